What follows belongs to an exercise in optimizing a design on an open flow for small area; a production flow would make more cautious choices.
Where RTL was checked, it was by simulation tests only, not by an equivalence proof against the original.
Order is by start time. A run may have started before the one above it ended, and the first run may already hold edits.
Not every run is shown, and edits may drop behaviour that the tests do not exercise.
No functional check of the RTL was part of runs 2 and 3.

<file path="design/flow/design.v">
module pe (input clk, trigger, rst,
       input 		       rsel_i, csel_i,  
       input               vga_rsel, vga_csel,  
       input [3-1:0]    cmd,
       output [1-1:0] status_out,  
       input [1-1:0]  state_in,
       output reg [1-1:0] state_out,  
       output reg [1-1:0] vga_out,
       output 		       active,  
       input [1-1:0]  w_i, e_i, n_i, s_i,  
       input [1-1:0]  nw_i, ne_i, sw_i, se_i,     
       output reg written  
       );
   logic sel_i, vga_sel, nwritten;
   assign sel_i = rsel_i & csel_i;
   assign vga_sel = vga_rsel & vga_csel;
   logic [1-1:0] 	      state, nstate, nstate_out, nvga_out;
    function [1-1:0] status_from_state;
        input [1-1:0] state;
        status_from_state = state;   
    endfunction  
    assign              status_out = status_from_state(state);
   logic [3*1:0] 			 neighbor_count;
   assign neighbor_count = w_i + n_i + e_i + s_i
      + nw_i + ne_i + sw_i + se_i;
    always_ff @(posedge clk)
        if (rst) begin 
            state <= 1'b0;
            state_out <= 1'b0;
            vga_out <= 1'b0;
            written <= 0;
        end
        else begin 
            state <= nstate;
            state_out <= nstate_out;
            vga_out <= nvga_out;
            written <= nwritten;
        end
    always_comb begin
        if(vga_sel)
            nvga_out = state;
        else
            nvga_out = 0;
       nstate_out = 0;
       nstate = state;
       nwritten = 0;
       case (cmd)
            3'd0: begin
                    nstate = state;   
                end
            3'd1: begin
                    if (!trigger) nstate = state;  
                    else if (neighbor_count < 2) nstate = 1'b0;
                    else if (neighbor_count == 2) nstate = state;
                    else if (neighbor_count == 3) nstate = 1'b1;
                    else nstate = 1'b0;
                end
            3'd3:
                if (sel_i) begin
                    nstate = state_in;
                    nwritten = 1;
                end
                else begin
                    nstate = state;
                    nwritten = 0;
                end
            3'd2:
                if(sel_i) begin
                    nstate_out = state;
                end
            default: begin
                nstate = state;
                nstate_out = 0;
            end
        endcase  
   end  
   assign active = nstate != state;
endmodule  
module pe_array ( input                       clk,
          input trigger,
 		  input [3-1:0]    cmd,
		  input [1-1:0]  state_in,
		  output logic [1-1:0] state_out,
		  output logic [1-1:0] vga_out,
		  output logic		      active,
		  output logic            written,
		  input [5-1:0]      adr_x_i,
		  input [5-1:0]      adr_y_i,
          input [5-1:0]      adr_x_vga,
          input [5-1:0]      adr_y_vga
		  );
   assign reset = (cmd == 3'd4);
   genvar i, j;
   logic [32+2-1:0][32+2-1:0][1-1:0] status_a;   
   logic [32-1:0][32-1:0] active_a;
   logic [32-1:0][32-1:0][1-1:0] state_out_a; 
   logic [32-1:0][32-1:0][1-1:0] vga_out_a; 
   logic [32-1:0][32-1:0] written_a; 
    logic [32-1:0] 		csel_i;
    logic [32-1:0] 		rsel_i;
    logic [32-1:0] 		csel_vga;
    logic [32-1:0] 		rsel_vga;
    generate
        for (i=0; i<32; i=i+1) begin
            assign csel_i[i] = (adr_x_i == i);
            assign csel_vga[i] = (adr_x_vga == i);
        end
    endgenerate
    generate
        for (i=0; i<32; i=i+1) begin
            assign rsel_i[i] = (adr_y_i == i);
            assign rsel_vga[i] = (adr_y_vga == i);
        end
    endgenerate
    generate
        for (i=1; i<32+1; i=i+1)  
	    begin: col
	        for (j=1; j<32+1; j=j+1)  
	        begin : row
		    pe PE_INST (
		                .clk(clk),
		                .trigger(trigger),
		                .rst(reset),
		                .rsel_i(rsel_i[(j-1)]),
		                .csel_i(csel_i[(i-1)]),
                        .vga_rsel(rsel_vga[(j-1)]),
                        .vga_csel(csel_vga[(i-1)]),
                        .cmd(cmd),
		      	        .status_out(status_a[(i)][(j)]),
		      	        .state_in(state_in),
		                .state_out(state_out_a[(i-1)][(j-1)]),
		      	        .active(active_a[(i-1)][(j-1)]),
		      	        .vga_out(vga_out_a[(i-1)][(j-1)]),
		      	        .w_i(status_a[i-1][j]),
		      	        .n_i(status_a[i][j-1]),
		      	        .e_i(status_a[i+1][j]),
		      	        .s_i(status_a[i][j+1]),
		      	        .nw_i(status_a[i-1][j-1]),
		      	        .ne_i(status_a[i+1][j-1]),
		      	        .se_i(status_a[i+1][j+1]),
		      	        .sw_i(status_a[i-1][j+1]),
		      	        .written(written_a[i-1][j-1])
	                    );
		  end
	    end
    endgenerate
    generate
        for (i=0; i<32+2; i=i+1) begin
            assign status_a[i][0] = 1'b0;    
	        assign status_a[i][32+1] = 1'b0;   
        end
    endgenerate
    generate
        for (j=1; j<32+2; j=j+1) begin
	       assign status_a[0][j] = 1'b0;    
	       assign status_a[32+1][j] = 1'b0;   
        end
    endgenerate
    always_comb
        begin
	       integer i, j;
	       active = 0;
	       state_out = 0;
	       written = 0;
	       for (i=0; i<32; i=i+1) begin
	           for (j=0; j<32; j=j+1) begin
	               active = active | active_a[i][j];
	               state_out = state_out | state_out_a[i][j];
	               written = written | written_a[i][j];
	           end
	       end
        end
     always_comb
         begin
            integer i, j;
            vga_out = 0;
            for (i=0; i<32; i=i+1) begin
                for (j=0; j<32; j=j+1) begin
                    vga_out = vga_out | vga_out_a[i][j];
                end
            end
         end
endmodule  
`timescale 1ns / 1ps
module Timer(
    input clk,
    input rst,
    output reg trigger
    );
    parameter COUNT_MAX = 1000;
    reg [31:0] count;
    always @(posedge clk) begin
      if (rst) begin
        count <= 0;
        trigger <= 0;
      end
      else begin
        count <= count + 1;
        if (count == COUNT_MAX) begin
            trigger <= 1;
            count <= 0;
        end
        else trigger <= 0;
      end
   end
endmodule
`timescale 1ns / 1ps
module VESADriver(
		  input clk,
		  input rst,
		  output reg Hsyncb,
		  output reg Vsyncb,
		  output [10:0] x,
		  output reg [10:0] y
		  );
   parameter 		 HLEN             = 11'd1280;
   parameter 		 HFRONT_PORCH_LEN = 11'd48;
   parameter 		 HSYNC_WIDTH      = 11'd112;
   parameter 		 HBACK_PORCH_LEN  = 11'd248;
   parameter 		 HTOTAL           = 11'd1688;
   parameter 		 VHEIGHT          = 11'd1024;
   parameter  		 VFRONT_PORCH_LEN = 11'd1;
   parameter 		 VSYNC_LEN        = 11'd3; 
   parameter 		 VBACK_PORCH_LEN  = 11'd38;
   parameter 		 VTOTAL           = 11'd1066;
   reg [10:0] 		 xinternal;
   assign 		 x = xinternal;
   assign 		 Hsync = ~((xinternal > HLEN + HFRONT_PORCH_LEN)
				   && (xinternal < HLEN + HFRONT_PORCH_LEN + HSYNC_WIDTH));
   assign 		 Vsync = ~((y > VHEIGHT + VFRONT_PORCH_LEN)
				   && (y < VHEIGHT + VFRONT_PORCH_LEN + VSYNC_LEN));
   assign 		 frame = (xinternal == HTOTAL-1 && y == VTOTAL-1);
   always @(posedge clk) begin
    if (rst) begin
      Hsyncb <= 1'b1;
      Vsyncb <= 1'b1;
      xinternal <= 0;
      y <= 0;
    end
    else begin
      Hsyncb <= Hsync;
      Vsyncb <= Vsync;
      if (xinternal == HTOTAL-1 && y != VTOTAL-1) begin
			 xinternal <= 0;
			 y <= y+1;
      end
      else xinternal<= xinternal+1;
      if (xinternal == HTOTAL-1 &&y == VTOTAL-1) begin
			 y <= 0;
			 xinternal <= 0;
      end
    end
   end
endmodule
`timescale 1ns / 1ps
module Display(
    input [10:0] x,
    input [10:0] y,
    input [1-1:0] state,
    output [11:0] rgb,
    output [5-1:0] x_array,
    output [5-1:0] y_array
    );
    logic [11:0] color;
    assign out_of_range = x[10] == 1'b1 || y[10] == 1'b1;
    assign rgb = ~out_of_range ? color : 0;
    assign x_array = x[9:9-5+1];
    assign y_array = y[9:9-5+1];
    always_comb begin
        case(state)
        1'b1:
            color = 12'hFFF;
        1'b0:
            color = 12'h000;
        default:
            color = 12'h000;
        endcase
    end
endmodule
`timescale 1ns / 1ps
module Top(
    input clk,
    input rst,
    input [5-1:0] adr_x,
    input [5-1:0] adr_y,
    input [3-1:0] opcode,
    input [1-1:0] vali,
    output [1-1:0] valo,
    output [3:0] red,
    output [3:0] green,
    output [3:0] blue,
    output Hsync, Vsync, written
    );
    logic [1:0] cmd;
    wire [10:0] x,y;
    wire [5-1:0] vga_x;
    wire [5-1:0] vga_y;
    wire [1-1:0] vga_out;
    Timer #(.COUNT_MAX(7)) timer (.clk(clk),.rst(rst),.trigger(trigger));
    pe_array ARRAY (.clk(clk),
                    .trigger(trigger),
                    .cmd(opcode),
                    .adr_x_i(adr_x),
                    .adr_y_i(adr_y),
                    .adr_x_vga(vga_x),
                    .adr_y_vga(vga_y),
                    .state_in(vali),
                    .active(active),
                    .state_out(valo),
                    .vga_out(vga_out),
                    .written(written)
                    );
    VESADriver vga_driver (.clk(clk),
                           .rst(rst),
                           .Hsyncb(Hsync),
                           .Vsyncb(Vsync),
                           .x(x),
                           .y(y)
                           );
    Display display (.x(x),
                     .y(y),
                     .state(vga_out),
                     .rgb({red,green,blue}),
                     .x_array(vga_x),
                     .y_array(vga_y)
                     );
endmodule
</file>
<file path="design/flow/run.sh">
#!/bin/bash
# synth_recipe.tcl (not shown) runs the flow's synth.tcl, then flattens the netlist and writes it again
# the make line also repeats each setting of config.mk as NAME=value (left out here)
make -C /OpenROAD-flow-scripts/flow DESIGN_CONFIG=/design/flow/config.mk WORK_HOME=/design/flow/orfs CLKGATE_MAP_FILE= SYNTH_SCRIPT=/design/flow/synth_recipe.tcl finish
</file>
<file path="design/flow/config.mk">
export PLATFORM = sky130hd
export DESIGN_NAME = Top
export DESIGN_NICKNAME = Top
export VERILOG_FILES = /design/flow/design.v
export SDC_FILE = /design/flow/constraint.sdc
export NUM_CORES = 8
export LEC_CHECK = 0
export CAP_MARGIN = 20
export CORE_MARGIN = 2
export CORE_UTILIZATION = 35
export PLACE_DENSITY_LB_ADDON = 0.2
export SLEW_MARGIN = 20
</file>
<file path="design/flow/constraint.sdc">
create_clock -name core_clock -period 10.0 [get_ports {clk}]
set_input_delay 2.0000 -clock core_clock [delete_from_list [all_inputs] [get_ports {clk}]]
set_output_delay 2.0000 -clock core_clock [all_outputs]
set_load 0.01 [all_outputs]
</file>
==> reports/results.tsv, run 1 <==
stage	metric	value	unit
status	status	timing/DRC/antenna clean	
cells_and_area	final_common_cell	inv_1	
synthesis	ys.flop_type	dfxtp_1	
clock_network	post_cts_buffers	0	
clock_network	cts_tree	yes	
global_routing	grt_start_max_net_pins	147	
routing	routedWlPerCell	25.7	um
routing	vias	246000	
synthesis	yosys_register_bits	4153	
setup_path	cp.required	8.00	ns
timing	skew	0.0805	ns
clock_network	cts_max_level	5	
setup_path	reg2reg_to	ARRAY.col[30].row[13].PE_INST.state	
setup_path	cp_max_fo	8	
setup_path	worstSetupEndpointType	primary output	
setup_path	max_stage_delay	1.18	ns
clock_network	ctsHoldBuffers	0	
synthesis	async_flop_share	0	%
setup_path	arrival	6.04	ns
clock_network	clkSinkCount	4153	
synthesis	synth_edf_count	0	
setup_path	crit_family	simple AND/OR/NAND/NOR gates	
routing	drc_errors	0	
timing	grt_setup_unrepaired	false	
floorplan	die_w	945	um
cells_and_area	area_delta_synth_final	10.3	%
routing	vias_per_cell	5.45	
place	gp_congestion	0.864	
cells_and_area	layoutNonFillerInstCount	45100	
timing	setup_violations	0	
floorplan	num_rows	345	
clock_network	cts_inserted_buffers	477	
routing	drt_iter0_markers	20300	
routing	routed_wl	1160000	um
cells_and_area	fin_util	38.7	%
setup_path	worst_path_most_repeated_cell	nand4_1	
timing	worstMarginPinSlew	1.29	ns
floorplan	start_util	35.1	%
timing	drv_slew	0	
timing	tns	0	ns
timing	finalCriticalPeriod	8.04	ns
timing	hold_viol_final	0	
setup_path	worstPathCellList	nor4_1 -> nand4_1 -> nor4_2 -> nand4_1 -> or4_1 -> clkdlybuf4s50_1	
routing	first_pass_iters	6	
global_routing	antenna_found_initial	139	
synthesis	avgSynthCellArea	9.34	um2
setup_path	crit_end	written	
floorplan	die_area	894000	um2
clock_network	clk_latency	1.16	ns
global_routing	grt-ovfl-total	0	
clock_network	cts_max_path_buffers	4	
synthesis	ys_seq_area_share	26.8	%
setup_path	cp-startpoint	ARRAY.col[2].row[2].PE_INST.written	
synthesis	yosys_warnings	12	
setup_path	worstReg2RegStart	ARRAY.col[31].row[14].PE_INST.state	
flow_run	drv_cap	0	
setup_path	critPathLaunchType	flop	
cells_and_area	final_nets	39500	
setup_path	path_buf_inv	1	
timing	slew_headroom	13.8	%
floorplan	coreArea	883000	um2
synthesis	netlist_instances	33200	
synthesis	synth_cell_types	54	
floorplan	chipHeight	945	um
setup_path	crit_type	flop to primary output	
cells_and_area	drive_above_1_share	4.25	%
setup_path	reg2reg_depth	14	
global_routing	grt_pass1_wl	1710000	um
global_routing	grt_pass1_vias	249000	
synthesis	synth_area	310000	um2
floorplan	boundaryPins	32	
clock_network	root_buffer	clkbuf_16	
hold_path	hold_path.class	flop to flop	
place	dpl.hpwl	836000	um
global_routing	grt.total_usage	25.6	%
routing	ant_nets	0	
timing	min_period_over_period	80.4	%
place	dpl.cell_count	44000	
clock_network	path_clk_slew	0.06	ns
clock_network	cts_resized	0	
place	numPortBuffers	31	
setup_path	ff2ff_setup_slack	5.74	ns
cells_and_area	final_cell_mix	inv_1, dfxtp_1, nor2_1	
setup_path	worstSetupPathDepth	6	
timing	timing.fmax	124	MHz
cells_and_area	fill_cells	87500	
setup_path	cpMaxStageDelayCell	or4_1	
-- final cells by class --
class / count / area [um2] / share of cell area, %
Sequential cell: 4153 / 83100 / 24.3
Clock inverter: 292 / 4050 / 1.18
Clock buffer: 609 / 13200 / 3.86
Antenna cell: 217 / 543 / 0.159
Inverter: 6684 / 25100 / 7.34
Timing Repair Buffer: 396 / 3750 / 1.10
Multi-Input combinational cell: 21000 / 197000 / 57.7
Tap cell: 11800 / 14800 / 4.32
-- tightest hold or removal path: stages, from the launching register on --
cell,delay (ns)
dfxtp_1,0.32
nand2_1,0.06
nor3_1,0.03
-- through the flow --
stage / hold slack [ns] / worst slack, ns / area, um2
after floorplan: 0.418 / 6.28 / 310000
after global placement: 0.429 / 1.06 / 324000
after detailed placement: 0.444 / 3.06 / 324000
after CTS: 0.455 / 1.87 / 341000
after global routing: 0.481 / 2.01 / 342000
final: 0.452 / 1.96 / 342000
-- registers in the layout (all words and copies together), names as in the netlist --
name,cells
timer.count,32
vga_driver.xinternal,11
ARRAY.col.row.PE_INST.vga_out,1024
ARRAY.col.row.PE_INST.state_out,1024
ARRAY.col.row.PE_INST.state,1024
timer.trigger,1
vga_driver.Hsyncb,1
ARRAY.col.row.PE_INST.written,1024
vga_driver.y,11
vga_driver.Vsyncb,1
-- kinds of logic (layout without fill, tap and decap cells) --
kind of cell | Yosys count | count (layout) | synth area share (%)
simple gates | 9345 | 9345 | 13.8
buf+inv | 8051 | 7981 | 9.87
fa+ha+maj | 6789 | 6789 | 36.7
compound gates | 4231 | 4231 | 10.8
flops | 4153 | 4153 | 26.8
mux | 579 | 579 | 1.87
xor+xnor | 41 | 41 | 0.116
other cells | 0 | 217 | 0
-- metal layers --
| layer | track usage [%] | routed length, um |
|---|---|---|
| met4 | 10.2 | 49500 |
| met1 | 34.0 | 486000 |
| met2 | 41.9 | 539000 |
| met3 | 3.96 | 87700 |
| met5 | 0 | 165 |
-- worst min path at each step --
stage                                             start  depth (start not counted)  slack [ns]                                 endpoint
floorplan                                timer.count[0]                          1        0.42                           timer.count[0]
global placement                         timer.count[0]                          1        0.43                           timer.count[0]
detailed placement                       timer.count[0]                          1        0.44                           timer.count[0]
CTS                                      timer.count[0]                          1        0.45                           timer.count[0]
global route        ARRAY.col[32].row[32].PE_INST.state                          2        0.48  ARRAY.col[32].row[32].PE_INST.state_out
finish              ARRAY.col[32].row[32].PE_INST.state                          2        0.45  ARRAY.col[32].row[32].PE_INST.state_out
-- cells in the mapped netlist, drive strengths merged (15+ instances only) --
library cell,instances,share of area (%)
a211oi,1597,3.9
clkbuf,1041,1.3
nand3,338,0.55
nor2,3970,4.8
nand3b,125,0.30
buf,326,0.51
fa,3844,25
a221o,892,2.9
a21oi,453,0.73
xnor2,15,0.042
nor3b,25,0.061
inv,6684,8.1
nand4,216,0.44
xor2,26,0.073
a311oi,915,2.6
mux2i,576,1.9
nand2b,341,0.69
o21ai,239,0.39
ha,2945,12
a31oi,17,0.034
a41oi,106,0.30
nor4,836,1.7
dfxtp,4153,27
nor3,189,0.31
nand2,2097,2.5
and3,1144,2.3
Power of run 1 is not shown: the default activity estimate is doubtful for this run.
==> run 2, diff against run 1 <==
==> design/flow/design.v (replaced) <==
module Top(
    input clk,
    input rst,
    input [4:0] adr_x,
    input [4:0] adr_y,
    input [2:0] opcode,
    input [0:0] vali,
    output reg [0:0] valo,
    output [3:0] red,
    output [3:0] green,
    output [3:0] blue,
    output reg Hsync,
    output reg Vsync,
    output reg written
    );
    wire op_proc  = (opcode == 3'd1);
    wire op_read  = (opcode == 3'd2);
    wire op_write = (opcode == 3'd3);
    wire op_reset = (opcode == 3'd4);
    reg [2:0] cnt;
    reg trig;
    always @(posedge clk)
        if (rst) begin
            cnt <= 3'd0;
            trig <= 1'b0;
        end else begin
            cnt <= cnt + 3'd1;
            trig <= (cnt == 3'd7);
        end
    reg [10:0] x, y;
    always @(posedge clk)
        if (rst) begin
            x <= 11'd0;
            y <= 11'd0;
            Hsync <= 1'b1;
            Vsync <= 1'b1;
        end else begin
            Hsync <= ~((x > 11'd1328) && (x < 11'd1440));
            Vsync <= ~((y > 11'd1025) && (y < 11'd1028));
            if (x == 11'd1687) begin
                x <= 11'd0;
                y <= (y == 11'd1065) ? 11'd0 : y + 11'd1;
            end else
                x <= x + 11'd1;
        end
    wire gen = op_proc & trig;
    wire keep_all = ~gen & ~op_reset;
    wire [31:0] wset_c, keep_c, keep_r, row_r;
    genvar i, j;
    generate
        for (i = 0; i < 32; i = i + 1) begin : dec
            wire colh = op_write & (adr_x == i);
            assign wset_c[i] = colh & vali;
            assign keep_c[i] = keep_all & ~(colh & ~vali);
            assign row_r[i]  = (adr_y == i);
            assign keep_r[i] = keep_all & ~row_r[i];
        end
    endgenerate
    reg  [31:0] s [0:31];
    reg  [31:0] nxt [0:15];
    wire [31:0] life [0:15];         
    wire [31:0] d [0:31];
    wire [31:0] halo;                
    generate
        for (i = 0; i < 32; i = i + 1) begin : col
            for (j = 0; j < 32; j = j + 1) begin : row
                if (i < 16)
                    upd_a ua (.g(gen), .t(nxt[i][j]), .wc(wset_c[i]), .row(row_r[j]),
                              .kc(keep_c[i]), .kr(keep_r[j]), .s(s[i][j]), .d(d[i][j]));
                else
                    upd_a ub (.g(gen), .t(life[31-i][j]), .wc(wset_c[i]), .row(row_r[j]),
                              .kc(keep_c[i]), .kr(keep_r[j]), .s(s[i][j]), .d(d[i][j]));
            end
            always @(posedge clk)
                s[i] <= d[i];
        end
        for (j = 0; j < 32; j = j + 1) begin : hl
            upd_b uh (.gl(1'b0), .wc(wset_c[16]), .row(row_r[j]),
                      .kc(keep_c[16]), .kr(keep_r[j]), .s(s[16][j]), .d(halo[j]));
        end
    endgenerate
    wire [31:0] u [0:16];
    generate
        for (i = 0; i < 17; i = i + 1) begin : um
            for (j = 0; j < 32; j = j + 1) begin : r
                if (i < 16)
                    mux2 m (.s(trig), .a(d[i][j]), .b(s[31-i][j]), .y(u[i][j]));
                else
                    mux2 m (.s(trig), .a(halo[j]), .b(s[15][j]), .y(u[i][j]));
            end
        end
    endgenerate
    wire [31:0] v0 [0:17];
    wire [31:0] v1 [0:17];
    assign v0[0] = 32'd0;
    assign v1[0] = 32'd0;
    generate
        for (i = 0; i < 17; i = i + 1) begin : vs
            ha2 vt (.a(u[i][0]), .b(u[i][1]), .s(v0[i+1][0]), .co(v1[i+1][0]));
            for (j = 1; j < 31; j = j + 1) begin : r
                fa3 vf (.a(u[i][j-1]), .b(u[i][j]), .c(u[i][j+1]), .s(v0[i+1][j]), .co(v1[i+1][j]));
            end
            ha2 vb (.a(u[i][30]), .b(u[i][31]), .s(v0[i+1][31]), .co(v1[i+1][31]));
        end
    endgenerate
    generate
        for (i = 0; i < 16; i = i + 1) begin : lc
            for (j = 0; j < 32; j = j + 1) begin : lr
                wire up = (j > 0) ? u[i][j-1] : 1'b0;
                wire dn = (j < 31) ? u[i][j+1] : 1'b0;
                wire p0, p1, n0, q, d0, d1;
                if (i == 0) begin : e
                    ha2 f1 (.a(v0[i+2][j]), .b(up), .s(p0), .co(p1));
                    ha2 f2 (.a(p0), .b(dn), .s(n0), .co(q));
                    ha2 f3 (.a(v1[i+2][j]), .b(p1), .s(d0), .co(d1));
                end else begin : m
                    fa3 f1 (.a(v0[i][j]), .b(v0[i+2][j]), .c(up), .s(p0), .co(p1));
                    ha2 f2 (.a(p0), .b(dn), .s(n0), .co(q));
                    fa3 f3 (.a(v1[i][j]), .b(v1[i+2][j]), .c(p1), .s(d0), .co(d1));
                end
                lfin lf (.d0(d0), .d1(d1), .q(q), .n0(n0), .me(u[i][j]), .life(life[i][j]));
                always @(posedge clk)
                    nxt[i][j] <= life[i][j];
            end
        end
    endgenerate
    wire [1023:0] sflat;
    generate
        for (i = 0; i < 32; i = i + 1) begin : fl
            assign sflat[32*i+31:32*i] = s[i];
        end
    endgenerate
    wire rd;
    mux1k rmux (.c(sflat), .x(adr_x), .y(adr_y), .q(rd));
    always @(posedge clk) begin
        valo <= op_read & rd;
        written <= op_write;
    end
    wire pv;
    reg p;
    mux1k vmux (.c(sflat), .x(x[9:5]), .y(y[9:5]), .q(pv));
    always @(posedge clk)
        p <= ~op_reset & pv;
    wire vis = p & ~x[10] & ~y[10];
    assign red = {4{vis}};
    assign green = {4{vis}};
    assign blue = {4{vis}};
endmodule
module fa3(input a, b, c, output s, co);
    assign s = a ^ b ^ c;
    assign co = (a & b) | (a & c) | (b & c);
endmodule
module ha2(input a, b, output s, co);
    assign s = a ^ b;
    assign co = a & b;
endmodule
module mux2(input s, a, b, output y);
    assign y = s ? b : a;
endmodule
module mux4(input [1:0] s, input [3:0] a, output y);
    assign y = a[s];
endmodule
module lfin(input d0, d1, q, n0, me, output life);
    assign life = ~d1 & (d0 ^ q) & (n0 | me);
endmodule
module upd_a(input g, t, wc, row, kc, kr, s, output d);
    assign d = (g & t) | (wc & row) | (s & (kc | kr));
endmodule
module upd_b(input gl, wc, row, kc, kr, s, output d);
    assign d = gl | (wc & row) | (s & (kc | kr));
endmodule
module mux1k(input [1023:0] c, input [4:0] x, input [4:0] y, output q);
    wire [255:0] l1;
    wire [63:0] l2;
    wire [15:0] l3;
    wire [3:0] l4;
    genvar i, k;
    generate
        for (i = 0; i < 32; i = i + 1) begin : cl
            for (k = 0; k < 8; k = k + 1) begin : a
                mux4 m (.s(y[1:0]), .a(c[32*i+4*k+3:32*i+4*k]), .y(l1[8*i+k]));
            end
            for (k = 0; k < 2; k = k + 1) begin : b
                mux4 m (.s(y[3:2]), .a(l1[8*i+4*k+3:8*i+4*k]), .y(l2[2*i+k]));
            end
        end
        for (i = 0; i < 16; i = i + 1) begin : c3
            mux4 m (.s({x[0], y[4]}), .a(l2[4*i+3:4*i]), .y(l3[i]));
        end
        for (i = 0; i < 4; i = i + 1) begin : c4
            mux4 m (.s(x[2:1]), .a(l3[4*i+3:4*i]), .y(l4[i]));
        end
    endgenerate
    mux4 m5 (.s(x[4:3]), .a(l4), .y(q));
endmodule
--- a/design/flow/config.mk
+++ b/design/flow/config.mk
@@ -11,2 +11,4 @@
 export PLACE_DENSITY_LB_ADDON = 0.2
 export SLEW_MARGIN = 20
+export SYNTH_HIERARCHICAL = 1
+export SYNTH_MINIMUM_KEEP_SIZE = 0
==> run 2 against run 1 <==
Net effect:
- die area down 62%
- count of clock-buffer cells in the layout down 329
- critical path depth up 9
- highest routed layer unchanged
- fmax up 17%
- still clean
==> reports/results.tsv, run 2 <==
stage	metric	value	unit
status	status	timing/DRC/antenna clean	
setup_path	arrival	7.71	ns
routing	drt_iter0_markers	8129	
floorplan	start_util	35.1	%
setup_path	cp.required	10.82	ns
place	gp_congestion	0.930	
setup_path	critPathLaunchType	input port	
global_routing	antenna_found_initial	40	
routing	ant_nets	0	
synthesis	yosys.area.top_type	dfxtp_1	
clock_network	clkSinkCount	1567	
cells_and_area	drive_above_1_share	18.9	%
synthesis	ys.flop_type	dfxtp_1	
floorplan	num_rows	213	
cells_and_area	area_delta_synth_final	13.0	%
timing	tns	0	ns
cells_and_area	largest_register	s	
clock_network	cts_inserted_buffers	197	
routing	routed_wl	412000	um
synthesis	avgSynthCellArea	12.5	um2
cells_and_area	final_cell_mix	dfxtp_1, fa_1, nand2_1	
clock_network	post_cts_buffers	0	
setup_path	worstPathCellList	clkdlybuf4s50_1 -> nor2_1 -> nand2_1 -> nor2_4 -> buf_4 -> a21oi_1 -> nand2_1 -> mux2_4 -> fa_1 -> fa_1 -> fa_1 -> o22ai_1 -> a211oi_1 -> a22oi_1 -> nand2_1	
synthesis	yosys_warnings	11	
timing	worstMarginPinSlew	1.20	ns
timing	slew_headroom	20.1	%
synthesis	synth_edf_count	0	
clock_network	path_clk_slew	0.06	ns
floorplan	die_area	342000	um2
cells_and_area	final_common_cell	dfxtp_1	
timing	finalCriticalPeriod	6.89	ns
timing	grt_setup_unrepaired	false	
floorplan	chipHeight	584	um
floorplan	boundaryPins	32	
timing	timing.fmax	145	MHz
global_routing	grt-ovfl-total	0	
synthesis	yosysMostFrequentCell	dfxtp_1	
clock_network	cts_max_path_buffers	4	
routing	drc_errors	0	
routing	vias	88900	
routing	first_pass_iters	6	
synthesis	async_flop_share	0	%
synthesis	yosys_register_bits	1567	
cells_and_area	largest_reg_flops	1024	
place	numPortBuffers	31	
timing	min_period_over_period	68.9	%
floorplan	coreArea	336000	um2
setup_path	max_stage_delay	0.95	ns
timing	hold_viol_final	0	
hold_path	hold_path.class	flop to flop	
setup_path	cpMaxStageDelayCell	clkdlybuf4s50_1	
synthesis	netlist.area_leader.share	26.6	%
synthesis	ys_seq_area_share	26.6	%
synthesis	synth_area	118000	um2
flow_run	drv_cap	0	
setup_path	cp_max_fo	33	
global_routing	grt_start_max_net_pins	137	
synthesis	netlist_instances	9405	
clock_network	cts_max_level	4	
place	dpl.hpwl	318000	um
synthesis	synthTopCellsByCount	dfxtp_1, fa_1, nand2_1	
global_routing	grt.total_usage	24.1	%
routing	vias_per_cell	6.12	
setup_path	worstSetupEndpointType	flop	
global_routing	grt_pass1_wl	619000	um
cells_and_area	final_nets	12000	
clock_network	clk_latency	0.88	ns
timing	drv_slew	0	
clock_network	ctsHoldBuffers	0	
timing	setup_violations	0	
clock_network	cts_resized	0	
clock_network	cts_tree	yes	
clock_network	root_buffer	clkbuf_16	
floorplan	die_w	584	um
routing	routedWlPerCell	28.4	um
synthesis	synth_area_leaders	dfxtp_1, fa_1, mux4_2	
setup_path	crit_type	input port to flop	
timing	skew	0.0365	ns
synthesis	synth_cell_types	48	
cells_and_area	reg.largest.list	s x1024, nxt x512	
global_routing	grt_pass1_vias	93800	
run 2: cell types whose count changed in the layout (fill, tap and decap cells not counted), moves of 789 or more:
cell      delta
a211oi_1  -1085
a22oi_1   +1024
ha_1      -2329
nor4_1     -800
o21ai_0    +789
a221o_1    -892
nor2_1    -3837
inv_1     -6678
dfxtp_1   -2591
and3_1    -1139
nand2_1   -1013
fa_1      -2375
a311oi_1   -915
run 2: final cells by class:
type                    instances  area, um2
multi-input cells            7862      87200
repair buffers                237       2180
diodes                          4       10.0
clock buffers                 280       5780
clock inverters                61        955
well taps                    4515       5650
fillers                     31600     203000
flip-flops and latches       1567      31400
inverters                       6       22.5
run 2: worst paths after layout:
path | start | to | cells after the start | slack [ns]
max | adr_x[2] | s[16][26] | 15 | 3.11
min | cnt[0] | cnt[0] | 1 | 0.42
max reg2reg | trig | s[29][4] | 16 | 3.63
min reg2reg | cnt[0] | cnt[0] | 1 | 0.42
run 2: metal layers:
layer / GRT usage [%] / vias to the layer above / part of all wire, % / wire [um]
li1: - / 38200 / - / -
met1: 32.2 / 46600 / 41 / 169000
met2: 40.0 / 3410 / 48 / 199000
met3: 3.47 / 691 / 7.3 / 30000
met4: 8.03 / 4 / 3.6 / 14700
met5: 0 / - / 0.0065 / 27
run 2: per-module statistics from Yosys, one instance, submodules excluded, a selection:
| module | flip-flops and latches | cells |
|---|---|---|
| Top | 1567 | 1907 |
| mux4 | 0 | 1 |
| fa3 | 0 | 1 |
| upd_a | 0 | 3 |
| mux2 | 0 | 1 |
| lfin | 0 | 2 |
| upd_b | 0 | 3 |
run 2: worst max-delay path, delay by kind of cell:
kind | cells | cell delay, ns
fa+ha+maj | 3 | 1.37
compound gates | 4 | 0.66
simple gates | 5 | 1.93
buf+inv | 2 | 1.46
mux | 1 | 0.19
run 2: through the flow:
stage               setup slack, ns  utilization, %  hold slack [ns]  cells  instance area (um2)
floorplan                    -42.92               -            0.397   9468               118000
global placement               2.43            37.6            0.407  14200               126000
detailed placement             2.38            37.6            0.413  14200               126000
CTS                            3.30            39.6            0.422  14500               133000
global route                   2.93            39.6            0.437  14500               133000
finish                         3.11            39.6            0.417  14500               133000
run 2: kinds of logic (layout without fill, tap and decap cells):
logic type,count (synthesis),count (layout),share of synthesized area (%)
compound gates,3188,3188,17.4
fa+ha+maj,2086,2086,31.5
flops,1567,1567,26.6
simple gates,1286,1286,4.33
mux,1226,1226,20.0
buf+inv,39,584,0.180
xor+xnor,12,12,0.0891
other cells,1,68,0.00318
Power of run 2 is not shown: the default activity estimate is doubtful for this run.
==> run 3, diff against run 2 <==
--- a/design/flow/design.v
+++ b/design/flow/design.v
@@ -76,5 +76,5 @@
         end
         for (j = 0; j < 32; j = j + 1) begin : hl
-            upd_b uh (.gl(1'b0), .wc(wset_c[16]), .row(row_r[j]),
+            upd_h uh (.wc(wset_c[16]), .row(row_r[j]),
                       .kc(keep_c[16]), .kr(keep_r[j]), .s(s[16][j]), .d(halo[j]));
         end
@@ -93,6 +93,4 @@
     wire [31:0] v0 [0:17];
     wire [31:0] v1 [0:17];
-    assign v0[0] = 32'd0;
-    assign v1[0] = 32'd0;
     generate
         for (i = 0; i < 17; i = i + 1) begin : vs
@@ -107,17 +105,33 @@
         for (i = 0; i < 16; i = i + 1) begin : lc
             for (j = 0; j < 32; j = j + 1) begin : lr
-                wire up = (j > 0) ? u[i][j-1] : 1'b0;
-                wire dn = (j < 31) ? u[i][j+1] : 1'b0;
                 wire p0, p1, n0, q, d0, d1;
-                if (i == 0) begin : e
-                    ha2 f1 (.a(v0[i+2][j]), .b(up), .s(p0), .co(p1));
-                    ha2 f2 (.a(p0), .b(dn), .s(n0), .co(q));
+                if (i == 0 && j == 0) begin : p_a
+                    assign p0 = v0[i+2][j];
+                end else if (i == 0) begin : p_b
+                    ha2 f1 (.a(v0[i+2][j]), .b(u[i][j-1]), .s(p0), .co(p1));
+                end else if (j == 0) begin : p_c
+                    ha2 f1 (.a(v0[i][j]), .b(v0[i+2][j]), .s(p0), .co(p1));
+                end else begin : p_d
+                    fa3 f1 (.a(v0[i][j]), .b(v0[i+2][j]), .c(u[i][j-1]), .s(p0), .co(p1));
+                end
+                if (j < 31) begin : n_a
+                    ha2 f2 (.a(p0), .b(u[i][j+1]), .s(n0), .co(q));
+                end else begin : n_b
+                    assign n0 = p0;
+                end
+                if (i == 0 && j == 0) begin : d_a
+                    assign d0 = v1[i+2][j];
+                end else if (i == 0) begin : d_b
                     ha2 f3 (.a(v1[i+2][j]), .b(p1), .s(d0), .co(d1));
-                end else begin : m
-                    fa3 f1 (.a(v0[i][j]), .b(v0[i+2][j]), .c(up), .s(p0), .co(p1));
-                    ha2 f2 (.a(p0), .b(dn), .s(n0), .co(q));
+                end else begin : d_c
                     fa3 f3 (.a(v1[i][j]), .b(v1[i+2][j]), .c(p1), .s(d0), .co(d1));
                 end
-                lfin lf (.d0(d0), .d1(d1), .q(q), .n0(n0), .me(u[i][j]), .life(life[i][j]));
+                if (i == 0 && j == 0) begin : f_a
+                    lfin_d q0 (.d0(d0), .q(q), .n0(n0), .me(u[i][j]), .life(life[i][j]));
+                end else if (j == 31) begin : f_b
+                    lfin_q lf (.d0(d0), .d1(d1), .n0(n0), .me(u[i][j]), .life(life[i][j]));
+                end else begin : f_c
+                    lfin lf (.d0(d0), .d1(d1), .q(q), .n0(n0), .me(u[i][j]), .life(life[i][j]));
+                end
                 always @(posedge clk)
                     nxt[i][j] <= life[i][j];
@@ -167,6 +181,12 @@
     assign d = (g & t) | (wc & row) | (s & (kc | kr));
 endmodule
-module upd_b(input gl, wc, row, kc, kr, s, output d);
-    assign d = gl | (wc & row) | (s & (kc | kr));
+module upd_h(input wc, row, kc, kr, s, output d);
+    assign d = (wc & row) | (s & (kc | kr));
+endmodule
+module lfin_d(input d0, q, n0, me, output life);
+    assign life = (d0 ^ q) & (n0 | me);
+endmodule
+module lfin_q(input d0, d1, n0, me, output life);
+    assign life = ~d1 & d0 & (n0 | me);
 endmodule
 module mux1k(input [1023:0] c, input [4:0] x, input [4:0] y, output q);
--- a/design/flow/config.mk
+++ b/design/flow/config.mk
@@ -8,5 +8,6 @@
 export CAP_MARGIN = 20
 export CORE_MARGIN = 2
-export CORE_UTILIZATION = 35
+export CORE_UTILIZATION = 50
+export CTS_BUF_LIST = sky130_fd_sc_hd__clkbuf_4 sky130_fd_sc_hd__clkbuf_8
 export PLACE_DENSITY_LB_ADDON = 0.2
 export SLEW_MARGIN = 20
==> run 3 against run 2 <==
Net effect:
- highest routed layer unchanged
- cell area fell by 2.0%
- critical path type unchanged
- critical endpoint is now s[24][24]
- global-route usage rose by 8.8 points
- routed wire length fell by 5.2%
- largest cell class unchanged
==> reports/results.tsv, run 3 <==
stage	metric	value	unit
status	status	timing/DRC/antenna clean	
setup_path	worstReg2RegStart	trig	
synthesis	ys.flop_type	dfxtp_1	
timing	hold_viol_final	0	
synthesis	synth_cell_types	48	
place	dpl.hpwl	298000	um
clock_network	cts_max_level	5	
setup_path	cp.required	10.97	ns
setup_path	crit_type	input port to flop	
routing	routedWlPerCell	29.5	um
timing	grt_setup_unrepaired	false	
clock_network	cts_max_path_buffers	4	
cells_and_area	largest_reg_flops	1024	
clock_network	cts_resized	0	
synthesis	ys_seq_area_share	26.7	%
timing	finalCriticalPeriod	6.72	ns
setup_path	cpMaxStageDelayCell	nor2_2	
synthesis	synthTopCellsByCount	dfxtp_1, fa_1, nand2_1	
setup_path	worstSetupEndpointType	flop	
floorplan	num_rows	178	
timing	worstMarginPinSlew	1.20	ns
clock_network	path_clk_slew	0.06	ns
timing	timing.fmax	149	MHz
cells_and_area	final_common_cell	dfxtp_1	
cells_and_area	area_delta_synth_final	11.0	%
cells_and_area	drive_above_1_share	20.9	%
clock_network	clkSinkCount	1567	
synthesis	async_flop_share	0	%
synthesis	yosys_register_bits	1567	
place	dpl.cell_count	12700	
routing	drc_errors	0	
global_routing	grt.total_usage	32.9	%
setup_path	max_stage_delay	0.94	ns
setup_path	cp-startpoint	opcode[1]	
routing	drt_iter0_markers	9641	
setup_path	worst_path_most_repeated_cell	fa_1	
synthesis	netlist.area_leader.share	26.7	%
setup_path	critPathLaunchType	input port	
synthesis	synth_area	118000	um2
global_routing	grt_pass1_vias	94900	
synthesis	synth_area_leaders	dfxtp_1, fa_1, mux4_2	
timing	setup_violations	0	
cells_and_area	final_nets	12000	
timing	drv_slew	0	
cells_and_area	largest_register	s	
timing	min_period_over_period	67.2	%
clock_network	root_buffer	clkbuf_8	
synthesis	yosys_warnings	11	
global_routing	antenna_found_initial	27	
synthesis	yosys.area.top_type	dfxtp_1	
clock_network	cts_inserted_buffers	306	
floorplan	die_w	489	um
global_routing	grt_pass1_wl	593000	um
cells_and_area	design_area	130000	um2
timing	skew	0.0509	ns
place	gp_congestion	0.931	
synthesis	synth_edf_count	0	
timing	tns	0	ns
setup_path	crit_family	simple AND/OR/NAND/NOR gates	
clock_network	clk_latency	1.07	ns
cells_and_area	layoutNonFillerInstCount	13200	
routing	routed_wl	391000	um
floorplan	start_util	50.1	%
global_routing	grt_start_max_net_pins	146	
routing	vias_per_cell	6.82	
place	numPortBuffers	31	
clock_network	ctsHoldBuffers	0	
hold_path	hold_start	cnt[0]	
setup_path	cp_max_fo	17	
place	dpl_cell_area	124000	um2
floorplan	coreArea	235000	um2
cells_and_area	reg.largest.list	s x1024, nxt x512	
setup_path	worstPathCellList	clkdlybuf4s50_1 -> nand3b_1 -> inv_1 -> nand3b_1 -> buf_4 -> nor2_2 -> buf_4 -> a22oi_1 -> nand2_1 -> mux2_4 -> fa_1 -> fa_1 -> fa_1 -> o22ai_1 -> a211oi_1 -> a22oi_1 -> nand2_1	
routing	ant_nets	0	
routing	vias	90400	
synthesis	netlist_instances	9386	
synthesis	avgSynthCellArea	12.5	um2
hold_path	hold_path.class	flop to flop	
floorplan	chipHeight	489	um
cells_and_area	final_cell_mix	dfxtp_1, fa_1, nand2_1	
clock_network	post_cts_buffers	0	
global_routing	grt-ovfl-total	0	
setup_path	path_buf_inv	4	
synthesis	yosysMostFrequentCell	dfxtp_1	
timing	slew_headroom	19.9	%
cells_and_area	fin_util	55.6	%
floorplan	boundaryPins	32	
floorplan	die_area	239000	um2
setup_path	arrival	7.69	ns
routing	first_pass_iters	8	
clock_network	cts_tree	yes	
flow_run	drv_cap	0	
run 3: changes by cell type after synthesis, sizes merged:
cell    delta
conb       -1
a211oi    -17
nor3b     +16
fa        -15
a21oi     -31
ha         -3
o22ai     -16
nor2      +16
nand2     +32
run 3: cell families after synthesis:
family / Yosys count / synth area share, %
buf+inv: 39 / 0.181
compound gates: 3124 / 17.1
fa+ha+maj: 2068 / 31.3
flops: 1567 / 26.7
xor+xnor: 12 / 0.0894
simple gates: 1350 / 4.67
mux: 1226 / 20.0
run 3: metal layers:
metal,track usage [%],vias up,wire length (um)
li1,-,38300,-
met1,42.1,46600,145000
met2,54.5,4439,191000
met3,6.04,1021,36300
met4,14.8,6,18900
met5,0,-,32
run 3: per-stage QoR:
stage                     hold WS [ns]  worst slack [ns]
after floorplan                  0.397            -42.92
after global placement           0.409              2.26
after detailed placement         0.433              2.35
after CTS                        0.441              3.48
after global routing             0.457              3.17
final                            0.429              3.28
run 3: final timing paths:
check,slack [ns],to,depth (start not counted)
worst min-delay path,0.43,cnt[0],1
worst max-delay path,3.28,s[24][24],17
worst min register to register,0.43,cnt[0],1
worst max register to register,3.91,s[16][21],11
run 3: final cells by class:
class / instances / area [um2]
clock buffers: 496 / 6160
fillers: 19300 / 104000
diodes: 5 / 12.5
repair buffers: 227 / 2200
clock inverters: 18 / 92.6
flip-flops and latches: 1567 / 31400
inverters: 6 / 22.5
well taps: 3150 / 3940
multi-input cells: 7780 / 86700
run 3: modules after synthesis, one instance, submodules excluded, excerpt:
module	cells inside	cell area, um2	flops+latches	copies in the design
Top	1906	33200	1567	1
upd_h	3	12.5	0	32
lfin_q	2	16.3	0	16
upd_a	3	16.3	0	1024
ha2	1	12.5	0	607
fa3	1	20.0	0	1455
lfin	2	13.8	0	495
mux2	1	15.0	0	544
mux4	1	22.5	0	682
Power of run 3 is not shown: the default activity estimate is doubtful for this run.
==> run 4, diff against run 3 <==
--- a/design/flow/design.v
+++ b/design/flow/design.v
@@ -46,5 +46,5 @@
     wire gen = op_proc & trig;
     wire keep_all = ~gen & ~op_reset;
-    wire [31:0] wset_c, keep_c, keep_r, row_r;
+    wire [31:0] wset_c, nkeep_c, nkeep_r, row_r, col_r, vrow, vcol;
     genvar i, j;
     generate
@@ -52,32 +52,36 @@
             wire colh = op_write & (adr_x == i);
             assign wset_c[i] = colh & vali;
-            assign keep_c[i] = keep_all & ~(colh & ~vali);
+            assign nkeep_c[i] = ~(keep_all & ~(colh & ~vali));
             assign row_r[i]  = (adr_y == i);
-            assign keep_r[i] = keep_all & ~row_r[i];
+            assign col_r[i]  = (adr_x == i);
+            assign vrow[i]   = (y[9:5] == i);
+            assign vcol[i]   = (x[9:5] == i);
+            assign nkeep_r[i] = ~(keep_all & ~row_r[i]);
         end
     endgenerate
-    reg  [31:0] s [0:31];
+    reg  [31:0] sn [0:31];
     reg  [31:0] nxt [0:15];
     wire [31:0] life [0:15];         
-    wire [31:0] d [0:31];
-    wire [31:0] halo;                
+    wire [31:0] dn [0:31];
+    wire [31:0] halon;               
     generate
         for (i = 0; i < 32; i = i + 1) begin : col
             for (j = 0; j < 32; j = j + 1) begin : row
                 if (i < 16)
-                    upd_a ua (.g(gen), .t(nxt[i][j]), .wc(wset_c[i]), .row(row_r[j]),
-                              .kc(keep_c[i]), .kr(keep_r[j]), .s(s[i][j]), .d(d[i][j]));
+                    upd_n ua (.g(gen), .t(nxt[i][j]), .wc(wset_c[i]), .row(row_r[j]),
+                              .nkc(nkeep_c[i]), .nkr(nkeep_r[j]), .sn(sn[i][j]), .dn(dn[i][j]));
                 else
-                    upd_a ub (.g(gen), .t(life[31-i][j]), .wc(wset_c[i]), .row(row_r[j]),
-                              .kc(keep_c[i]), .kr(keep_r[j]), .s(s[i][j]), .d(d[i][j]));
+                    upd_n ub (.g(gen), .t(life[31-i][j]), .wc(wset_c[i]), .row(row_r[j]),
+                              .nkc(nkeep_c[i]), .nkr(nkeep_r[j]), .sn(sn[i][j]), .dn(dn[i][j]));
             end
             always @(posedge clk)
-                s[i] <= d[i];
+                sn[i] <= dn[i];
         end
         for (j = 0; j < 32; j = j + 1) begin : hl
-            upd_h uh (.wc(wset_c[16]), .row(row_r[j]),
-                      .kc(keep_c[16]), .kr(keep_r[j]), .s(s[16][j]), .d(halo[j]));
+            upd_hn uh (.wc(wset_c[16]), .row(row_r[j]),
+                       .nkc(nkeep_c[16]), .nkr(nkeep_r[j]), .sn(sn[16][j]), .dn(halon[j]));
         end
     endgenerate
+    wire ntrig = ~trig;
     wire [31:0] u [0:16];
     generate
@@ -85,7 +89,7 @@
             for (j = 0; j < 32; j = j + 1) begin : r
                 if (i < 16)
-                    mux2 m (.s(trig), .a(d[i][j]), .b(s[31-i][j]), .y(u[i][j]));
+                    aoi22 m (.a1(trig), .a2(sn[31-i][j]), .b1(ntrig), .b2(dn[i][j]), .y(u[i][j]));
                 else
-                    mux2 m (.s(trig), .a(halo[j]), .b(s[15][j]), .y(u[i][j]));
+                    aoi22 m (.a1(trig), .a2(sn[15][j]), .b1(ntrig), .b2(halon[j]), .y(u[i][j]));
             end
         end
@@ -139,21 +143,21 @@
         end
     endgenerate
-    wire [1023:0] sflat;
+    wire [31:0] rcol, vcolv;
     generate
-        for (i = 0; i < 32; i = i + 1) begin : fl
-            assign sflat[32*i+31:32*i] = s[i];
+        for (i = 0; i < 32; i = i + 1) begin : rp
+            aomux32 rm (.d(sn[i]), .sel(row_r), .y(rcol[i]));
+            aomux32 vm (.d(sn[i]), .sel(vrow), .y(vcolv[i]));
         end
     endgenerate
-    wire rd;
-    mux1k rmux (.c(sflat), .x(adr_x), .y(adr_y), .q(rd));
+    wire rdn, pvn;            
+    aomux32 rmf (.d(rcol), .sel(col_r), .y(rdn));
+    aomux32 vmf (.d(vcolv), .sel(vcol), .y(pvn));
     always @(posedge clk) begin
-        valo <= op_read & rd;
+        valo <= op_read & ~rdn;
         written <= op_write;
     end
-    wire pv;
     reg p;
-    mux1k vmux (.c(sflat), .x(x[9:5]), .y(y[9:5]), .q(pv));
     always @(posedge clk)
-        p <= ~op_reset & pv;
+        p <= ~op_reset & ~pvn;
     wire vis = p & ~x[10] & ~y[10];
     assign red = {4{vis}};
@@ -169,18 +173,18 @@
     assign co = a & b;
 endmodule
-module mux2(input s, a, b, output y);
-    assign y = s ? b : a;
+module aoi22(input a1, a2, b1, b2, output y);
+    assign y = ~((a1 & a2) | (b1 & b2));
 endmodule
-module mux4(input [1:0] s, input [3:0] a, output y);
-    assign y = a[s];
+module aomux32(input [31:0] d, input [31:0] sel, output y);
+    assign y = |(d & sel);
 endmodule
 module lfin(input d0, d1, q, n0, me, output life);
     assign life = ~d1 & (d0 ^ q) & (n0 | me);
 endmodule
-module upd_a(input g, t, wc, row, kc, kr, s, output d);
-    assign d = (g & t) | (wc & row) | (s & (kc | kr));
+module upd_n(input g, t, wc, row, nkc, nkr, sn, output dn);
+    assign dn = ~((g & t) | (wc & row) | (~sn & ~(nkc & nkr)));
 endmodule
-module upd_h(input wc, row, kc, kr, s, output d);
-    assign d = (wc & row) | (s & (kc | kr));
+module upd_hn(input wc, row, nkc, nkr, sn, output dn);
+    assign dn = ~((wc & row) | (~sn & ~(nkc & nkr)));
 endmodule
 module lfin_d(input d0, q, n0, me, output life);
@@ -190,26 +194,2 @@
     assign life = ~d1 & d0 & (n0 | me);
 endmodule
-module mux1k(input [1023:0] c, input [4:0] x, input [4:0] y, output q);
-    wire [255:0] l1;
-    wire [63:0] l2;
-    wire [15:0] l3;
-    wire [3:0] l4;
-    genvar i, k;
-    generate
-        for (i = 0; i < 32; i = i + 1) begin : cl
-            for (k = 0; k < 8; k = k + 1) begin : a
-                mux4 m (.s(y[1:0]), .a(c[32*i+4*k+3:32*i+4*k]), .y(l1[8*i+k]));
-            end
-            for (k = 0; k < 2; k = k + 1) begin : b
-                mux4 m (.s(y[3:2]), .a(l1[8*i+4*k+3:8*i+4*k]), .y(l2[2*i+k]));
-            end
-        end
-        for (i = 0; i < 16; i = i + 1) begin : c3
-            mux4 m (.s({x[0], y[4]}), .a(l2[4*i+3:4*i]), .y(l3[i]));
-        end
-        for (i = 0; i < 4; i = i + 1) begin : c4
-            mux4 m (.s(x[2:1]), .a(l3[4*i+3:4*i]), .y(l4[i]));
-        end
-    endgenerate
-    mux4 m5 (.s(x[4:3]), .a(l4), .y(q));
-endmodule
==> design/flow/flow/run.sh (new file) <==
#!/bin/bash
set -euo pipefail
cd "$(dirname "$0")/.."
R=orfs/results/${FLOW_PLATFORM:-sky130hd}/Top/base
LIB=$FLOW_HOME/platforms/sky130hd/lib/sky130_fd_sc_hd__tt_025C_1v80.lib
bash standard.sh synth > synth.log 2>&1
python3 flow/downsize.py $R/1_2_yosys.v $LIB > downsize.log 2>&1
rm -f $R/1_synth.odb
bash standard.sh > layout.log 2>&1
==> design/flow/flow/downsize.py (new file) <==
#!/usr/bin/env python3
"""Rewrite a mapped sky130hd netlist so that every combinational cell uses the
smallest-area variant of its own family (same function and pin names).
Flip-flops, adders, tie cells and buffers/inverters are left alone.
usage: downsize.py NETLIST LIBERTY DONT_USE..."""
import re, sys

net, lib = sys.argv[1], sys.argv[2]
dont_use = set(sys.argv[3:])
txt = open(lib).read()

cells = {}
for m in re.finditer(r'\n\s*cell\s*\(\s*"?(sky130_fd_sc_hd__\w+)"?\s*\)\s*\{', txt):
    name = m.group(1)
    start = m.end()
    depth, i = 1, start
    while depth:
        c = txt[i]
        if c == '{': depth += 1
        elif c == '}': depth -= 1
        i += 1
    body = txt[start:i]
    area = float(re.search(r'\barea\s*:\s*([\d.]+)', body).group(1))
    pins = {}
    for pm in re.finditer(r'\bpin\s*\(\s*"?(\w+)"?\s*\)\s*\{([^{}]*)', body):
        d = re.search(r'direction\s*:\s*"?(\w+)', pm.group(2))
        f = re.search(r'function\s*:\s*"([^"]*)"', pm.group(2))
        pins[pm.group(1)] = (d.group(1) if d else '', f.group(1).replace(' ', '') if f else '')
    seq = bool(re.search(r'\b(ff|latch|statetable)\s*\(', body))
    cells[name] = (area, pins, seq)

def family(n):
    return re.sub(r'_\d+$', '', n)

keep_fam = re.compile(r'__(dfxtp|dfxbp|dfrtp|dfstp|dfbbp|edfxtp|sdf|dl|fa|ha|conb|buf|clkbuf|inv|clkinv|bufinv|clkdly|dlygate|dlymetal|tap|fill|decap|diode|lpflow|probe)')
best = {}
for n, (a, pins, seq) in cells.items():
    if seq or n in dont_use or keep_fam.search(n):
        continue
    f = family(n)
    if f not in best or a < cells[best[f]][0] or (a == cells[best[f]][0] and n < best[f]):
        best[f] = n

src = open(net).read()
count = {}
saved = 0.0
def sub(n, line):
    global saved
    if n not in cells or n not in best.values() and family(n) not in best:
        return line
    b = best.get(family(n))
    if b is None or b == n or keep_fam.search(n):
        return line
    if cells[b][1] != cells[n][1] or cells[b][0] >= cells[n][0]:
        return line
    count[(n, b)] = count.get((n, b), 0) + 1
    saved += cells[n][0] - cells[b][0]
    return line.replace(n, b, 1)

lines = src.split('\n')
for k, line in enumerate(lines):
    m = re.match(r'^(\s*)(sky130_fd_sc_hd__\w+)(\s.*)$', line)
    if m:
        lines[k] = sub(m.group(2), line)
open(net, 'w').write('\n'.join(lines))
for (a, b), c in sorted(count.items()):
    print(f"{c:6d} {a} -> {b}")
print(f"saved {saved:.1f} um2")
==> design/flow/standard.sh (new file) <==
#!/bin/bash
# synth_recipe.tcl (not shown) runs the flow's synth.tcl, then flattens the netlist and writes it again
# the make line also repeats each setting of config.mk as NAME=value (left out here)
make -C /OpenROAD-flow-scripts/flow DESIGN_CONFIG=/design/flow/config.mk WORK_HOME=/design/flow/orfs CLKGATE_MAP_FILE= SYNTH_SCRIPT=/design/flow/synth_recipe.tcl "${@:-finish}"
--- a/design/flow/config.mk
+++ b/design/flow/config.mk
@@ -9,5 +9,7 @@
 export CORE_MARGIN = 2
 export CORE_UTILIZATION = 50
-export CTS_BUF_LIST = sky130_fd_sc_hd__clkbuf_4 sky130_fd_sc_hd__clkbuf_8
+export CTS_BUF_LIST = sky130_fd_sc_hd__clkbuf_8
+export CTS_CLUSTER_DIAMETER = 60
+export CTS_CLUSTER_SIZE = 16
 export PLACE_DENSITY_LB_ADDON = 0.2
 export SLEW_MARGIN = 20
removed: design/flow/run.sh
==> run 4 against run 3 <==
Net effect:
- still clean on timing, DRC and antenna
- worst setup slack worse by 0.80 ns
- utilization rose by 0.44 points
- area after synthesis is 9.9% lower
- cell area shrank 9.7%
- first-iteration DRC count up 92%
- critical endpoint is now sn[21][16]
- highest routed layer unchanged
==> reports/results.tsv, run 4 <==
stage	metric	value	unit
timing	tns	0	ns
synthesis	synth_area	106000	um2
cells_and_area	reg.largest.list	sn x1024, nxt x512	
clock_network	cts_inserted_buffers	155	
routing	routed_wl	520000	um
place	numPortBuffers	31	
routing	vias_per_cell	7.90	
clock_network	cts_tree	yes	
cells_and_area	area_delta_synth_final	11.3	%
cells_and_area	largest_register	sn	
routing	routedWlPerCell	41.0	um
setup_path	critPathLaunchType	input port	
synthesis	avgSynthCellArea	11.6	um2
cells_and_area	final_nets	11800	
setup_path	ff2ff_setup_slack	3.72	ns
setup_path	cp_max_fo	18	
synthesis	netlist_instances	9159	
routing	vias	100000	
floorplan	die_area	216000	um2
hold_path	worstHoldPathCells	1	
timing	setup_violations	0	
global_routing	grtUsageMet2	64.4	%
setup_path	crit_type	input port to flop	
cells_and_area	fin_util	56.1	%
floorplan	start_util	50.4	%
clock_network	ctsHoldBuffers	0	
global_routing	antenna_found_initial	34	
routing	ant_nets	0	
status	status	timing/DRC/antenna clean	
cells_and_area	design_area	118000	um2
floorplan	boundaryPins	32	
clock_network	cts_resized	0	
global_routing	grt-ovfl-total	0	
timing	worstMarginPinSlew	1.22	ns
cells_and_area	final_common_cell	a22oi_1	
global_routing	grt.total_usage	47.1	%
setup_path	cp.required	10.86	ns
place	gp_congestion	1.10	
flow_run	drv_cap	0	
setup_path	arrival	8.37	ns
setup_path	worstSetupEndpointType	flop	
cells_and_area	multi_input_area	75300	um2
floorplan	chipHeight	464	um
timing	drv_slew	0	
timing	hold_viol_final	0	
cells_and_area	final_cell_mix	a22oi_1, dfxtp_1, fa_1	
setup_path	reg2reg_to	sn[25][6]	
routing	drc_errors	0	
place	dpl.hpwl	398000	um
setup_path	max_stage_delay	1.21	ns
cells_and_area	regArea	31400	um2
floorplan	coreArea	210000	um2
hold_path	hold_path.class	flop to flop	
global_routing	grt_start_max_net_pins	112	
cells_and_area	drive_above_1_share	9.18	%
global_routing	grt_pass1_wl	726000	um
timing	min_period_over_period	75.1	%
floorplan	die_w	464	um
routing	first_pass_iters	10	
clock_network	cts_max_level	4	
clock_network	clk_latency	1.01	ns
setup_path	cpMaxStageDelayCell	nor2_2	
timing	slew_headroom	18.6	%
timing	timing.fmax	133	MHz
cells_and_area	fill_cells	18000	
timing	holdWs	0.420	ns
floorplan	num_rows	168	
setup_path	worstReg2RegStart	trig	
hold_path	hold_start	nxt[11][7]	
setup_path	path_buf_inv	3	
timing	finalCriticalPeriod	7.51	ns
hold_path	holdPathEnd	sn[11][7]	
global_routing	use_met3	25.7	%
global_routing	grt_use_met1	62.2	%
setup_path	reg2reg_depth	14	
clock_network	root_buffer	clkbuf_8	
global_routing	grt_pass1_vias	96800	
routing	drt_iter0_markers	18500	
setup_path	worstPathCellList	clkdlybuf4s50_1 -> nand3b_1 -> inv_1 -> nand3_1 -> nor2_2 -> buf_4 -> a221oi_1 -> a22oi_1 -> fa_1 -> fa_1 -> fa_1 -> o22ai_1 -> a211oi_1 -> a221oi_1	
clock_network	cts_max_path_buffers	3	
setup_path	crit_family	simple AND/OR/NAND/NOR gates	
timing	grt_setup_unrepaired	false	
place	dpl_cell_area	114000	um2
setup_path	cp-startpoint	opcode[1]	
clock_network	clkSinkCount	1567	
setup_path	worst_path_most_repeated_cell	fa_1	
global_routing	top_usage_layer	met2	
timing	skew	0.0446	ns
synthesis	yosys_warnings	11	
cells_and_area	largest_reg_flops	1024	
clock_network	post_cts_buffers	0	
clock_network	path_clk_slew	0.11	ns
-- run 4: layer usage --
metal  routed length, um  vias up  part of all wire, %
met3               91600     1331                   18
met1              195000    50800                   38
li1                    -    40000                    -
met5                 415        -                0.080
met4               22800       30                  4.4
met2              210000     8096                   40
-- run 4: worst reg2reg max path, stage by stage (launching register included) --
cell      delay (ns)
dfxtp_4         0.45
nand3b_1        0.24
a21o_4          0.70
buf_4           0.54
o21ai_4         0.36
buf_4           0.32
a21oi_1         0.15
a221oi_1        0.08
a22oi_1         0.77
fa_1            0.69
fa_1            0.46
fa_1            0.52
o22ai_1         0.08
a211oi_1        0.54
a221oi_1        0.20
-- run 4: layout make-up --
type / count / area share (%)
Clock inverter: 103 / 0.912
Clock buffer: 173 / 2.02
Multi-Input combinational cell: 7528 / 63.9
Antenna cell: 17 / 0.0361
Tap cell: 2805 / 2.98
Timing Repair Buffer: 490 / 3.53
Inverter: 11 / 0.0414
Sequential cell: 1567 / 26.6
-- run 4: worst max path at each step --
stage | endpoint | slack [ns] | depth (start not counted)
final | sn[21][16] | 2.49 | 14
after global routing | sn[21][15] | 2.39 | 14
after CTS | sn[21][15] | 2.74 | 14
after detailed placement | sn[21][15] | 1.64 | 14
after global placement | sn[29][14] | 1.85 | 15
after floorplan | sn[16][10] | -8.78 | 10
-- run 4: metrics by stage --
stage | setup WS, ns | instances
floorplan | -8.78 | 9159
global placement | 1.85 | 12400
detailed placement | 1.64 | 12400
CTS | 2.74 | 12700
global route | 2.39 | 12700
finish | 2.49 | 12700
Power of run 4 is not shown: the default activity estimate is doubtful for this run.
==> run 5, diff against run 4 <==
--- a/design/flow/flow/run.sh
+++ b/design/flow/flow/run.sh
@@ -7,3 +7,4 @@
 python3 flow/downsize.py $R/1_2_yosys.v $LIB > downsize.log 2>&1
 rm -f $R/1_synth.odb
-bash standard.sh > layout.log 2>&1
+CTS='-sink_clustering_enable -repair_clock_nets -dont_use_dummy_load -sink_clustering_size 12 -sink_clustering_max_diameter 50 -buf_list {sky130_fd_sc_hd__clkbuf_4 sky130_fd_sc_hd__clkbuf_8}'
+bash standard.sh "CTS_ARGS=$CTS" finish > layout.log 2>&1
--- a/design/flow/config.mk
+++ b/design/flow/config.mk
@@ -8,8 +8,5 @@
 export CAP_MARGIN = 20
 export CORE_MARGIN = 2
-export CORE_UTILIZATION = 50
-export CTS_BUF_LIST = sky130_fd_sc_hd__clkbuf_8
-export CTS_CLUSTER_DIAMETER = 60
-export CTS_CLUSTER_SIZE = 16
+export CORE_UTILIZATION = 65
 export PLACE_DENSITY_LB_ADDON = 0.2
 export SLEW_MARGIN = 20
==> run 5 against run 4 <==
Net effect:
- count of clock-buffer cells in the layout rose by 8
- critical path type unchanged
- worst setup slack got worse by 0.45 ns
- synthesized cell count did not move
- flip-flop and latch count did not move
- global-route usage rose by 12 points
- via count rose by 5.5%
- utilization rose by 15 points
- non-clock buffer count fell by 48
- area after synthesis did not move
- cell count fell by 6.0%
- still clean
- cell area fell by 1.9%
==> reports/results.tsv, run 5 <==
stage	metric	value	unit
timing	skew	0.102	ns
floorplan	coreArea	162000	um2
routing	ant_nets	0	
setup_path	max_stage_delay	0.91	ns
cells_and_area	area_delta_synth_final	9.11	%
setup_path	ff2ff_setup_slack	3.10	ns
setup_path	reg2reg_to	sn[30][4]	
routing	drc_errors	0	
floorplan	die_w	408	um
flow_run	drv_cap	0	
setup_path	critPathLaunchType	input port	
hold_path	worstHoldPathCells	1	
timing	drv_slew	0	
floorplan	start_util	65.2	%
global_routing	grt-ovfl-total	0	
global_routing	grt_start_max_net_pins	133	
setup_path	worstSetupEndpointType	flop	
global_routing	grt.total_usage	58.9	%
cells_and_area	final_common_cell	a22oi_1	
routing	first_pass_iters	12	
status	status	timing/DRC/antenna clean	
hold_path	hold_start	nxt[1][9]	
clock_network	clk_latency	1.03	ns
setup_path	cp.required	10.82	ns
routing	vias_per_cell	8.86	
routing	routedWlPerCell	42.2	um
hold_path	hold_path.class	flop to flop	
clock_network	cts_tree	yes	
cells_and_area	fill_cells	11300	
cells_and_area	final_cell_mix	a22oi_1, dfxtp_1, fa_1	
place	numPortBuffers	31	
routing	drt_iter0_markers	23200	
floorplan	die_area	166000	um2
cells_and_area	regArea	31400	um2
clock_network	path_clk_slew	0.09	ns
routing	routed_wl	503000	um
global_routing	antenna_found_initial	33	
setup_path	cp_max_fo	32	
clock_network	cts_resized	0	
clock_network	cts_max_level	4	
floorplan	num_rows	148	
global_routing	grt_pass1_wl	709000	um
place	dpl.hpwl	382000	um
timing	hold_viol_final	0	
setup_path	worstPathCellList	clkdlybuf4s50_1 -> nand3b_1 -> a21o_4 -> buf_4 -> o21ai_2 -> buf_4 -> a21oi_1 -> a221oi_1 -> a22oi_1 -> fa_1 -> fa_1 -> fa_1 -> o22ai_1 -> a211oi_2 -> a221oi_1	
clock_network	cts_max_path_buffers	3	
clock_network	ctsHoldBuffers	0	
place	gp_congestion	1.17	
cells_and_area	drive_above_1_share	7.96	%
clock_network	cts_inserted_buffers	181	
synthesis	synth_area	106000	um2
routing	vias	106000	
setup_path	reg2reg_depth	14	
timing	tns	0	ns
timing	finalCriticalPeriod	7.96	ns
synthesis	yosys_warnings	11	
clock_network	root_buffer	clkbuf_8	
clock_network	clkSinkCount	1567	
timing	timing.fmax	126	MHz
setup_path	cpMaxStageDelayCell	a211oi_2	
timing	worstMarginPinSlew	1.33	ns
synthesis	avgSynthCellArea	11.6	um2
floorplan	chipHeight	408	um
cells_and_area	largest_reg_flops	1024	
synthesis	netlist_instances	9159	
global_routing	grt_pass1_vias	103000	
cells_and_area	final_nets	11800	
timing	setup_violations	0	
cells_and_area	multi_input_area	75200	um2
setup_path	crit_type	input port to flop	
timing	grt_setup_unrepaired	false	
setup_path	worst_path_most_repeated_cell	fa_1	
setup_path	worstReg2RegStart	trig	
floorplan	boundaryPins	32	
cells_and_area	largest_register	sn	
cells_and_area	reg.largest.list	sn x1024, nxt x512	
clock_network	post_cts_buffers	0	
timing	slew_headroom	11.6	%
timing	min_period_over_period	79.6	%
hold_path	holdPathEnd	sn[1][9]	
setup_path	arrival	8.78	ns
run 5: layout make-up:
| type | instances | area share, % |
|---|---|---|
| Inverter | 11 | 0.0422 |
| Clock buffer | 181 | 2.15 |
| Antenna cell | 32 | 0.0693 |
| Tap cell | 2175 | 2.35 |
| Sequential cell | 1567 | 27.1 |
| Multi-Input combinational cell | 7528 | 65.0 |
| Timing Repair Buffer | 442 | 3.21 |
run 5: through the flow:
stage	util [%]	instance area (um2)	hold slack (ns)	worst slack, ns	std cells
2_1_floorplan	-	106000	0.399	-8.78	9159
3_3_place_gp	69.5	113000	0.408	1.62	11700
3_5_place_dp	69.5	113000	0.414	1.63	11700
4_1_cts	71.1	115000	0.358	2.69	11900
5_1_grt	71.2	116000	0.382	2.18	11900
6_report	71.2	116000	0.355	2.04	11900
run 5: per-layer routing:
layer	GRT usage (%)	vias to the layer above	part of all wire (%)	wire length (um)
li1	-	39900	-	-
met1	71.2	51500	33	167000
met2	76.9	11500	38	191000
met3	43.2	2849	22	110000
met4	26.7	74	6.7	33600
met5	9.43	-	0.53	2670
run 5: how the worst max path moves through the flow:
stage	from	end	slack, ns	depth (start not counted)
4_1_cts	opcode[2]	sn[30][4]	2.69	15
3_3_place_gp	adr_y[2]	sn[17][4]	1.62	12
5_1_grt	opcode[1]	sn[25][4]	2.18	14
2_1_floorplan	trig	sn[16][10]	-8.78	10
6_report	opcode[2]	sn[30][4]	2.04	15
3_5_place_dp	opcode[2]	sn[30][4]	1.63	15
run 5: critical path: cells and delay by family:
| kind | cells | cell delay (ns) |
|---|---|---|
| and+or+nand+nor | 1 | 0.23 |
| adders and majority gates | 3 | 1.64 |
| AOI/OAI and AO/OA | 8 | 3.39 |
| buffers and inverters | 3 | 1.44 |
Power of run 5 is not shown: the default activity estimate is doubtful for this run.
==> run 6, diff against run 5 <==
--- a/design/flow/config.mk
+++ b/design/flow/config.mk
@@ -6,9 +6,9 @@
 export NUM_CORES = 8
 export LEC_CHECK = 0
-export CAP_MARGIN = 20
+export CAP_MARGIN = 5
 export CORE_MARGIN = 2
 export CORE_UTILIZATION = 65
 export PLACE_DENSITY_LB_ADDON = 0.2
-export SLEW_MARGIN = 20
+export SLEW_MARGIN = 5
 export SYNTH_HIERARCHICAL = 1
 export SYNTH_MINIMUM_KEEP_SIZE = 0
==> run 6 against run 5 <==
Net effect:
- still clean
- non-clock buffer count down 9
- first-iteration DRC count down 0.39%
- cell count down 0.11%
- cell area about the same
- area after synthesis unchanged
- largest cell class unchanged
==> reports/results.tsv, run 6 <==
stage	metric	value	unit
timing	finalCriticalPeriod	7.91	ns
timing	slew_headroom	3.72	%
hold_path	holdPathEnd	sn[1][26]	
clock_network	ctsHoldBuffers	0	
status	status	timing/DRC/antenna clean	
cells_and_area	largest_register	sn	
routing	m1WireLength	167000	um
cells_and_area	regArea	31400	um2
routing	drc_errors	0	
routing	routedWlPerCell	42.2	um
cells_and_area	final_cell_mix	a22oi_1, dfxtp_1, fa_1	
place	dpl.hpwl	381000	um
hold_path	hold_path.class	flop to flop	
setup_path	worst_path_most_repeated_cell	fa_1	
place	dpl_cell_area	113000	um2
routing	vias_per_cell	8.89	
synthesis	netlist_instances	9159	
setup_path	cp.required	10.85	ns
synthesis	avgSynthCellArea	11.6	um2
timing	skew	0.0971	ns
routing	drt_iter0_markers	23100	
setup_path	reg2reg_depth	14	
clock_network	clk_latency	1.05	ns
timing	grt_setup_unrepaired	false	
timing	min_period_over_period	79.1	%
timing	drv_slew	0	
setup_path	crit_type	input port to flop	
cells_and_area	final_nets	11800	
cells_and_area	multi_input_area	75200	um2
timing	tns	0	ns
hold_path	hold_start	nxt[1][26]	
clock_network	post_cts_buffers	0	
clock_network	root_buffer	clkbuf_8	
cells_and_area	final_common_cell	a22oi_1	
global_routing	grt-ovfl-total	0	
floorplan	num_rows	148	
cells_and_area	area_delta_synth_final	9.00	%
place	gp_congestion	1.17	
floorplan	boundaryPins	32	
timing	setup_violations	0	
cells_and_area	reg.largest.list	sn x1024, nxt x512	
floorplan	chipHeight	408	um
clock_network	cts_resized	0	
timing	timing.fmax	126	MHz
floorplan	die_w	408	um
clock_network	cts_max_path_buffers	3	
global_routing	grt_pass1_vias	103000	
cells_and_area	design_area	116000	um2
global_routing	grt_start_max_net_pins	133	
floorplan	die_area	166000	um2
floorplan	start_util	65.2	%
global_routing	grt_pass1_wl	710000	um
cells_and_area	largest_reg_flops	1024	
routing	first_pass_iters	15	
synthesis	synth_area	106000	um2
setup_path	max_stage_delay	0.87	ns
setup_path	cpMaxStageDelayCell	a211oi_2	
place	numPortBuffers	31	
floorplan	coreArea	162000	um2
setup_path	worstPathCellList	clkdlybuf4s50_1 -> nand3b_1 -> a21o_4 -> buf_4 -> o21ai_2 -> buf_4 -> a21oi_1 -> a221oi_1 -> a22oi_1 -> fa_1 -> fa_1 -> fa_1 -> o22ai_1 -> a211oi_2 -> a221oi_1	
routing	vias	106000	
global_routing	antenna_found_initial	37	
clock_network	clkSinkCount	1567	
cells_and_area	fill_cells	11500	
hold_path	worstHoldPathCells	1	
routing	met2_length	191000	um
setup_path	reg2reg_to	sn[30][4]	
setup_path	arrival	8.75	ns
clock_network	cts_inserted_buffers	180	
cells_and_area	drive_above_1_share	7.85	%
flow_run	drv_cap	0	
setup_path	worstReg2RegStart	trig	
timing	holdWs	0.377	ns
setup_path	ff2ff_setup_slack	3.14	ns
synthesis	yosys_warnings	11	
setup_path	critPathLaunchType	input port	
clock_network	cts_tree	yes	
routing	dr.max_layer_used	met5	
routing	routed_wl	503000	um
clock_network	cts_max_level	4	
global_routing	grt.total_usage	58.9	%
timing	worstMarginPinSlew	1.44	ns
routing	ant_nets	0	
timing	hold_viol_final	0	
setup_path	worstSetupEndpointType	flop	
routing	wl_met3	109000	um
clock_network	path_clk_slew	0.09	ns
setup_path	cp_max_fo	32	
[run 6: changes by cell type in the layout (fill, tap and decap cells not counted), sizes merged]
cell | previous run | this run
buf | 410 | 402
diode | 32 | 29
clkbuf | 182 | 180
[run 6: cell type report]
| cell class | count | area share (%) |
|---|---|---|
| antenna | 29 | 0.0628 |
| clock buffer | 180 | 2.14 |
| inverter | 11 | 0.0422 |
| multi-input combinational | 7528 | 65.1 |
| sequential | 1567 | 27.2 |
| tap | 2175 | 2.36 |
| timing repair buffer | 433 | 3.14 |
[run 6: stage by stage]
step	std cells	utilization (%)	setup WS, ns
floorplan	9159	-	-8.78
CTS	11900	71.0	2.54
finish	11900	71.1	2.09
detailed placement	11700	69.5	1.54
global route	11900	71.1	2.16
global placement	11700	69.5	1.62
[run 6: worst max-delay path by stage]
| stage | start | to | slack (ns) | depth (start not counted) |
|---|---|---|---|---|
| finish | opcode[2] | sn[30][4] | 2.09 | 15 |
| global route | adr_x[2] | sn[27][1] | 2.16 | 14 |
| CTS | opcode[1] | sn[26][7] | 2.54 | 14 |
| detailed placement | adr_y[2] | sn[18][5] | 1.54 | 12 |
| global placement | adr_y[2] | sn[17][4] | 1.62 | 12 |
| floorplan | trig | sn[16][10] | -8.78 | 10 |
[run 6: critical path, delay by kind of cell]
kind / cells / cell delay (ns)
AOI/OAI and AO/OA: 8 / 3.36
adders and majority gates: 3 / 1.63
buffers and inverters: 3 / 1.43
and+or+nand+nor: 1 / 0.22
[run 6: layer usage]
metal,track usage (%),up-vias
met2,77.0,11600
met4,26.0,79
met1,72.1,51700
li1,-,39800
met3,41.9,2797
met5,11.2,-
Power of run 6 is not shown: the default activity estimate is doubtful for this run.
==> run 7, diff against run 6 <==
--- a/design/flow/design.v
+++ b/design/flow/design.v
@@ -177,5 +177,20 @@
 endmodule
 module aomux32(input [31:0] d, input [31:0] sel, output y);
-    assign y = |(d & sel);
+    wire [10:0] t;           
+    genvar k;
+    generate
+        for (k = 0; k < 10; k = k + 1) begin : g
+            aoi222 a (.a1(d[3*k]), .a2(sel[3*k]), .b1(d[3*k+1]), .b2(sel[3*k+1]),
+                      .c1(d[3*k+2]), .c2(sel[3*k+2]), .y(t[k]));
+        end
+    endgenerate
+    aoi22 a10 (.a1(d[30]), .a2(sel[30]), .b1(d[31]), .b2(sel[31]), .y(t[10]));
+    nand11 n (.a(t), .y(y));
+endmodule
+module aoi222(input a1, a2, b1, b2, c1, c2, output y);
+    assign y = ~((a1 & a2) | (b1 & b2) | (c1 & c2));
+endmodule
+module nand11(input [10:0] a, output y);
+    assign y = ~&a;
 endmodule
 module lfin(input d0, d1, q, n0, me, output life);
==> run 7 against run 6 <==
Net effect:
- register-to-register slack better by 0.34 ns
- clock skew is 0.018 ns lower
- now fails the layout checks on slew limit
- non-clock buffer count is 65 lower
- area after synthesis is 1.3% lower
- count of clock-buffer cells in the layout stayed put
- global-route usage is 9.8 points lower
- critical path depth is 1 lower
==> reports/results.tsv, run 7 <==
stage	metric	value	unit
floorplan	start_util	65.3	%
global_routing	grt_pass1_vias	96300	
cells_and_area	final_cell_mix	dfxtp_1, fa_1, a21oi_1	
synthesis	avgSynthCellArea	11.9	um2
floorplan	die_w	405	um
setup_path	reg2reg_depth	10	
hold_path	hold_path.class	flop to flop	
floorplan	boundaryPins	32	
setup_path	cp-startpoint	opcode[1]	
global_routing	antenna_found_initial	23	
floorplan	num_rows	147	
flow_run	drv_cap	0	
timing	tns	0	ns
status	check.faults	slew limit	
setup_path	worstReg2RegStart	trig	
routing	routed_wl	410000	um
routing	ant_nets	0	
clock_network	cts_inserted_buffers	180	
timing	drv_slew	6	
routing	first_pass_iters	14	
setup_path	crit_type	input port to flop	
clock_network	ctsHoldBuffers	0	
clock_network	cts_tree	yes	
floorplan	coreArea	160000	um2
timing	grt_setup_unrepaired	false	
routing	routedWlPerCell	35.8	um
timing	timing.fmax	126	MHz
global_routing	grt_start_max_net_pins	143	
status	status	failed layout checks	
setup_path	cp_max_fo	19	
floorplan	chipHeight	405	um
timing	min_period_over_period	79.5	%
global_routing	grt_pass1_wl	606000	um
clock_network	cts_max_level	4	
cells_and_area	reg.largest.list	sn x1024, nxt x512	
clock_network	post_cts_buffers	0	
timing	skew	0.0789	ns
setup_path	reg2reg_to	sn[30][8]	
global_routing	grt-ovfl-total	0	
timing	finalCriticalPeriod	7.95	ns
routing	vias	97300	
setup_path	critPathLaunchType	input port	
cells_and_area	drive_above_1_share	7.50	%
place	dpl.hpwl	308000	um
synthesis	netlist_instances	8763	
clock_network	root_buffer	clkbuf_8	
clock_network	clk_latency	1.04	ns
cells_and_area	area_delta_synth_final	8.46	%
timing	hold_viol_final	0	
setup_path	ff2ff_setup_slack	3.48	ns
cells_and_area	final_common_cell	dfxtp_1	
routing	drc_errors	0	
place	numPortBuffers	31	
global_routing	grt.total_usage	49.2	%
place	gp_congestion	1.09	
timing	setup_violations	0	
setup_path	arrival	8.79	ns
routing	vias_per_cell	8.51	
cells_and_area	final_nets	11300	
cells_and_area	largest_register	sn	
setup_path	worstSetupEndpointType	flop	
cells_and_area	fill_cells	11700	
hold_path	hold_start	nxt[3][25]	
timing	slew_headroom	-1.06	%
timing	worstMarginPinSlew	1.52	ns
clock_network	cts_max_path_buffers	3	
clock_network	cts_resized	0	
clock_network	clkSinkCount	1567	
clock_network	path_clk_slew	0.08	ns
setup_path	cp.required	10.84	ns
synthesis	synth_area	105000	um2
floorplan	die_area	164000	um2
setup_path	crit_end	sn[18][14]	
routing	drt_iter0_markers	21300	
cells_and_area	largest_reg_flops	1024	
synthesis	yosys_warnings	11	
[run 7: cell types whose count changed in the layout (fill, tap and decap cells not counted), moves of 16 or more]
cell	delta
a222oi_1	+660
a22oi_1	-990
buf_4	-63
diode_2	-16
nand3_1	+66
nand4_1	-132
or3_1	+66
or4_1	-66
[run 7: how the worst min path moves through the flow]
stage	slack (ns)	to	depth (start not counted)
after floorplan	0.40	cnt[0]	1
after global placement	0.41	cnt[0]	1
after global routing	0.39	sn[1][17]	1
after detailed placement	0.42	cnt[0]	1
final	0.37	sn[3][25]	1
after CTS	0.38	sn[3][25]	1
[run 7: stage by stage]
| step | hold WS [ns] | util [%] | worst slack [ns] | area [um2] | instances |
|---|---|---|---|---|---|
| global route | 0.395 | 70.8 | 1.93 | 113000 | 11400 |
| detailed placement | 0.422 | 69.2 | 1.41 | 111000 | 11200 |
| global placement | 0.407 | 69.2 | 1.67 | 111000 | 11200 |
| floorplan | 0.399 | - | -8.78 | 105000 | 8763 |
| finish | 0.375 | 70.8 | 2.05 | 113000 | 11400 |
| CTS | 0.379 | 70.8 | 2.50 | 113000 | 11400 |
[run 7: area by class of cell]
class,count,area [um2],area share (%)
timing repair buffer,368,3130,2.76
multi-input combinational,7132,73600,64.9
clock buffer,180,2480,2.18
inverter,11,48.8,0.0430
sequential,1567,31400,27.7
tap,2160,2700,2.38
antenna,13,32.5,0.0287
[run 7: per-layer routing]
metal | vias up | wire length (um) | track usage [%]
met3 | 1656 | 71400 | 21.2
met5 | - | 85 | 0
li1 | 38900 | - | -
met1 | 48100 | 139000 | 63.4
met4 | 14 | 22200 | 21.2
met2 | 8589 | 177000 | 72.2
[run 7: worst max-delay path, cell delays in order]
cell and delay, ns:
clkdlybuf4s50_1 0.61, nand3b_1 0.54, inv_1 0.28, nand3_1 0.52, nor2_2 0.97, buf_4 0.46
a221oi_1 0.15, a22oi_1 1.02, fa_1 0.70, fa_1 0.46, fa_1 0.52, o22ai_1 0.09
a211oi_1 0.30, a221oi_1 0.14
Power of run 7 is not shown: the default activity estimate is doubtful for this run.
==> run 8, diff against run 7 <==
--- a/design/flow/config.mk
+++ b/design/flow/config.mk
@@ -9,4 +9,5 @@
 export CORE_MARGIN = 2
 export CORE_UTILIZATION = 65
+export GPL_TIMING_DRIVEN = 0
 export PLACE_DENSITY_LB_ADDON = 0.2
 export SLEW_MARGIN = 5
==> run 8 against run 7 <==
Net effect:
- the layout still fails its checks (slew limit)
- cell count decreased by 0.32%
- worst setup slack got worse by 0.60 ns
- die area unchanged
- routed wire length decreased by 1.1%
- global-route usage decreased by 0.39 points
- sequential share of layout area decreased by 0.75 points
- largest cell class unchanged
- register-to-register slack got worse by 1.0 ns
- first-iteration DRC count decreased by 0.18%
- flip-flop and latch count unchanged
- highest routed layer unchanged
- critical endpoint is now sn[25][5]
- cell area increased by 2.8%
- via count decreased by 0.23%
- area after synthesis unchanged
==> reports/results.tsv, run 8 <==
stage	metric	value	unit
setup_path	worst_path_most_repeated_cell	fa_1	
synthesis	yosys_warnings	11	
setup_path	crit_family	buffers and inverters	
timing	grt_setup_unrepaired	false	
clock_network	cts_inserted_buffers	179	
setup_path	worstSetupEndpointType	flop	
setup_path	cpMaxStageDelayCell	a22oi_1	
routing	routed_wl	405000	um
synthesis	avgSynthCellArea	11.9	um2
timing	timing.fmax	117	MHz
floorplan	start_util	65.3	%
routing	met2_length	175000	um
global_routing	grt.total_usage	48.8	%
setup_path	path_buf_inv	4	
global_routing	grt_pass1_vias	96800	
setup_path	arrival	9.41	ns
timing	worstMarginPinSlew	1.55	ns
floorplan	die_area	164000	um2
floorplan	num_rows	147	
routing	routedWlPerCell	35.5	um
routing	vias_per_cell	8.52	
clock_network	cts_tree	yes	
timing	setup_violations	0	
cells_and_area	largest_register	sn	
timing	finalCriticalPeriod	8.55	ns
timing	min_period_over_period	85.5	%
routing	drc_errors	0	
setup_path	ff2ff_setup_slack	2.46	ns
status	check.faults	slew limit	
timing	tns	0	ns
synthesis	synth_area	105000	um2
clock_network	ctsHoldBuffers	0	
floorplan	boundaryPins	32	
cells_and_area	area_delta_synth_final	11.5	%
timing	slew_headroom	-3.60	%
clock_network	cts_resized	0	
timing	skew	0.0963	ns
cells_and_area	final_common_cell	dfxtp_1	
routing	ant_nets	0	
global_routing	grt_pass1_wl	601000	um
timing	drv_slew	6	
routing	m1WireLength	135000	um
routing	first_pass_iters	15	
floorplan	coreArea	160000	um2
cells_and_area	drive_above_1_share	6.85	%
routing	dr.max_layer_used	met5	
setup_path	worstPathCellList	clkdlybuf4s50_1 -> nand3b_1 -> inv_1 -> nand3_1 -> clkbuf_2 -> nor2_4 -> buf_16 -> a221oi_1 -> a22oi_1 -> fa_1 -> fa_1 -> fa_1 -> o22ai_1 -> a211oi_1 -> a221oi_1	
cells_and_area	fin_util	72.8	%
clock_network	clk_latency	1.03	ns
routing	vias	97100	
place	gp_congestion	1.12	
clock_network	clkSinkCount	1567	
clock_network	post_cts_buffers	0	
setup_path	crit_type	input port to flop	
cells_and_area	final_cell_mix	dfxtp_1, fa_1, a21oi_1	
clock_network	root_buffer	clkbuf_8	
status	status	failed layout checks	
cells_and_area	largest_reg_flops	1024	
global_routing	antenna_found_initial	17	
clock_network	cts_max_path_buffers	3	
setup_path	cp_max_fo	19	
floorplan	die_w	405	um
flow_run	drv_cap	0	
clock_network	path_clk_slew	0.08	ns
setup_path	critPathLaunchType	input port	
place	dpl.hpwl	306000	um
cells_and_area	reg.largest.list	sn x1024, nxt x512	
setup_path	max_stage_delay	1.21	ns
cells_and_area	final_nets	11300	
routing	wl_met3	72500	um
hold_path	hold_path.class	flop to flop	
setup_path	cp.required	10.86	ns
place	numPortBuffers	30	
routing	drt_iter0_markers	21300	
clock_network	cts_max_level	4	
synthesis	netlist_instances	8763	
timing	hold_viol_final	0	
floorplan	chipHeight	405	um
global_routing	grt-ovfl-total	0	
global_routing	grt_start_max_net_pins	119	
## run 8: cell type report
cell class	count	area, um2
Inverter	11	48.8
Buffer	53	273
Tap cell	2160	2700
Sequential cell	1567	31400
Clock buffer	179	2460
Timing Repair Buffer	281	5350
Fill cell	11200	43600
Multi-Input combinational cell	7132	74300
Antenna cell	11	27.5
## run 8: final timing paths
path	from	end	cells past startpoint
max reg2reg	trig	sn[25][5]	15
min	nxt[12][10]	sn[12][10]	1
min reg2reg	nxt[12][10]	sn[12][10]	1
max	opcode[1]	sn[25][5]	15
## run 8: metal layers
metal,up-vias,track usage (%)
li1,38900,-
met4,12,20.7
met3,1768,22.7
met1,47800,61.2
met5,-,0.327
met2,8581,72.4
## run 8: worst register-to-register path: stages, from the launching register on
cell	delay, ns
dfxtp_4	0.54
buf_16	0.30
nand3b_1	0.19
a21o_2	0.79
clkbuf_1	1.08
o21ai_4	0.44
buf_16	0.31
a21oi_1	0.16
a221oi_1	0.07
a22oi_1	1.21
fa_1	0.70
fa_1	0.47
fa_1	0.52
o22ai_1	0.09
a211oi_1	0.37
a221oi_1	0.16
## run 8: per-stage QoR
| stage | hold WS [ns] | area [um2] | setup slack [ns] | cells |
|---|---|---|---|---|
| floorplan | 0.399 | 105000 | -8.78 | 8763 |
| global placement | 0.406 | 108000 | -28.24 | 11000 |
| detailed placement | 0.414 | 114000 | 0.635 | 11200 |
| CTS | 0.367 | 116000 | 1.65 | 11400 |
| global route | 0.396 | 117000 | 1.46 | 11400 |
| finish | 0.374 | 117000 | 1.45 | 11400 |
Power of run 8 is not shown: the default activity estimate is doubtful for this run.
==> run 9, diff against run 8 <==
--- a/design/flow/config.mk
+++ b/design/flow/config.mk
@@ -8,6 +8,5 @@
 export CAP_MARGIN = 5
 export CORE_MARGIN = 2
-export CORE_UTILIZATION = 65
-export GPL_TIMING_DRIVEN = 0
+export CORE_UTILIZATION = 72
 export PLACE_DENSITY_LB_ADDON = 0.2
 export SLEW_MARGIN = 5
==> run 9 against run 8 <==
Net effect:
- the layout still fails its checks (slew limit)
- fmax up 11%
- hold slack better by 0.0047 ns
- flip-flop and latch count unchanged
- clock skew up 0.017 ns
- register-to-register slack better by 0.42 ns
- global-route usage up 5.2 points
- routed wire length about the same
- via count up 2.1%
- worst setup slack better by 0.82 ns
- cell area down 3.3%
==> reports/results.tsv, run 9 <==
stage	metric	value	unit
place	gp_congestion	1.17	
floorplan	die_w	385	um
setup_path	critPathLaunchType	input port	
synthesis	yosys_warnings	11	
global_routing	grt_pass1_wl	604000	um
synthesis	synth_area	105000	um2
clock_network	post_cts_buffers	0	
place	dp_slack	1.76	ns
global_routing	grt.total_usage	54.0	%
routing	vias	99100	
floorplan	coreArea	144000	um2
global_routing	grt_pass1_vias	99300	
clock_network	cts_max_level	4	
timing	grt_setup_unrepaired	false	
timing	skew	0.113	ns
floorplan	boundaryPins	32	
clock_network	ctsHoldBuffers	0	
routing	first_pass_iters	17	
floorplan	start_util	72.7	%
place	dpl.hpwl	300000	um
setup_path	arrival	8.51	ns
cells_and_area	reg.largest.list	sn x1024, nxt x512	
clock_network	cts_tree	yes	
place	numPortBuffers	31	
timing	worstMarginPinSlew	1.51	ns
clock_network	path_clk_slew	0.08	ns
global_routing	antenna_found_initial	26	
cells_and_area	final_nets	11300	
setup_path	cp_max_fo	30	
floorplan	num_rows	139	
timing	slew_headroom	-0.592	%
cells_and_area	layoutNonFillerInstCount	11100	
routing	drt_iter0_markers	22400	
setup_path	worstSetupEndpointType	flop	
synthesis	netlist_instances	8763	
setup_path	crit_type	input port to flop	
status	status	failed layout checks	
timing	setup_violations	0	
clock_network	clkSinkCount	1567	
timing	drv_slew	1	
routing	routedWlPerCell	36.4	um
cells_and_area	largest_reg_flops	1024	
cells_and_area	largest_register	sn	
cells_and_area	area_delta_synth_final	7.85	%
clock_network	cts_resized	0	
setup_path	cp.required	10.78	ns
routing	ant_nets	0	
clock_network	root_buffer	clkbuf_8	
global_routing	grt_start_max_net_pins	167	
global_routing	grt-ovfl-total	0	
cells_and_area	fin_util	78.4	%
timing	min_period_over_period	77.3	%
synthesis	avgSynthCellArea	11.9	um2
timing	finalCriticalPeriod	7.73	ns
timing	timing.fmax	129	MHz
routing	drc_errors	0	
cells_and_area	drive_above_1_share	7.14	%
routing	routed_wl	405000	um
timing	tns	0	ns
hold_path	hold_path.class	flop to flop	
cells_and_area	final_cell_mix	dfxtp_1, fa_1, a21oi_1	
clock_network	cts_max_path_buffers	3	
floorplan	chipHeight	385	um
cells_and_area	final_common_cell	dfxtp_1	
timing	hold_viol_final	0	
clock_network	clk_latency	1.00	ns
timing	setup_slack	2.27	ns
status	check.faults	slew limit	
flow_run	drv_cap	0	
floorplan	die_area	148000	um2
place	dpl.cell_count	10900	
routing	vias_per_cell	8.90	
clock_network	cts_inserted_buffers	177	
==> run 9: final cells by class <==
class                           instances  area (um2)
Antenna cell                           18        45.0
Clock buffer                          177        2440
Fill cell                            9155       31100
Inverter                               11        48.8
Multi-Input combinational cell       7132       73600
Sequential cell                      1567       31400
Tap cell                             1903        2380
Timing Repair Buffer                  337        2850
==> run 9: path summary, 6_finish.rpt <==
kind	from	endpoint	slack, ns	cells after the start
min	nxt[9][9]	sn[9][9]	0.38	1
max	adr_y[2]	sn[24][29]	2.27	12
min reg2reg	nxt[9][9]	sn[9][9]	0.38	1
max reg2reg	trig	sn[24][13]	2.88	10
==> run 9: metrics by stage <==
step	area [um2]	hold slack [ns]
floorplan	105000	0.399
global placement	110000	0.408
detailed placement	110000	0.427
CTS	113000	0.370
global route	113000	0.407
finish	113000	0.379
==> run 9: critical path, stage by stage <==
cell,delay [ns]
clkdlybuf4s50_1,0.71
nand3_1,1.06
o21ai_4,1.49
a21oi_1,0.17
a221oi_1,0.36
a22oi_1,0.33
fa_1,0.73
fa_1,0.48
fa_1,0.54
o22ai_1,0.10
a211oi_1,0.37
a221oi_1,0.15
==> run 9: metal layers <==
layer  wire length [um]  up-vias  track usage, %
met5                336        -           0.650
met4              27400       30            26.7
met3              77700     2384            27.3
met2             170000     9912            78.2
met1             129000    48000            66.6
li1                   -    38900               -
Power of run 9 is not shown: the default activity estimate is doubtful for this run.
==> run 10, diff against run 9 <==
--- a/design/flow/config.mk
+++ b/design/flow/config.mk
@@ -6,9 +6,9 @@
 export NUM_CORES = 8
 export LEC_CHECK = 0
-export CAP_MARGIN = 5
+export CAP_MARGIN = 20
 export CORE_MARGIN = 2
 export CORE_UTILIZATION = 72
 export PLACE_DENSITY_LB_ADDON = 0.2
-export SLEW_MARGIN = 5
+export SLEW_MARGIN = 20
 export SYNTH_HIERARCHICAL = 1
 export SYNTH_MINIMUM_KEEP_SIZE = 0
==> run 10 against run 9 <==
Net effect:
- now clean on timing, DRC and antenna
- cell count is 0.31% higher
- utilization is 0.19 points higher
- count of clock-buffer cells in the layout is 1 lower
- sequential share of layout area is 0.067 points lower
- critical path type unchanged
- critical endpoint is now sn[29][17]
- clock skew is 0.014 ns lower
- global-route usage hardly changed
- synthesized cell count stayed put
- area after synthesis stayed put
- flip-flop and latch count stayed put
- non-clock buffer count is 37 higher
- critical path depth is 2 higher
==> reports/results.tsv, run 10 <==
stage	metric	value	unit
status	status	timing/DRC/antenna clean	
setup_path	crit_type	input port to flop	
cells_and_area	area_delta_synth_final	8.11	%
setup_path	reg2reg_to	sn[28][8]	
clock_network	cts_tree	yes	
timing	setup_violations	0	
setup_path	worstSetupPathDepth	14	
setup_path	cpMaxStageDelayCell	o21ai_2	
floorplan	coreArea	144000	um2
place	dpl.hpwl	300000	um
timing	hold_viol_final	0	
timing	drv_slew	0	
floorplan	chipHeight	385	um
setup_path	max_stage_delay	1.10	ns
cells_and_area	regArea	31400	um2
cells_and_area	fill_cells	9167	
cells_and_area	multi_input_area	73700	um2
setup_path	critPathLaunchType	input port	
cells_and_area	final_nets	11300	
routing	vias	99500	
timing	finalCriticalPeriod	7.67	ns
timing	min_period_over_period	76.7	%
timing	worstMarginPinSlew	1.39	ns
cells_and_area	reg.largest.list	sn x1024, nxt x512	
clock_network	path_clk_slew	0.08	ns
floorplan	boundaryPins	32	
synthesis	netlist_instances	8763	
clock_network	post_cts_buffers	0	
routing	drc_errors	0	
cells_and_area	final_cell_mix	dfxtp_1, fa_1, a21oi_1	
floorplan	num_rows	139	
routing	vias_per_cell	8.90	
cells_and_area	largest_reg_flops	1024	
setup_path	cp.required	10.82	ns
place	numPortBuffers	31	
routing	routed_wl	407000	um
setup_path	cp_max_fo	18	
routing	first_pass_iters	17	
setup_path	arrival	8.48	ns
clock_network	clkSinkCount	1567	
global_routing	grt.total_usage	54.0	%
hold_path	hold_start	nxt[2][22]	
floorplan	start_util	72.7	%
routing	drt_iter0_markers	22800	
clock_network	root_buffer	clkbuf_8	
global_routing	grt-ovfl-total	0	
clock_network	cts_max_level	4	
clock_network	ctsHoldBuffers	0	
setup_path	crit_family	compound AO/OA/AOI/OAI gates	
place	gp_congestion	1.17	
cells_and_area	final_common_cell	dfxtp_1	
setup_path	ff2ff_setup_slack	3.04	ns
timing	tns	0	ns
timing	slew_headroom	7.61	%
timing	holdWs	0.395	ns
timing	grt_setup_unrepaired	false	
synthesis	synth_area	105000	um2
clock_network	cts_max_path_buffers	3	
flow_run	drv_cap	0	
global_routing	grt_pass1_vias	99200	
setup_path	reg2reg_depth	10	
global_routing	grt_start_max_net_pins	167	
setup_path	worstSetupEndpointType	flop	
setup_path	worstReg2RegStart	trig	
hold_path	worstHoldPathCells	1	
global_routing	grt_pass1_wl	604000	um
timing	skew	0.0996	ns
cells_and_area	largest_register	sn	
hold_path	hold_path.class	flop to flop	
floorplan	die_area	148000	um2
floorplan	die_w	385	um
routing	routedWlPerCell	36.4	um
cells_and_area	drive_above_1_share	7.52	%
clock_network	cts_inserted_buffers	176	
routing	ant_nets	0	
timing	timing.fmax	130	MHz
clock_network	clk_latency	1.00	ns
clock_network	cts_resized	0	
synthesis	avgSynthCellArea	11.9	um2
hold_path	holdPathEnd	sn[2][22]	
setup_path	path_buf_inv	2	
global_routing	antenna_found_initial	21	
setup_path	worstPathCellList	clkdlybuf4s50_1 -> nor2_1 -> nand3_1 -> o21ai_2 -> buf_4 -> a21oi_1 -> a221oi_1 -> a22oi_1 -> fa_1 -> fa_1 -> fa_1 -> o22ai_1 -> a211oi_1 -> a221oi_1	
synthesis	yosys_warnings	11	
setup_path	worst_path_most_repeated_cell	fa_1	
run 10: cell type report:
type / instances / area share, %
sequential: 1567 / 27.8
antenna: 16 / 0.0354
timing repair buffer: 374 / 2.76
multi-input combinational: 7132 / 65.2
clock buffer: 176 / 2.14
inverter: 11 / 0.0432
tap: 1903 / 2.11
run 10: through the flow:
stage	area [um2]	utilization [%]	setup WS, ns	instances
2_1_floorplan	105000	-	-8.78	8763
3_3_place_gp	110000	76.7	2.02	10900
3_5_place_dp	110000	76.7	1.80	11000
4_1_cts	113000	78.4	2.78	11100
5_1_grt	113000	78.6	2.33	11200
6_report	113000	78.6	2.33	11200
run 10: worst max-delay path by stage:
stage	startpoint	to	slack, ns
2_1_floorplan	trig	sn[16][10]	-8.78
3_3_place_gp	adr_y[2]	sn[17][29]	2.02
3_5_place_dp	opcode[1]	sn[17][18]	1.80
4_1_cts	opcode[1]	sn[17][18]	2.78
5_1_grt	opcode[1]	sn[17][18]	2.33
6_report	adr_x[3]	sn[29][17]	2.33
run 10: routing by layer:
layer / part of all wire (%) / global-route usage (%) / routed length, um
met2: 42 / 78.2 / 171000
met1: 32 / 67.8 / 131000
met3: 19 / 25.7 / 76700
met5: 0.031 / 0 / 125
met4: 6.8 / 27.1 / 27600
run 10: worst register-to-register path: cells and delay by family (launching register included):
| kind | cells | cell delay (ns) |
|---|---|---|
| buf+inv | 3 | 2.95 |
| flops | 1 | 0.83 |
| fa+ha+maj | 3 | 1.66 |
| compound gates | 4 | 1.39 |
Power of run 10 is not shown: the default activity estimate is doubtful for this run.
==> run 11, diff against run 10 <==
--- a/design/flow/config.mk
+++ b/design/flow/config.mk
@@ -8,5 +8,5 @@
 export CAP_MARGIN = 20
 export CORE_MARGIN = 2
-export CORE_UTILIZATION = 72
+export CORE_UTILIZATION = 78
 export PLACE_DENSITY_LB_ADDON = 0.2
 export SLEW_MARGIN = 20
==> run 11 against run 10 <==
Net effect:
- die area shrank 7.6%
- via count up 5.2%
- flip-flop and latch count unchanged
- routed wire length grew 4.9%
- fmax decreased by 2.5%
- still clean on timing, DRC and antenna
==> reports/results.tsv, run 11 <==
stage	metric	value	unit
status	status	timing/DRC/antenna clean	
hold_path	hold_path.class	flop to flop	
clock_network	ctsHoldBuffers	0	
timing	drv_slew	0	
cells_and_area	drive_above_1_share	7.54	%
timing	slew_headroom	10.1	%
cells_and_area	area_delta_synth_final	8.03	%
timing	tns	0	ns
floorplan	chipHeight	370	um
floorplan	start_util	78.4	%
cells_and_area	largest_reg_flops	1024	
clock_network	cts_resized	0	
routing	ant_nets	0	
floorplan	die_area	137000	um2
flow_run	drv_cap	0	
timing	finalCriticalPeriod	7.86	ns
cells_and_area	final_common_cell	dfxtp_1	
floorplan	coreArea	133000	um2
clock_network	cts_max_path_buffers	3	
clock_network	post_cts_buffers	0	
synthesis	netlist_instances	8763	
routing	drt_iter0_markers	28200	
place	gp_congestion	1.19	
clock_network	clkSinkCount	1567	
setup_path	critPathLaunchType	input port	
routing	drc_errors	0	
clock_network	cts_inserted_buffers	174	
floorplan	num_rows	134	
global_routing	grt_pass1_vias	106000	
clock_network	clk_latency	1.01	ns
clock_network	cts_max_level	4	
synthesis	avgSynthCellArea	11.9	um2
timing	min_period_over_period	78.6	%
cells_and_area	reg.largest.list	sn x1024, nxt x512	
setup_path	worstSetupEndpointType	flop	
clock_network	cts_tree	yes	
global_routing	grt.total_usage	61.5	%
routing	first_pass_iters	17	
floorplan	boundaryPins	32	
place	dpl.hpwl	304000	um
timing	skew	0.0956	ns
synthesis	yosys_warnings	11	
cells_and_area	largest_register	sn	
global_routing	grt_start_max_net_pins	156	
setup_path	cp_max_fo	18	
routing	routedWlPerCell	38.6	um
clock_network	root_buffer	clkbuf_8	
place	numPortBuffers	31	
timing	grt_setup_unrepaired	false	
clock_network	path_clk_slew	0.08	ns
setup_path	arrival	8.62	ns
global_routing	grt_pass1_wl	636000	um
cells_and_area	final_cell_mix	dfxtp_1, fa_1, a21oi_1	
routing	vias	105000	
routing	routed_wl	426000	um
timing	setup_violations	0	
setup_path	crit_type	input port to flop	
global_routing	antenna_found_initial	36	
setup_path	cp.required	10.75	ns
routing	vias_per_cell	9.46	
timing	timing.fmax	127	MHz
timing	worstMarginPinSlew	1.35	ns
synthesis	synth_area	105000	um2
global_routing	grt-ovfl-total	0	
floorplan	die_w	370	um
timing	hold_viol_final	0	
cells_and_area	final_nets	11300	
## run 11: per-stage QoR
stage / utilization [%] / hold slack, ns / worst slack (ns) / std cells / area, um2
global placement: 82.7 / 0.407 / 2.00 / 10800 / 110000
finish: 84.7 / 0.390 / 2.14 / 11100 / 113000
floorplan: - / 0.399 / -8.78 / 8763 / 105000
detailed placement: 82.7 / 0.429 / 1.77 / 10800 / 110000
global route: 84.7 / 0.413 / 2.22 / 11000 / 113000
CTS: 84.5 / 0.399 / 2.65 / 11000 / 113000
## run 11: layer usage
layer | share of wire [%] | track usage (%) | up-vias | wire (um)
met5 | 0.31 | 2.52 | - | 1320
met4 | 9.8 | 41.5 | 50 | 41600
met3 | 20 | 34.2 | 4091 | 85900
met2 | 40 | 85.8 | 12600 | 172000
met1 | 29 | 71.9 | 49000 | 125000
li1 | - | - | 38900 | -
## run 11: worst max-delay path: stages
cell and delay (ns):
clkdlybuf4s50_1 0.65, nand3b_1 0.49, or3_1 0.49, buf_4 0.26, o21ai_2 0.84, buf_4 0.45
a21oi_1 0.13, a221oi_1 0.43, a22oi_1 0.42, fa_1 0.70, fa_1 0.49, fa_1 0.57
o22ai_1 0.11, a211oi_1 0.37, a221oi_1 0.17
## run 11: layout make-up
class / count / area (um2)
multi-input combinational: 7132 / 73700
sequential: 1567 / 31400
clock buffer: 174 / 2390
inverter: 11 / 48.8
fill: 6873 / 20300
timing repair buffer: 376 / 3160
antenna: 32 / 80.1
tap: 1768 / 2210
## run 11: final timing paths
kind | start | endpoint | slack, ns | cells past startpoint
max | opcode[1] | sn[26][20] | 2.14 | 15
min | nxt[12][23] | sn[12][23] | 0.39 | 1
max reg2reg | trig | sn[21][30] | 2.96 | 10
min reg2reg | nxt[12][23] | sn[12][23] | 0.39 | 1
Power of run 11 is not shown: the default activity estimate is doubtful for this run.
==> run 12, diff against run 11 <==
--- a/design/flow/config.mk
+++ b/design/flow/config.mk
@@ -8,5 +8,5 @@
 export CAP_MARGIN = 20
 export CORE_MARGIN = 2
-export CORE_UTILIZATION = 78
+export CORE_UTILIZATION = 75
 export PLACE_DENSITY_LB_ADDON = 0.2
 export SLEW_MARGIN = 20
==> run 12 against run 11 <==
Net effect:
- count of clock-buffer cells in the layout shrank 2
- utilization down 3.4 points
- hold slack better by 0.0044 ns
- synthesized cell count did not move
- cell area is 0.13% higher
- sequential share of layout area hardly changed
- via count is 2.4% lower
- register-to-register slack better by 0.54 ns
- first-iteration DRC count down 12%
- clock skew decreased by 0.0030 ns
- area after synthesis is the same
- non-clock buffer count is 10 higher
- still clean
==> reports/results.tsv, run 12 <==
stage	metric	value	unit
timing	slew_headroom	3.69	%
cells_and_area	drive_above_1_share	7.61	%
cells_and_area	final_cell_mix	dfxtp_1, fa_1, a21oi_1	
floorplan	die_area	142000	um2
clock_network	clkSinkCount	1567	
cells_and_area	largest_reg_flops	1024	
setup_path	cp_max_fo	32	
clock_network	post_cts_buffers	0	
setup_path	crit_type	input port to flop	
floorplan	die_w	377	um
clock_network	clk_latency	1.02	ns
timing	grt_setup_unrepaired	false	
routing	first_pass_iters	22	
timing	holdWs	0.394	ns
timing	finalCriticalPeriod	7.86	ns
timing	setup_slack	2.14	ns
cells_and_area	multi_input_area	73700	um2
global_routing	grt_pass1_vias	103000	
floorplan	chipHeight	377	um
clock_network	cts_inserted_buffers	172	
floorplan	boundaryPins	32	
timing	worstMarginPinSlew	1.44	ns
clock_network	root_buffer	clkbuf_8	
clock_network	ctsHoldBuffers	0	
routing	ant_nets	0	
place	dp_slack	1.63	ns
floorplan	start_util	75.2	%
hold_path	hold_path.class	flop to flop	
place	dpl.hpwl	306000	um
synthesis	yosys_warnings	11	
timing	timing.fmax	127	MHz
cells_and_area	reg.largest.list	sn x1024, nxt x512	
routing	vias_per_cell	9.16	
global_routing	grt.total_usage	58.3	%
global_routing	grt_start_max_net_pins	166	
cells_and_area	largest_register	sn	
routing	routedWlPerCell	37.7	um
timing	tns	0	ns
global_routing	antenna_found_initial	25	
clock_network	cts_max_path_buffers	3	
setup_path	cp.required	10.82	ns
floorplan	num_rows	137	
clock_network	cts_tree	yes	
routing	drc_errors	0	
status	status	timing/DRC/antenna clean	
setup_path	arrival	8.68	ns
routing	routed_wl	421000	um
cells_and_area	area_delta_synth_final	8.17	%
place	numPortBuffers	31	
clock_network	path_clk_slew	0.08	ns
setup_path	critPathLaunchType	input port	
place	gp_congestion	1.11	
routing	drt_iter0_markers	24800	
setup_path	worstSetupEndpointType	flop	
clock_network	cts_max_level	4	
global_routing	grt_pass1_wl	625000	um
cells_and_area	final_nets	11400	
timing	drv_slew	0	
timing	hold_viol_final	0	
timing	min_period_over_period	78.6	%
cells_and_area	fill_cells	7923	
routing	vias	102000	
clock_network	cts_resized	0	
timing	skew	0.0926	ns
floorplan	coreArea	139000	um2
cells_and_area	final_common_cell	dfxtp_1	
timing	setup_violations	0	
flow_run	drv_cap	0	
synthesis	netlist_instances	8763	
synthesis	synth_area	105000	um2
synthesis	avgSynthCellArea	11.9	um2
global_routing	grt-ovfl-total	0	
cells_and_area	regArea	31400	um2
run 12: changes by cell type in the layout (fill, tap and decap cells not counted), moves of 2 or more:
cell,delta
buf_4,-7
diode_2,-20
clkbuf_4,+7
nor2_2,+3
nor2_4,-3
buf_12,+3
clkbuf_8,-2
buf_2,+6
run 12: final timing paths:
path / end / slack (ns) / cells past startpoint / from
setup / recovery: sn[22][17] / 2.14 / 14 / opcode[1]
hold / removal: sn[15][16] / 0.39 / 1 / nxt[15][16]
setup reg to reg: sn[17][28] / 3.50 / 13 / trig
hold reg to reg: sn[15][16] / 0.39 / 1 / nxt[15][16]
run 12: layout make-up:
type	instances	area share (%)
Multi-Input combinational cell	7132	65.1
Sequential cell	1567	27.7
Timing Repair Buffer	386	2.90
Clock buffer	172	2.09
Tap cell	1876	2.08
Inverter	11	0.0431
Antenna cell	12	0.0266
run 12: through the flow:
| step | area, um2 | cells | util [%] |
|---|---|---|---|
| after floorplan | 105000 | 8763 | - |
| after global placement | 110000 | 10900 | 79.3 |
| after detailed placement | 110000 | 10900 | 79.4 |
| after CTS | 113000 | 11100 | 81.1 |
| after global routing | 113000 | 11100 | 81.3 |
| final | 113000 | 11200 | 81.4 |
run 12: worst max-delay path: stages:
cell and delay, ns:
clkdlybuf4s50_1 0.60, nand3b_1 0.46, or3_1 0.89, buf_4 0.34
o21ai_4 0.87, a21oi_1 0.26, a221oi_1 0.47, a22oi_1 0.42
fa_1 0.71, fa_1 0.48, fa_1 0.54, o22ai_1 0.11
a211oi_1 0.35, a221oi_1 0.14
run 12: metal layers:
| layer | GRT usage (%) | part of all wire, % | wire length (um) |
|---|---|---|---|
| met3 | 31.5 | 20 | 83100 |
| met4 | 36.7 | 8.8 | 36900 |
| met2 | 81.3 | 40 | 170000 |
| met1 | 70.2 | 31 | 130000 |
| met5 | 0.823 | 0.13 | 537 |
Power of run 12 is not shown: the default activity estimate is doubtful for this run.

## port drivers added, routing unchanged
The flow's constraints put no driver on any port. The routed layouts listed below were extracted and timed again, unchanged, in two steps.
Step 1 sets driving cells, clkbuf_16 on the clock port and buf_2 on the other inputs (assumed; they add their load-dependent delay and slew).
Step 2, shift: input delay + t, output delay - t, t = (earliest + latest rising clock arrival at the registers) / 2. This alone moves slack from input paths to output paths.
Slacks: ideal / step 1 / step 2; pairs: ideal / step 1.
run	t (ns)	slack for setup (ns)	worst setup path at the end	slew at the worst register clock pin (ns)
run 1	1.258	1.959 / 1.810 / 3.068	register to output	0.07 / 0.07
run 2	0.963	3.113 / 3.193 / 2.230	input to register	0.07 / 0.07
run 3	1.119	3.283 / 3.331 / 2.212	input to register	0.07 / 0.07
run 4	1.077	2.487 / 2.542 / 1.465	input to register	0.11 / 0.11
run 5	1.058	2.040 / 2.093 / 1.035	input to register	0.09 / 0.09
run 6	1.111	2.095 / 2.169 / 1.058	input to register	0.09 / 0.09
run 7	1.089	2.052 / 2.117 / 1.028	input to register	0.09 / 0.09
run 8	1.066	1.448 / 1.504 / 0.439	input to register	0.09 / 0.09
run 9	1.022	2.271 / 2.312 / 1.291	input to register	0.09 / 0.09
run 10	1.027	2.333 / 2.389 / 1.362	input to register	0.09 / 0.09
run 11	1.056	2.135 / 2.188 / 1.132	input to register	0.09 / 0.09
run 12	1.062	2.139 / 2.203 / 1.141	input to register	0.09 / 0.09
The setup slack of run 3, which loses most, moves by +0.048 ns with the drivers and by -1.071 ns with both steps.
